This is an optimization exercise on Yosys and OpenROAD, whose aim is small area, not a production implementation.
In this exercise RTL edits were held to simulation tests only and were not proved equivalent to the original.
Order is by start time. A run may have started before the one above it ended, and the first run may already hold edits.
Not every run is shown, and edits may drop behaviour that the tests do not exercise.
The clock port is modelled as an ideal driver; clocking choices that lean on that would not hold on a real chip.
Power is estimated from default activity; no workload was simulated.

### flow/run.sh
#!/bin/bash
# synth_recipe.tcl (not shown) runs the flow's synth.tcl, then flattens the netlist and writes it again
# the make line also repeats each setting of config.mk as NAME=value (left out here)
make -C /OpenROAD-flow-scripts/flow DESIGN_CONFIG=/design/flow/config.mk WORK_HOME=/design/flow/orfs CLKGATE_MAP_FILE= SYNTH_SCRIPT=/design/flow/synth_recipe.tcl finish
### flow/config.mk
export PLATFORM = sky130hd
export DESIGN_NAME = pwm_in_button
export DESIGN_NICKNAME = pwm_in_button
export VERILOG_FILES = /design/flow/design.v
export SDC_FILE = /design/flow/constraint.sdc
export NUM_CORES = 4
export LEC_CHECK = 0
export CAP_MARGIN = 20
export CORE_MARGIN = 2
export CORE_UTILIZATION = 40
export SLEW_MARGIN = 20
### flow/constraint.sdc
create_clock -name core_clock -period 5.0 [get_ports {clk}]
set_input_delay 1.0000 -clock core_clock [delete_from_list [all_inputs] [get_ports {clk}]]
set_output_delay 1.0000 -clock core_clock [all_outputs]
set_load 0.01 [all_outputs]
### flow/design.v
`timescale 1ns / 1ps
module counter #(size = 8) (clk, rst, ld, ld_val, en, up, val);
    input clk, rst, ld, en, up;
    input [size-1:0] ld_val;
    output reg [size-1:0] val;
    always @(posedge clk, posedge rst) begin
        if (rst) begin
            val <= 0;
        end else if (ld) begin
            val <= ld_val;
        end else if (en) begin
            val <= (up) ? val+1 : val-1;
        end
    end
endmodule
module slow_clk #(reload_ge = 0) (clk, rst, n, clk_out);
    input clk, rst;
    input [31:0] n;
    output reg clk_out;
    wire [31:0] counter_slow_clk_val;
    wire counter_slow_clk_load;
    wire counter_slow_clk_reload = reload_ge ? (counter_slow_clk_val >= n) : (counter_slow_clk_val == n);
    always @(posedge clk, posedge rst) begin
        if (rst) begin
            clk_out <= 0;
        end else if (counter_slow_clk_reload) begin
            clk_out <= ~clk_out;
        end
    end
    counter #(32) counter_slow_clk(clk, rst, counter_slow_clk_load, 0, 1, 1, counter_slow_clk_val);
    assign counter_slow_clk_load = counter_slow_clk_reload;
endmodule
module pos_edge_det (clk, rst, sig, pos_edge);
    input clk, rst, sig;
    output pos_edge;
    reg sig_dly;
    always @(posedge clk, posedge rst) begin
        if (rst) begin
            sig_dly <= 0;
        end else begin
            sig_dly <= sig;
        end
    end
    assign pos_edge = ~sig_dly & sig;
endmodule
module async_to_sync (clk, rst, slow_clk_pe, async, sync);
    input clk, rst, slow_clk_pe, async;
    output reg sync;
    reg intermediate;
    always @(posedge clk, posedge rst) begin
        if (rst) begin
            intermediate <= 0;
            sync <= 0;
        end else if (slow_clk_pe) begin
            intermediate <= async;
            sync <= intermediate;
        end
    end
endmodule
module button_handle (clk, rst, slow_clk_pe, bt_in, bt_out);
    input clk, rst, slow_clk_pe, bt_in;
    output bt_out;
    wire bt_out_intermediate;
    async_to_sync async_to_sync_0 (clk, rst, slow_clk_pe, bt_in, bt_out_intermediate);
    pos_edge_det pos_edge_det_0 (clk, rst, bt_out_intermediate, bt_out);
endmodule
module pwm #(duty_size = 8, cycl_size = 8) (clk, rst, duty_in, cycl_in, pwm_out);
    input clk, rst;
    input [duty_size-1:0] duty_in;
    input [cycl_size-1:0] cycl_in;
    output pwm_out;
    wire [duty_size-1:0] counter_duty_val;
    wire counter_duty_ld, counter_duty_en, slow_clk_cycl;
    counter #(duty_size) counter_duty (clk, rst, counter_duty_ld, 0, counter_duty_en, 1, counter_duty_val);
    assign counter_duty_ld = (counter_duty_val == 254);
    slow_clk #(1) slow_clk_freq (clk, rst, {24'b0, cycl_in}, slow_clk_cycl);
    pos_edge_det pos_edge_det_counter_duty_en (clk, rst, slow_clk_cycl, counter_duty_en);
    assign pwm_out = (counter_duty_val < duty_in);
endmodule
module pwm_in_sync #(duty_size = 8, cycl_size = 8) (clk, rst, increase_duty, decrease_duty, increase_freq, decrease_freq, pwm_out);
    input clk, rst, increase_duty, decrease_duty, increase_freq, decrease_freq;
    output pwm_out;
    reg [duty_size-1:0] duty_in, duty_in_n;
    reg [cycl_size-1:0] cycl_in, cycl_in_n;
    always @(posedge clk, posedge rst) begin
        if (rst) begin
            duty_in <= 0;
            cycl_in <= 0;
        end else begin
            duty_in <= duty_in_n;
            cycl_in <= cycl_in_n;
        end
    end
    always @(duty_in, increase_duty, decrease_duty) begin
        if (increase_duty & duty_in < 255) begin
            duty_in_n <= duty_in + 1;
        end else if (decrease_duty & duty_in > 0) begin
            duty_in_n <= duty_in - 1;
        end else begin
            duty_in_n <= duty_in;
        end
    end
    always @(cycl_in, increase_freq, decrease_freq) begin
        if (decrease_freq & cycl_in < 255) begin
            cycl_in_n <= cycl_in + 1;
        end else if (increase_freq & cycl_in > 0) begin
            cycl_in_n <= cycl_in - 1;
        end else begin
            cycl_in_n <= cycl_in;
        end
    end
    pwm #(duty_size, cycl_size) pwm_0 (clk, rst, duty_in, cycl_in, pwm_out);
endmodule
module pwm_in_button #(n = 49, duty_size = 8, cycl_size = 8) (clk, rst, increase_duty_bt, decrease_duty_bt, increase_freq_bt, decrease_freq_bt, pwm_out);
    input clk, rst, increase_duty_bt, decrease_duty_bt, increase_freq_bt, decrease_freq_bt;
    output pwm_out;
    wire increase_duty, decrease_duty, increase_freq, decrease_freq, clk100Hz, clk100Hz_pe;
    button_handle button_handle_inc_duty (clk, rst, clk100Hz_pe, increase_duty_bt, increase_duty);
    button_handle button_handle_dec_duty (clk, rst, clk100Hz_pe, decrease_duty_bt, decrease_duty);
    button_handle button_handle_inc_freq (clk, rst, clk100Hz_pe, increase_freq_bt, increase_freq);
    button_handle button_handle_dec_freq (clk, rst, clk100Hz_pe, decrease_freq_bt, decrease_freq);
    pwm_in_sync #(duty_size, cycl_size) pwm_in_sync_0 (clk, rst, increase_duty, decrease_duty, increase_freq, decrease_freq, pwm_out);
    slow_clk slow_clk_0(clk, rst, n, clk100Hz);
    pos_edge_det pos_edge_det_clk100Hz(clk, rst, clk100Hz, clk100Hz_pe);
endmodule
==> qor.yml, run 1 <==
die_h_um: 115
cts-htree-levels: 3
hp-start: "button_handle_dec_freq.async_to_sync_0.sync"
critPathBufInv: 2
worstPathRequired_ps: 4000
ys_seq_area_frac: 0.528
drc: 0
r2r-start: "pwm_in_sync_0.cycl_in[0]"
power.leakage_nw: 2.55
cts_tree: "done"
antenna_found_initial: 0
worst_slew_pin_slew_ps: 765
diodes: 0
finalMaxSlewViolations: 0
max_stage_delay_ps: 560
syn_to_final_growth_pct: 12.4
clock_path_buffers: 2
clk_pin_slew_ps: 70
finalInstanceArea_um2: 5540
yosysMostFrequentCell: "dfrtp_1"
regToRegSetupSlack_ps: 2400
layout.nets: 519
finalSetupTns_ps: 0
ys_ff_latch: 104
synth.area.top_cells: "dfrtp_1 53%, ha_1 8.1%, xnor2_1 6.6%"
start_kind: "flop"
synth_warnings: 13
routed-via-count: 3131
grt_max_degree: 80
syn-cell-area_um2: 4930
root_buffer: "clkbuf_16"
wl_per_cell_um: 12.8
cellPowerDensity_nw_per_um2: 276
synthFlopType: "dfrtp_1"
hold_path.class: "reg2reg"
drt-vias-per-instance: 4.98
drt-total-wl_um: 8030
post_cts_buffers: 0
cp_cell_sequence: "inv_1, ha_1, a21o_1, a21o_1, a21oi_1, o21ai_1, o21ai_0, clkdlybuf4s50_1"
synth_edf_count: 0
start_util: 0.411
grt_pass1_vias: 3221
async_flop_share: 1.00
fin_crit_ps: 3420
synth_top_area_frac: 0.528
clk_latency_ps: 340
dp_hpwl_um: 5640
dieArea_um2: 13200
maxCapViolCount: 0
rsz0062_at_grt: "false"
crit_family: "compound AO/OA/AOI/OAI gates"
arrival_ps: 2420
cts.sinks: 104
grt_pass1_wl_um: 14900
drive_above_1_share: 0.0768
ioPinCount: 7
fmaxAchievable_mhz: 292
startpoint: "pwm_in_sync_0.duty_in[1]"
endpoint_kind: "output port"
synth.distinct_cells: 42
chipWidth_um: 115
hold_buffers: 0
gr-total-overflow: 0
fill_cells: 1127
max-slew-margin-rel: 0.489
critPathKind: "reg2out"
critPathMaxFanout: 6
setup_viol: 0
syn_avg_cell_area_um2: 11.2
syn_inst: 442
cts_made_buffers: 9
ant_nets: 0
rows: 40
ir_drop_uv: 183
ctsResizeCount: 0
io_buffers: 6
synthTopCellsByCount: "104 x dfrtp_1, 37 x xnor2_1, 34 x nor2_1, 32 x ha_1, 27 x nand2_1"
cp_slowest_cell: "clkdlybuf4s50_1"
grtUsageTotal: 0.142
drtIter0Drc: 184
final_hold_viol_count: 0
status: "timing/DRC/antenna clean"
period_share: 0.684
cp_common_cell: "a21o_1"
placed_area_um2: 5250
firstDrtPassIters: 4
gp_congestion: 0.774
fin_skew_ps: 8.00
yosysTopAreaCell: "dfrtp_1"
core_area_um2: 12000
==> logic make-up (layout without fill, tap and decap cells) <==
kind of cell    count (synthesis)  count (layout)  share of synthesized area
flops                         104             104                      0.528
compound gates                 58              58                     0.0749
xor+xnor                       56              56                     0.0995
mux                            12              12                     0.0269
fa+ha+maj                      34              34                     0.0893
simple gates                  147             147                      0.157
other cells                     1              23                   0.000760
buf+inv                        30              48                     0.0241
==> stage by stage <==
step                       util  worst slack [ps]  cells  hold WS (ps)  power [mW]
after floorplan               -              1270    464           363       0.883
after detailed placement  0.437              1960    614           378       0.894
after CTS                 0.459              1570    628           395        1.55
after global placement    0.437              2020    614           376       0.893
after global routing      0.461              1380    629           407        1.60
final                     0.461              1580    629           388        1.53
==> metal layers <==
layer	up-vias	track usage	share of wire
met3	10	0.0253	0.020
met2	23	0.222	0.46
met4	0	0.0627	0.019
met1	1510	0.195	0.50
li1	1588	-	-
met5	-	0	0
==> power breakdown <==
part | switching [mW] | internal [mW] | total (mW)
clock network | 0.301 | 0.348 | 0.649
registers | 0.00248 | 0.850 | 0.853
logic | 0.0192 | 0.00716 | 0.0263
total | 0.323 | 1.21 | 1.53
==> worst paths after layout <==
| check | to | cells after the start |
|---|---|---|
| max | pwm_out | 8 |
| min | button_handle_dec_freq.pos_edge_det_0.sig_dly | 0 |
| max reg2reg | pwm_in_sync_0.cycl_in[7] | 10 |
| min reg2reg | button_handle_dec_freq.pos_edge_det_0.sig_dly | 0 |
| max in group asynchronous | pwm_in_sync_0.cycl_in[3] | 4 |
| min in group asynchronous | slow_clk_0.counter_slow_clk.val[23] | 2 |
==> cell type report <==
type / instances / area (um^2) / area share
Sequential cell: 104 / 2600 / 0.470
Multi-Input combinational cell: 330 / 2290 / 0.414
Clock buffer: 10 / 239 / 0.0431
Tap cell: 147 / 184 / 0.0332
Inverter: 26 / 100 / 0.0181
Timing Repair Buffer: 8 / 95.1 / 0.0172
Clock inverter: 4 / 30.0 / 0.00542
==> sequential cells by signal, summed over array words and instances, names as in the netlist, 8 cells and up <==
signal / count
pwm_in_sync_0.pwm_0.counter_duty.val: 8
pwm_in_sync_0.duty_in: 8
slow_clk_0.counter_slow_clk.val: 32
pwm_in_sync_0.pwm_0.slow_clk_freq.counter_slow_clk.val: 32
pwm_in_sync_0.cycl_in: 8
==> layout by cell type (no fill, tap or decap), drive strengths merged, types with 4 or more instances in the layout <==
cell,n
and3,9
mux2,10
nand4,16
nor2b,4
clkdlybuf4s50,6
xor2,19
nand2,27
a21o,9
xnor2,37
nand3,24
nor2,34
clkbuf,10
nor4,14
conb,23
a211oi,4
nand2b,4
dfrtp,104
inv,28
ha,32
nor3,9
o21ai,14
a21oi,19
==> run 2, diff against run 1 <==
==> flow/design.v (replaced) <==
`timescale 1ns / 1ps
module pwm_in_button (clk, rst, increase_duty_bt, decrease_duty_bt, increase_freq_bt, decrease_freq_bt, pwm_out);
    input clk, rst, increase_duty_bt, decrease_duty_bt, increase_freq_bt, decrease_freq_bt;
    output pwm_out;
    integer i;
    reg [5:0] db_cnt;
    reg       db_clk;
    wire      db_wrap = db_cnt[5] & db_cnt[4] & db_cnt[0];    
    wire      tick = db_clk & ~|db_cnt;
    reg [5:0] db_nxt;
    reg       db_c;
    always @* begin
        db_c = 1'b1;
        for (i = 0; i < 6; i = i + 1) begin
            db_nxt[i] = ~db_wrap & (db_cnt[i] ^ db_c);
            db_c = db_c & db_cnt[i];
        end
    end
    always @(posedge clk, posedge rst) begin
        if (rst) begin
            db_cnt <= 0;
            db_clk <= 0;
        end else begin
            db_cnt <= db_nxt;
            db_clk <= db_clk ^ db_wrap;
        end
    end
    wire [3:0] bt = {decrease_freq_bt, increase_freq_bt, decrease_duty_bt, increase_duty_bt};
    reg  [3:0] bt_s1, bt_s2, bt_dly;
    wire [3:0] bt_pulse = bt_s2 & ~bt_dly;
    always @(posedge clk, posedge rst) begin
        if (rst) begin
            bt_s1 <= 0;
            bt_s2 <= 0;
            bt_dly <= 0;
        end else begin
            if (tick) begin
                bt_s1 <= bt;
                bt_s2 <= bt_s1;
            end
            bt_dly <= bt_s2;
        end
    end
    reg [7:0] duty, cycl, duty_nxt, cycl_nxt;
    reg       d_dn, d_go, d_all, c_dn, c_go, c_all, d_t, c_t;
    always @* begin
        d_dn  = bt_pulse[1] & ~(bt_pulse[0] & ~&duty);
        d_all = 1'b1;
        for (i = 0; i < 8; i = i + 1) d_all = d_all & (duty[i] ^ d_dn);
        d_go  = (bt_pulse[0] | bt_pulse[1]) & ~d_all;
        d_t   = d_go;
        for (i = 0; i < 8; i = i + 1) begin
            duty_nxt[i] = duty[i] ^ d_t;
            d_t = d_t & (duty[i] ^ d_dn);
        end
        c_dn  = bt_pulse[2] & ~(bt_pulse[3] & ~&cycl);
        c_all = 1'b1;
        for (i = 0; i < 8; i = i + 1) c_all = c_all & (cycl[i] ^ c_dn);
        c_go  = (bt_pulse[2] | bt_pulse[3]) & ~c_all;
        c_t   = c_go;
        for (i = 0; i < 8; i = i + 1) begin
            cycl_nxt[i] = cycl[i] ^ c_t;
            c_t = c_t & (cycl[i] ^ c_dn);
        end
    end
    always @(posedge clk, posedge rst) begin
        if (rst) begin
            duty <= 0;
            cycl <= 0;
        end else begin
            duty <= duty_nxt;
            cycl <= cycl_nxt;
        end
    end
    reg [7:0] fd_cnt, fd_nxt;
    reg       fd_clk;
    reg       fd_lt, fd_c;
    always @* begin
        fd_lt = 1'b0;    
        for (i = 0; i < 8; i = i + 1)
            fd_lt = (~fd_cnt[i] & cycl[i]) | (~(fd_cnt[i] ^ cycl[i]) & fd_lt);
        fd_c = 1'b1;
        for (i = 0; i < 8; i = i + 1) begin
            fd_nxt[i] = fd_lt & (fd_cnt[i] ^ fd_c);
            fd_c = fd_c & fd_cnt[i];
        end
    end
    wire fd_reload = ~fd_lt;
    wire en = fd_clk & ~|fd_cnt;
    always @(posedge clk, posedge rst) begin
        if (rst) begin
            fd_cnt <= 0;
            fd_clk <= 0;
        end else begin
            fd_cnt <= fd_nxt;
            fd_clk <= fd_clk ^ fd_reload;
        end
    end
    reg [7:0] pc, pc_nxt;
    reg       pc_c, pc_lt;
    wire      pc_wrap = &pc[7:1];
    always @* begin
        pc_c = en;
        for (i = 0; i < 8; i = i + 1) begin
            pc_nxt[i] = ~pc_wrap & (pc[i] ^ pc_c);
            pc_c = pc_c & pc[i];
        end
        pc_lt = 1'b0;
        for (i = 0; i < 8; i = i + 1)
            pc_lt = (~pc[i] & duty[i]) | (~(pc[i] ^ duty[i]) & pc_lt);
    end
    always @(posedge clk, posedge rst) begin
        if (rst)
            pc <= 0;
        else
            pc <= pc_nxt;
    end
    assign pwm_out = pc_lt;
endmodule
==> qor.yml, run 2 <==
cellPowerDensity_nw_per_um2: 224
cts-htree-levels: 2
drc: 0
core_area_um2: 7210
final_hold_viol_count: 0
clk_pin_slew_ps: 90
comb_power_share: 0.019
status: "timing/DRC/antenna clean"
r2r-start: "fd_cnt[0]"
ir_drop_uv: 123
r2r.worst_path.cells: 13
grtUsageTotal: 0.133
drive_above_1_share: 0.100
gr-usage-met2: 0.225
wl_per_cell_um: 12.7
syn_inst: 281
placed_area_um2: 3130
layout_common_cells: "52 x dfrtp_1, 33 x ha_1, 19 x inv_1"
drt-vias-per-instance: 5.17
cts_tree: "done"
hp-start: "bt_s2[0]"
syn_to_final_growth_pct: 8.95
ioPinCount: 7
drtIter0Drc: 72
fmaxAchievable_mhz: 295
crit_family: "compound AO/OA/AOI/OAI gates"
critPathKind: "reg2out"
fin_crit_ps: 3400
cts.sinks: 52
post_cts_buffers: 0
hold_path.class: "reg2reg"
yosysTopAreaCell: "dfrtp_1"
power.leakage_nw: 1.52
async_flop_share: 1.00
period_share: 0.679
rows: 31
drt-total-wl_um: 4930
dp_hpwl_um: 3530
cts_made_buffers: 5
rsz0062_at_grt: "false"
ant_nets: 0
finalMaxSlewViolations: 0
regToRegSetupSlack_ps: 2360
io_buffers: 6
die_h_um: 90.3
ctsResizeCount: 0
clk_latency_ps: 310
fin_skew_ps: 3.17
max-slew-margin-rel: 0.509
synthTopCellsByCount: "52 x dfrtp_1, 33 x ha_1, 20 x inv_1, 17 x nor2_1, 15 x nand2_1"
arrival_ps: 2400
syn_avg_cell_area_um2: 10.6
chipWidth_um: 90.3
grt_util_met1: 0.168
ys_seq_area_frac: 0.437
worstPathRequired_ps: 4000
synth_edf_count: 0
setup_viol: 0
synth.distinct_cells: 48
synth_warnings: 1
p_switching_mw: 0.153
hold-path-endpoint: "bt_dly[0]"
gr-total-overflow: 0
met3_usage: 0.0250
layout.nets: 327
synthFlopType: "dfrtp_1"
worst_slew_pin_slew_ps: 730
finalInstanceArea_um2: 3250
max_stage_delay_ps: 480
grt_pass1_vias: 1992
synth_top_area_frac: 0.437
final_util: 0.450
gr-max-usage-layer: "met2"
grt_pass1_wl_um: 8930
power_frac_seq: 0.580
maxCapViolCount: 0
root_buffer: "clkbuf_8"
clock_path_buffers: 2
critPathBufInv: 1
cp_cell_sequence: "ha_1, nand2_1, nor2_1, o21a_1, o21ai_0, a21oi_1, o41a_1, clkdlybuf4s50_1"
clkPwrFrac: 0.401
critPathMaxFanout: 9
start_kind: "flop"
endpoint_kind: "output port"
finalSetupTns_ps: 0
firstDrtPassIters: 5
p_int_mw: 0.575
grt_max_degree: 53
synth.area.top_cells: "dfrtp_1 44%, ha_1 14%, xnor2_1 3.8%"
start_util: 0.413
sw_frac_of_total: 0.210
whs_path_depth: 0
cp_slowest_cell: "dfrtp_1"
routed-via-count: 2006
antenna_found_initial: 0
hold_buffers: 0
syn-cell-area_um2: 2980
r2r-end: "pc[7]"
final_common_cell: "dfrtp_1"
fill_cells: 700
diodes: 0
ys_ff_latch: 52
yosysMostFrequentCell: "dfrtp_1"
dieArea_um2: 8150
gp_congestion: 0.831
-- run 2: changes by cell type in the layout (fill, tap and decap cells not counted), sizes merged, moves of 8 or more --
cell,previous run,this run
xnor2,37,13
nor2,34,17
dfrtp,104,52
nor4,14,3
a21o,9,0
xor2,19,10
conb,23,0
nand4,16,4
nand2,27,15
inv,28,20
nand3,24,8
a21oi,19,5
-- run 2: cell families after synthesis --
family	Yosys count	synth area share
AO/OA/AOI/OAI	40	0.105
XOR/XNOR	23	0.0676
multiplexers	8	0.0302
adder cells (fa/ha/maj)	33	0.139
AND/OR/NAND/NOR	98	0.182
buffers and inverters	27	0.0395
flip-flops	52	0.437
-- run 2: layout make-up --
class                      instances  area [um^2]  share of cell area
tap                               99          124              0.0382
clock buffer                       5         68.8              0.0212
timing repair buffer               7         67.6              0.0208
multi-input combinational        202         1570               0.483
inverter                          20         75.1              0.0231
sequential                        52         1300               0.401
clock inverter                     3         42.5              0.0131
-- run 2: power by group through the flow --
stage               clock network, mW  registers (mW)  logic [mW]
floorplan                           0           0.431     0.00760
global placement                    0           0.431      0.0148
detailed placement                  0           0.431      0.0151
CTS                             0.306           0.423      0.0151
global route                    0.320           0.423      0.0165
finish                          0.292           0.423      0.0139
-- run 2: worst max path at each step --
stage,startpoint,end,slack (ps),depth (start not counted)
2_1_floorplan,fd_cnt[0],pc[6],2550,12
3_3_place_gp,duty[1],pwm_out,1960,8
3_5_place_dp,duty[1],pwm_out,1950,8
4_1_cts,duty[1],pwm_out,1580,8
5_1_grt,duty[1],pwm_out,1470,8
6_report,duty[1],pwm_out,1600,8
-- run 2: stage by stage --
stage	instances	hold WS, ps	power (mW)	setup slack, ps
after floorplan	281	361	0.438	2550
after global placement	380	378	0.446	1960
after detailed placement	380	389	0.446	1950
after CTS	388	412	0.744	1580
after global routing	388	430	0.759	1470
final	388	408	0.729	1600
-- run 2: metal layers --
layer  vias up  wire length [um]
met5         -                 0
met4         0                59
met3         6               104
met2        17              2350
met1       973              2420
li1       1010                 -
==> run 3, diff against run 2 <==
==> flow/design.v (replaced) <==
`timescale 1ns / 1ps
module pwm_in_button (clk, rst, increase_duty_bt, decrease_duty_bt, increase_freq_bt, decrease_freq_bt, pwm_out);
    input clk, rst, increase_duty_bt, decrease_duty_bt, increase_freq_bt, decrease_freq_bt;
    output pwm_out;
    integer i;
    reg  [6:0] db;
    wire [15:0] db_tt = 16'he619;    
    wire       db_fb = db_tt[{db[6], db[4], db[3], db[1]}];
    wire       tick = ~db[0] & db[1] & ~db[2] & db[3] & ~db[4] & ~db[6];
    always @(posedge clk, posedge rst) begin
        if (rst)
            db <= 0;
        else
            db <= {db[5:0], db_fb};
    end
    wire [3:0] bt = {decrease_freq_bt, increase_freq_bt, decrease_duty_bt, increase_duty_bt};
    reg  [3:0] bt_s1, bt_s2, bt_dly;
    wire [3:0] bt_pulse = bt_s2 & ~bt_dly;
    always @(posedge clk, posedge rst) begin
        if (rst) begin
            bt_s1 <= 0;
            bt_s2 <= 0;
            bt_dly <= 0;
        end else begin
            if (tick) begin
                bt_s1 <= bt;
                bt_s2 <= bt_s1;
            end
            bt_dly <= bt_s2;
        end
    end
    reg [7:0] duty, cycl, duty_nxt, cycl_nxt;
    reg [8:0] d_one, d_zero, c_one, c_zero;
    reg       d_inc, d_dec, c_inc, c_dec;
    always @* begin
        d_one[0] = 1'b1;
        d_zero[0] = 1'b1;
        c_one[0] = 1'b1;
        c_zero[0] = 1'b1;
        for (i = 0; i < 8; i = i + 1) begin
            d_one[i+1]  = d_one[i] & duty[i];
            d_zero[i+1] = d_zero[i] & ~duty[i];
            c_one[i+1]  = c_one[i] & cycl[i];
            c_zero[i+1] = c_zero[i] & ~cycl[i];
        end
        d_inc = bt_pulse[0] & ~d_one[8];
        d_dec = ~d_inc & bt_pulse[1] & ~d_zero[8];
        c_inc = bt_pulse[3] & ~c_one[8];
        c_dec = ~c_inc & bt_pulse[2] & ~c_zero[8];
        for (i = 0; i < 8; i = i + 1) begin
            duty_nxt[i] = duty[i] ^ ((d_inc & d_one[i]) | (d_dec & d_zero[i]));
            cycl_nxt[i] = cycl[i] ^ ((c_inc & c_one[i]) | (c_dec & c_zero[i]));
        end
    end
    always @(posedge clk, posedge rst) begin
        if (rst) begin
            duty <= 0;
            cycl <= 0;
        end else begin
            duty <= duty_nxt;
            cycl <= cycl_nxt;
        end
    end
    reg [7:0] fd_cnt, fd_nxt;
    reg       fd_clk;
    reg       fd_lt, fd_c;
    always @* begin
        fd_lt = 1'b0;    
        for (i = 0; i < 8; i = i + 1)
            fd_lt = (~fd_cnt[i] & cycl[i]) | (~fd_cnt[i] & fd_lt) | (cycl[i] & fd_lt);
        fd_c = 1'b1;
        for (i = 0; i < 8; i = i + 1) begin
            fd_nxt[i] = fd_lt & (fd_cnt[i] ^ fd_c);
            fd_c = fd_c & fd_cnt[i];
        end
    end
    wire en = fd_clk & ~|fd_cnt;
    always @(posedge clk, posedge rst) begin
        if (rst) begin
            fd_cnt <= 0;
            fd_clk <= 0;
        end else begin
            fd_cnt <= fd_nxt;
            fd_clk <= fd_clk ^ ~fd_lt;
        end
    end
    reg [7:0] pc, pc_nxt;
    reg       pc_c, pc_lt;
    wire      pc_wrap = &pc[7:1];
    always @* begin
        pc_c = en;
        for (i = 0; i < 8; i = i + 1) begin
            pc_nxt[i] = ~pc_wrap & (pc[i] ^ pc_c);
            pc_c = pc_c & pc[i];
        end
        pc_lt = 1'b0;    
        for (i = 0; i < 8; i = i + 1)
            pc_lt = (~pc[i] & duty[i]) | (~pc[i] & pc_lt) | (duty[i] & pc_lt);
    end
    always @(posedge clk, posedge rst) begin
        if (rst)
            pc <= 0;
        else
            pc <= pc_nxt;
    end
    assign pwm_out = pc_lt;
endmodule
==> flow/flow/run.sh (new file) <==
#!/bin/bash
# Own layout flow: the standard synthesis, then an area-oriented re-mapping of
# its combinational logic (flip-flops kept as the standard synthesis made them,
# and the result proven equal to it), then the standard layout steps with the
# smallest port buffers and a clock tree without dummy loads.
set -euo pipefail
W=$(pwd)
F=$W/flow
R=$W/orfs/results/$FLOW_PLATFORM/pwm_in_button/base
LIB=$FLOW_HOME/platforms/$FLOW_PLATFORM/lib/sky130_fd_sc_hd__tt_025C_1v80.lib

# 1. standard synthesis
bash standard.sh synth > $W/log_synth.txt 2>&1
cp $R/1_2_yosys.v $W/netlist_standard.v

# 2. re-map the combinational logic for area
if RESYN_LIB=$LIB RESYN_IN=$W/netlist_standard.v RESYN_OUT=$W/netlist_resyn.v \
     RESYN_DONT_USE="$(cat $F/dont_use.txt)" yosys -c $F/resyn.tcl > $W/log_resyn.txt 2>&1 \
   && bash $F/equiv.sh $LIB $W/netlist_standard.v $W/netlist_resyn.v $W/log_equiv.txt; then
  echo "re-mapped netlist proven equal; using it" > $W/log_choice.txt
  cp $W/netlist_resyn.v $R/1_2_yosys.v
  rm -f $R/1_synth.odb $R/1_synth.sdc
  bash standard.sh synth > $W/log_synth_odb.txt 2>&1
else
  echo "re-mapping failed or not proven; keeping the standard netlist" > $W/log_choice.txt
fi

# 3. the standard layout steps
bash standard.sh \
  "BUFFER_PORTS_ARGS=-buffer_cell sky130_fd_sc_hd__buf_1" \
  "CTS_ARGS=-sink_clustering_enable -repair_clock_nets -dont_use_dummy_load -sink_clustering_size 60 -sink_clustering_max_diameter 500 -buf_list sky130_fd_sc_hd__clkbuf_8" \
  finish > $W/log_layout.txt 2>&1
==> flow/flow/cut.py (new file) <==
# cut.py in.v out.v modname : replace flop instances by ports (combinational view)
import re,sys
src=open(sys.argv[1]).read()
inst_re=re.compile(r'^\s*(sky130_fd_sc_hd__(?:df|dl|edf|sdf)\w*)\s+(\\\S+|\w+)\s*\((.*?)\);',re.S|re.M)
ins=[];outs=[];assigns=[]
def repl(m):
    cell,name,body=m.group(1),m.group(2),m.group(3)
    key=re.sub(r'[^A-Za-z0-9_]','_',name)
    for pin,net in re.findall(r'\.(\w+)\(([^()]*)\)',body):
        net=net.strip()
        if pin in ('Q','Q_N'):
            p='ff_%s_%s'%(key,pin); ins.append(p); assigns.append('assign %s = %s ;'%(net,p))
        else:
            p='ff_%s_%s'%(key,pin); outs.append(p); assigns.append('assign %s = %s ;'%(p,net))
    return ''
body=inst_re.sub(repl,src)
hdr=re.search(r'module\s+pwm_in_button\s*\((.*?)\);',body,re.S)
ports=hdr.group(1)
newports=ports+', '+', '.join(ins+outs)
body=body.replace(hdr.group(0),'module %s(%s);\n'%(sys.argv[3],newports)+'\n'.join('  input %s;'%p for p in ins)+'\n'+'\n'.join('  output %s;'%p for p in outs)+'\n',1)
body=body.replace('endmodule','\n'.join(assigns)+'\nendmodule')
open(sys.argv[2],'w').write(body)
==> flow/flow/dont_use.txt (new file) <==
sky130_fd_sc_hd__probe_p_8 sky130_fd_sc_hd__probec_p_8 sky130_fd_sc_hd__lpflow_* sky130_fd_sc_hd__fill_* sky130_fd_sc_hd__tap* sky130_fd_sc_hd__decap_* sky130_fd_sc_hd__diode_* sky130_fd_sc_hd__dly* sky130_fd_sc_hd__clkdly* sky130_fd_sc_hd__clkbuf_* sky130_fd_sc_hd__clkinv* sky130_fd_sc_hd__ebuf* sky130_fd_sc_hd__einv* sky130_fd_sc_hd__buf_[2-9]* sky130_fd_sc_hd__buf_1[0-9]* sky130_fd_sc_hd__bufbuf* sky130_fd_sc_hd__bufinv* sky130_fd_sc_hd__conb_1 sky130_fd_sc_hd__fa_* sky130_fd_sc_hd__ha_* sky130_fd_sc_hd__fah* sky130_fd_sc_hd__macro*
==> flow/flow/equiv.sh (new file) <==
#!/bin/bash
# equiv.sh LIB gold.v gate.v LOG : proves the two netlists' combinational logic
# equal, with every flip-flop cut into a port pair matched by instance name.
LIB=$1; G=$2; T=$3; LOG=$4
D=$(dirname "$0")
python3 $D/cut.py $G eq_gold.v gold
python3 $D/cut.py $T eq_gate.v gate
yosys -p "read_liberty -ignore_miss_func $LIB; read_verilog eq_gold.v eq_gate.v; hierarchy -check; flatten; opt_clean; miter -equiv -flatten -make_outputs gold gate miter; hierarchy -top miter; sat -verify -prove trigger 0 miter" > $LOG 2>&1
==> flow/flow/resyn.tcl (new file) <==
# Re-map the combinational logic of the standard synthesis netlist for area.
# Registers (and every other sequential or tie cell) are kept exactly as the
# standard synthesis made them, with their instance names.
yosys -import
set lib $::env(RESYN_LIB)
set in  $::env(RESYN_IN)
set out $::env(RESYN_OUT)
set dont_use {}
foreach c $::env(RESYN_DONT_USE) { lappend dont_use -dont_use $c }

read_liberty -ignore_miss_func $lib
read_verilog $in
hierarchy -top pwm_in_button
blackbox sky130_fd_sc_hd__df* sky130_fd_sc_hd__dl* sky130_fd_sc_hd__sdf* sky130_fd_sc_hd__edf* sky130_fd_sc_hd__conb*
flatten
hierarchy -top pwm_in_button
opt -purge
abc -script "+strash;&get,-n;&dch,-f;&nf,-R,1000;&put;strash;&get,-n;&dch,-f;&nf,-R,1000;&put" -liberty $lib {*}$dont_use
opt_clean -purge
hilomap -singleton -hicell sky130_fd_sc_hd__conb_1 HI -locell sky130_fd_sc_hd__conb_1 LO
yosys rename -hide w:*.*
opt_clean -purge
read_liberty -lib -ignore_miss_func $lib
check -assert
stat -liberty $lib
write_verilog -noattr -noexpr -nohex -nodec $out
==> flow/standard.sh (new file) <==
#!/bin/bash
# synth_recipe.tcl (not shown) runs the flow's synth.tcl, then flattens the netlist and writes it again
# the make line also repeats each setting of config.mk as NAME=value (left out here)
make -C /OpenROAD-flow-scripts/flow DESIGN_CONFIG=/design/flow/config.mk WORK_HOME=/design/flow/orfs CLKGATE_MAP_FILE= SYNTH_SCRIPT=/design/flow/synth_recipe.tcl "${@:-finish}"
--- a/flow/config.mk
+++ b/flow/config.mk
@@ -5,7 +5,7 @@
 export SDC_FILE = /design/flow/constraint.sdc
 export NUM_CORES = 4
 export LEC_CHECK = 0
-export CAP_MARGIN = 20
+export CAP_MARGIN = 0
 export CORE_MARGIN = 2
 export CORE_UTILIZATION = 40
-export SLEW_MARGIN = 20
+export SLEW_MARGIN = 0
removed: flow/run.sh
==> qor.yml, run 3 <==
syn_inst: 236
start_util: 0.408
gr-total-overflow: 0
drt-total-wl_um: 4220
syn_avg_cell_area_um2: 10.1
maxCapViolCount: 0
met3_usage: 0.0467
grtUsageTotal: 0.144
root_buffer: "clkbuf_8"
ioPinCount: 7
clk_latency_ps: 300
cts_made_buffers: 5
clkPwrFrac: 0.331
drt-vias-per-instance: 5.41
routed-via-count: 1742
fmaxAchievable_mhz: 316
fin_crit_ps: 3160
layout_common_cells: "52 x dfrtp_1, 25 x nor2_1, 20 x inv_1"
die_h_um: 81.3
grt_max_degree: 53
whs_ps: 353
worst_slew_pin_slew_ps: 1060
start_kind: "flop"
fill_cells: 565
drive_above_1_share: 0.0243
p_int_mw: 0.514
power.leakage_nw: 1.14
rows: 28
clk_pin_slew_ps: 90
final_util: 0.440
hold_buffers: 0
antenna_found_initial: 0
cts_tree: "done"
gr-usage-met2: 0.238
finalMaxSlewViolations: 0
gr-max-usage-layer: "met2"
worstPathRequired_ps: 4000
period_share: 0.633
firstDrtPassIters: 4
io_buffers: 6
finalSetupTns_ps: 0
max-slew-margin-rel: 0.294
gp_congestion: 0.762
chipWidth_um: 81.3
core_area_um2: 5850
regArea_um2: 1300
layout.nets: 255
arrival_ps: 2160
p_switching_mw: 0.132
final_hold_viol_count: 0
comb_power_share: 0.016
critPathMaxFanout: 8
status: "timing/DRC/antenna clean"
cts.sinks: 52
hold_path.class: "reg2reg"
clock_path_buffers: 2
r2r-start: "duty[0]"
ctsResizeCount: 0
final_common_cell: "dfrtp_1"
cellPowerDensity_nw_per_um2: 251
setup_viol: 0
fin_skew_ps: 7.37
drtIter0Drc: 88
startpoint: "duty[0]"
critPathKind: "reg2out"
grt_pass1_vias: 1667
ant_nets: 0
diodes: 0
ir_drop_uv: 136
syn_to_final_growth_pct: 7.75
rsz0062_at_grt: "false"
drc: 0
dp_hpwl_um: 2930
grt_pass1_wl_um: 7470
dieArea_um2: 6610
power_frac_seq: 0.653
syn-cell-area_um2: 2390
synth_warnings: 1
sw_frac_of_total: 0.205
wl_per_cell_um: 13.1
cts-htree-levels: 2
multi_input_area_um2: 1010
endpoint_kind: "output port"
hp-start: "db[5]"
grt_util_met1: 0.186
post_cts_buffers: 0
==> run 3: worst paths after layout <==
path	endpoint	slack, ps	cells after the start
max in group asynchronous	pc[0]	3420	2
worst max register to register	duty[5]	2510	5
worst max-delay path	pwm_out	1840	8
worst min-delay path	db[6]	350	0
worst min register to register	db[6]	350	0
min in group asynchronous	bt_s1[0]	930	2
==> run 3: power by group through the flow <==
stage / sequential (mW) / combinational [mW] / clock (mW)
after floorplan: 0.431 / 0.00727 / 0
after global placement: 0.431 / 0.0110 / 0
after detailed placement: 0.431 / 0.0112 / 0
after CTS: 0.422 / 0.0111 / 0.223
after global routing: 0.423 / 0.0129 / 0.242
final: 0.422 / 0.0103 / 0.214
==> run 3: metrics by stage <==
stage | cell area, um^2 | power, mW | std cells | worst slack, ps
after global routing | 2570 | 0.678 | 322 | 1690
after floorplan | 2390 | 0.438 | 236 | 2330
after global placement | 2510 | 0.442 | 317 | 2190
after CTS | 2570 | 0.657 | 322 | 1830
after detailed placement | 2510 | 0.442 | 317 | 2160
final | 2570 | 0.646 | 322 | 1840
==> run 3: worst max-delay path, stage by stage (launching register included) <==
cell and delay [ps]:
dfrtp_1 460, nor2b_1 170, maj3_1 340, a21oi_1 120, o22ai_1 90, o21ai_0 80
a222oi_1 130, maj3_1 360, buf_1 130
==> run 3: layout make-up <==
type                       count  area share
multi-input combinational    163       0.392
clock buffer                   5      0.0267
inverter                      21      0.0306
sequential                    52       0.505
tap                           75      0.0364
timing repair buffer           6     0.00875
==> run 3: layer usage <==
metal	vias to the layer above	wire length (um)	part of all wire
met4	0	28	0.0066
li1	873	-	-
met2	15	1950	0.46
met3	4	112	0.027
met5	-	0	0
met1	850	2130	0.50
==> run 4, diff against run 3 <==
--- a/flow/flow/run.sh
+++ b/flow/flow/run.sh
@@ -13,16 +13,40 @@
 bash standard.sh synth > $W/log_synth.txt 2>&1
 cp $R/1_2_yosys.v $W/netlist_standard.v
 
-# 2. re-map the combinational logic for area
-if RESYN_LIB=$LIB RESYN_IN=$W/netlist_standard.v RESYN_OUT=$W/netlist_resyn.v \
-     RESYN_DONT_USE="$(cat $F/dont_use.txt)" yosys -c $F/resyn.tcl > $W/log_resyn.txt 2>&1 \
-   && bash $F/equiv.sh $LIB $W/netlist_standard.v $W/netlist_resyn.v $W/log_equiv.txt; then
-  echo "re-mapped netlist proven equal; using it" > $W/log_choice.txt
-  cp $W/netlist_resyn.v $R/1_2_yosys.v
+# 2. re-map the combinational logic for area: a few ABC scripts, keep the
+#    smallest netlist that is proven equal to the standard one
+NF='&dch,-f;&nf,-R,1000;&put'
+SCRIPTS=("+strash;&get,-n;$NF;strash;&get,-n;$NF")
+for s in 0 1 2 3 4 5 6 7; do
+  SCRIPTS+=("+strash;&get,-n;&deepsyn,-J,50,-S,$s;$NF")
+done
+best=""; best_area=""
+i=0
+for scr in "${SCRIPTS[@]}"; do
+  out=$W/netlist_resyn_$i.v
+  if RESYN_LIB=$LIB RESYN_IN=$W/netlist_standard.v RESYN_OUT=$out RESYN_SCRIPT="$scr" \
+       RESYN_DONT_USE="$(cat $F/dont_use.txt)" timeout 300 yosys -c $F/resyn.tcl > $W/log_resyn_$i.txt 2>&1; then
+    a=$(awk '/Chip area/ {print $NF}' $out.stat)
+    echo "candidate $i area $a script $scr" >> $W/log_choice.txt
+    if [[ -z "$best_area" ]] || awk -v a="$a" -v b="$best_area" 'BEGIN{exit !(a < b)}'; then
+      if bash $F/equiv.sh $LIB $W/netlist_standard.v $out $W/log_equiv_$i.txt; then
+        best=$out; best_area=$a
+      else
+        echo "candidate $i not proven equal" >> $W/log_choice.txt
+      fi
+    fi
+  else
+    echo "candidate $i failed" >> $W/log_choice.txt
+  fi
+  i=$((i+1))
+done
+if [[ -n "$best" ]]; then
+  echo "using $best ($best_area)" >> $W/log_choice.txt
+  cp $best $R/1_2_yosys.v
   rm -f $R/1_synth.odb $R/1_synth.sdc
   bash standard.sh synth > $W/log_synth_odb.txt 2>&1
 else
-  echo "re-mapping failed or not proven; keeping the standard netlist" > $W/log_choice.txt
+  echo "keeping the standard netlist" >> $W/log_choice.txt
 fi
 
 # 3. the standard layout steps
--- a/flow/flow/resyn.tcl
+++ b/flow/flow/resyn.tcl
@@ -15,12 +15,12 @@
 flatten
 hierarchy -top pwm_in_button
 opt -purge
-abc -script "+strash;&get,-n;&dch,-f;&nf,-R,1000;&put;strash;&get,-n;&dch,-f;&nf,-R,1000;&put" -liberty $lib {*}$dont_use
+abc -script $::env(RESYN_SCRIPT) -liberty $lib {*}$dont_use
 opt_clean -purge
 hilomap -singleton -hicell sky130_fd_sc_hd__conb_1 HI -locell sky130_fd_sc_hd__conb_1 LO
 yosys rename -hide w:*.*
 opt_clean -purge
 read_liberty -lib -ignore_miss_func $lib
 check -assert
-stat -liberty $lib
+tee -o $out.stat stat -liberty $lib
 write_verilog -noattr -noexpr -nohex -nodec $out
==> qor.yml, run 4 <==
syn-cell-area_um2: 2290
regToRegSetupSlack_ps: 1420
syn_to_final_growth_pct: 7.91
start_kind: "flop"
max-slew-margin-rel: 0.311
drt-total-wl_um: 3520
syn_avg_cell_area_um2: 10.7
drtIter0Drc: 45
fmaxAchievable_mhz: 222
grt_max_degree: 53
finalInstanceArea_um2: 2480
r2r-end: "fd_clk"
clk_latency_ps: 310
r2r-start: "fd_cnt[0]"
arrival_ps: 3510
clk_pin_slew_ps: 100
cts.sinks: 52
startpoint: "duty[0]"
routed-via-count: 1478
maxCapViolCount: 0
post_cts_buffers: 0
syn_inst: 214
chipWidth_um: 79.7
ioPinCount: 7
placed_area_um2: 2410
setup_viol: 0
hold_path.class: "reg2reg"
worst_slew_pin_slew_ps: 1030
root_buffer: "clkbuf_8"
gr-total-overflow: 0
hp-start: "db[5]"
gp_congestion: 0.803
start_util: 0.414
final_util: 0.447
stdcell_count: 297
layout.nets: 233
ir_drop_uv: 158
top_layer_used: "met4"
wl_per_cell_um: 11.9
status: "timing/DRC/antenna clean"
worstPathRequired_ps: 4000
grt_pass1_vias: 1408
dp_hpwl_um: 2490
grt_pass1_wl_um: 6310
cellPowerDensity_nw_per_um2: 261
finalMaxSlewViolations: 0
core_area_um2: 5540
clock_path_buffers: 2
critPathMaxFanout: 6
final_common_cell: "dfrtp_1"
rows: 27
ctsResizeCount: 0
hold_buffers: 0
drc: 0
finalSetupTns_ps: 0
die_h_um: 79.7
drive_above_1_share: 0.0267
cts_tree: "done"
drt-vias-per-instance: 4.98
final_hold_viol_count: 0
wl_met1_um: 1790
grtUsageTotal: 0.128
r2r.worst_path.cells: 9
io_buffers: 6
preCtsSetupSlack_ps: 791
synth_warnings: 1
layout_common_cells: "52 x dfrtp_1, 23 x nor2_1, 17 x inv_1"
power.leakage_nw: 1.10
dieArea_um2: 6360
placedCellCount: 292
endpoint_kind: "output port"
setup_ws_ps: 487
cts-htree-levels: 2
fin_crit_ps: 4510
ant_nets: 0
critPathKind: "reg2out"
diodes: 0
fin_skew_ps: 25.4
rsz0062_at_grt: "false"
cts_made_buffers: 5
wl_met3_um: 95
crit_path_end: "pwm_out"
antenna_found_initial: 0
firstDrtPassIters: 4
whs_path_depth: 0
dr_wl_met2_um: 1570
period_share: 0.903
-- run 4: layer usage --
layer	up-vias	track usage
met1	705	0.174
li1	753	-
met5	-	0
met2	14	0.196
met4	0	0.0508
met3	6	0.0339
-- run 4: layout make-up --
type,count,area (um^2)
timing repair buffer,6,22.5
inverter,18,67.6
clock buffer,5,68.8
fill,547,3060
tap,72,90.1
sequential,52,1300
multi-input combinational,144,926
-- run 4: where the power goes --
part / switching [mW] / leakage [nW] / internal [mW]
logic: 0.00832 / 0.377 / 0.00179
clock network: 0.124 / 0.0359 / 0.0906
registers: 0.000666 / 0.690 / 0.422
-- run 4: worst min-delay path by stage --
| stage | end | slack, ps |
|---|---|---|
| CTS | db[6] | 360 |
| global route | db[6] | 370 |
| global placement | db[6] | 330 |
| finish | db[6] | 360 |
| floorplan | db[6] | 330 |
| detailed placement | db[6] | 350 |
-- run 4: per-stage QoR --
| stage | hold WS (ps) | power, mW |
|---|---|---|
| global placement | 335 | 0.442 |
| CTS | 359 | 0.658 |
| finish | 358 | 0.647 |
| global route | 370 | 0.674 |
| detailed placement | 345 | 0.442 |
| floorplan | 331 | 0.438 |
-- run 4: worst max-delay path: stages (launching register included) --
cell     delay, ps
dfrtp_1        440
nor2b_1        160
maj3_1         350
maj3_1         360
maj3_1         360
maj3_1         360
maj3_1         360
maj3_1         360
maj3_1         350
buf_1          130
==> run 5, diff against run 4 <==
--- a/flow/flow/run.sh
+++ b/flow/flow/run.sh
@@ -52,5 +52,5 @@
 # 3. the standard layout steps
 bash standard.sh \
   "BUFFER_PORTS_ARGS=-buffer_cell sky130_fd_sc_hd__buf_1" \
-  "CTS_ARGS=-sink_clustering_enable -repair_clock_nets -dont_use_dummy_load -sink_clustering_size 60 -sink_clustering_max_diameter 500 -buf_list sky130_fd_sc_hd__clkbuf_8" \
+  "CTS_ARGS=-sink_clustering_enable -repair_clock_nets -dont_use_dummy_load -sink_clustering_size 60 -sink_clustering_max_diameter 500 -buf_list sky130_fd_sc_hd__clkbuf_4 -root_buf sky130_fd_sc_hd__clkbuf_8" \
   finish > $W/log_layout.txt 2>&1
--- a/flow/config.mk
+++ b/flow/config.mk
@@ -7,5 +7,5 @@
 export LEC_CHECK = 0
 export CAP_MARGIN = 0
 export CORE_MARGIN = 2
-export CORE_UTILIZATION = 40
+export CORE_UTILIZATION = 80
 export SLEW_MARGIN = 0
==> qor.yml, run 5 <==
rsz0062_at_grt: "false"
ir_drop_uv: 333
drive_above_1_share: 0.0267
grt_pass1_wl_um: 8160
stdcell_count: 256
r2r.worst_path.cells: 9
power.leakage_nw: 1.10
regToRegSetupSlack_ps: 1370
gp_congestion: 0.902
fin_crit_ps: 4630
clock_path_buffers: 2
setup_viol: 0
dp_hpwl_um: 2990
hp-start: "db[5]"
chipWidth_um: 57.6
antenna_found_initial: 0
arrival_ps: 3630
placedCellCount: 251
start_kind: "flop"
drt-total-wl_um: 4750
maxCapViolCount: 0
clk_pin_slew_ps: 90
cp_slowest_cell: "dfrtp_1"
syn_avg_cell_area_um2: 10.7
max-slew-margin-rel: 0.310
die_h_um: 57.6
diodes: 0
start_util: 0.839
worst_slew_pin_slew_ps: 1030
ant_nets: 0
drtIter0Drc: 165
finalMaxSlewViolations: 0
ctsResizeCount: 0
cellPowerDensity_nw_per_um2: 266
core_area_um2: 2730
cts_tree: "done"
hold-path-endpoint: "db[6]"
cts_made_buffers: 5
finalSetupTns_ps: 0
wl_per_cell_um: 18.5
crit_family: "adder cells"
final_common_cell: "dfrtp_1"
ioPinCount: 7
r2r-end: "fd_cnt[1]"
grt_pass1_vias: 1723
critPathMaxFanout: 6
dieArea_um2: 3310
firstDrtPassIters: 4
critPathKind: "reg2out"
cp_cell_sequence: "nor2b_1, maj3_1, maj3_1, maj3_1, maj3_1, maj3_1, maj3_1, maj3_1, buf_1"
clk_latency_ps: 310
preCtsSetupSlack_ps: 708
layout.nets: 233
whs_path_depth: 0
grt_max_degree: 53
final_hold_viol_count: 0
endpoint_kind: "output port"
syn_to_final_growth_pct: 5.67
synth_warnings: 1
hold_buffers: 0
whs_ps: 371
syn-cell-area_um2: 2290
cts-htree-levels: 2
grtUsageTotal: 0.331
status: "timing/DRC/antenna clean"
fmaxAchievable_mhz: 216
fin_skew_ps: 21.2
max_stage_delay_ps: 460
syn_inst: 214
drc: 0
drt-vias-per-instance: 6.47
hold_path.class: "reg2reg"
critPathBufInv: 1
cp_common_cell: "maj3_1"
io_buffers: 6
layout_common_cells: "52 x dfrtp_1, 23 x nor2_1, 17 x inv_1"
setup_ws_ps: 371
rows: 19
root_buffer: "clkbuf_8"
gr-total-overflow: 0
cts.sinks: 52
worstPathRequired_ps: 4000
period_share: 0.926
post_cts_buffers: 0
r2r-start: "fd_cnt[0]"
routed-via-count: 1656
## run 5: final cells by class
cell class | instances | area (um^2)
repair buffers | 6 | 22.5
flip-flops and latches | 52 | 1300
fillers | 122 | 309
inverters | 18 | 67.6
well taps | 31 | 38.8
multi-input cells | 144 | 926
clock buffers | 5 | 68.8
## run 5: how the worst max path moves through the flow
stage,slack [ps],start,cells past startpoint,to
finish,370,duty[0],9,pwm_out
global placement,840,duty[0],9,pwm_out
CTS,380,duty[0],9,pwm_out
detailed placement,710,duty[0],9,pwm_out
global route,230,duty[0],9,pwm_out
floorplan,950,duty[0],8,pwm_out
## run 5: per-stage QoR
stage,cell area (um^2),util,total power [mW]
2_1_floorplan,2290,-,0.438
5_1_grt,2420,0.887,0.658
3_3_place_gp,2360,0.862,0.441
3_5_place_dp,2360,0.862,0.442
4_1_cts,2420,0.887,0.641
6_report,2420,0.887,0.644
## run 5: power breakdown
group,switching [mW],internal [mW],leakage (nW)
Sequential,0.000980,0.422,0.690
Combinational,0.00859,0.00180,0.377
Clock,0.121,0.0905,0.0359
## run 5: routing by layer
layer | vias up | global-route usage | routed length, um
met5 | - | 0 | 0
met4 | 0 | 0.116 | 116
met3 | 20 | 0.0748 | 316
met2 | 88 | 0.552 | 2440
met1 | 795 | 0.429 | 1880
li1 | 753 | - | -
==> run 6, diff against run 5 <==
==> flow/flow/run.sh (replaced) <==
#!/bin/bash
# Own layout flow: the standard synthesis, then an area-oriented re-mapping of
# its combinational logic (flip-flops kept as the standard synthesis made them,
# and the result proven equal to it), then the standard layout steps with the
# smallest port buffers and a clock tree without dummy loads.
set -euo pipefail
W=$(pwd)
F=$W/flow
R=$W/orfs/results/$FLOW_PLATFORM/pwm_in_button/base
LIB=$FLOW_HOME/platforms/$FLOW_PLATFORM/lib/sky130_fd_sc_hd__tt_025C_1v80.lib

# 1. standard synthesis
bash standard.sh synth > $W/log_synth.txt 2>&1
cp $R/1_2_yosys.v $W/netlist_standard.v

# 2. re-map the combinational logic for area. Round 0 tries a plain ABC
#    mapping and &deepsyn with several seeds on the standard netlist; each later
#    round starts &deepsyn again from the best netlist so far. A candidate is
#    kept only if it is smaller and proven equal to the standard netlist.
NF='&dch,-f;&nf,-R,1000;&put'
best=$W/netlist_standard.v
best_area=$(awk '/Chip area/ {print $NF}' $W/orfs/reports/$FLOW_PLATFORM/pwm_in_button/base/synth_stat.txt 2>/dev/null || true)
best_area=${best_area:-1e18}
echo "standard netlist area $best_area" > $W/log_choice.txt
candidate() {  # candidate ID INPUT SCRIPT
  RESYN_LIB=$LIB RESYN_IN=$2 RESYN_OUT=$W/cand_$1.v RESYN_SCRIPT="$3" \
    RESYN_DONT_USE="$(cat $F/dont_use.txt)" timeout 600 yosys -c $F/resyn.tcl > $W/log_resyn_$1.txt 2>&1 || true
}
for round in 0 1 2; do
  src=$best
  ids=()
  if [[ $round == 0 ]]; then
    candidate r0_plain $src "+strash;&get,-n;$NF;strash;&get,-n;$NF" &
    ids+=(r0_plain)
  fi
  for k in 0 1 2 3 4 5 6 7; do
    s=$((round * 8 + k))
    candidate r${round}_s$s $src "+strash;&get,-n;&deepsyn,-J,50,-S,$s;$NF" &
    ids+=(r${round}_s$s)
    if (( ${#ids[@]} % 4 == 0 )); then wait; fi
  done
  wait
  for id in "${ids[@]}"; do
    out=$W/cand_$id.v
    [[ -f $out.stat ]] || { echo "candidate $id failed" >> $W/log_choice.txt; continue; }
    a=$(awk '/Chip area/ {print $NF}' $out.stat)
    echo "candidate $id area $a" >> $W/log_choice.txt
    if awk -v a="$a" -v b="$best_area" 'BEGIN{exit !(a < b)}'; then
      if bash $F/equiv.sh $LIB $W/netlist_standard.v $out $W/log_equiv_$id.txt; then
        best=$out; best_area=$a
      else
        echo "candidate $id not proven equal" >> $W/log_choice.txt
      fi
    fi
  done
done
if [[ $best != $W/netlist_standard.v ]]; then
  echo "using $best ($best_area)" >> $W/log_choice.txt
  cp $best $R/1_2_yosys.v
  rm -f $R/1_synth.odb $R/1_synth.sdc
  bash standard.sh synth > $W/log_synth_odb.txt 2>&1
else
  echo "keeping the standard netlist" >> $W/log_choice.txt
fi

# 3. the standard layout steps
bash standard.sh \
  "BUFFER_PORTS_ARGS=-buffer_cell sky130_fd_sc_hd__buf_1" \
  "PRE_CTS_TCL=$F/cts_pre.tcl" CLK_GROUPS=3 CLK_BUF_CELL=sky130_fd_sc_hd__clkbuf_8 \
  "CTS_ARGS=-dont_use_dummy_load -buf_list sky130_fd_sc_hd__clkbuf_8" \
  finish > $W/log_layout.txt 2>&1
==> flow/flow/cts_pre.tcl (new file) <==
# Clock tree made here instead of by TritonCTS: the flip-flops are split by
# position (recursive bisection) into CLK_GROUPS groups of equal size, and each group is driven by
# one clock buffer placed at its centre and fed straight from the clock port.
# Every flip-flop sees the same depth of one buffer. TritonCTS is then told to
# leave these nets alone.
set ngroups $::env(CLK_GROUPS)
set cell $::env(CLK_BUF_CELL)
set block [ord::get_db_block]
set clknet [$block findNet clk]
set master [[ord::get_db] findMaster $cell]
set sinks {}
foreach it [$clknet getITerms] {
  set bb [[$it getInst] getBBox]
  lappend sinks [list [expr {([$bb xMin] + [$bb xMax]) / 2}] [expr {([$bb yMin] + [$bb yMax]) / 2}] $it]
}
# recursive bisection along the longer side of each part's bounding box
proc split_sinks {sinks parts} {
  if {$parts <= 1} { return [list $sinks] }
  set xs {}; set ys {}
  foreach s $sinks { lappend xs [lindex $s 0]; lappend ys [lindex $s 1] }
  set xs [lsort -integer $xs]; set ys [lsort -integer $ys]
  if {[lindex $xs end] - [lindex $xs 0] >= [lindex $ys end] - [lindex $ys 0]} { set key 0 } else { set key 1 }
  set sinks [lsort -integer -index $key $sinks]
  set p1 [expr {$parts / 2}]
  set p2 [expr {$parts - $p1}]
  set cut [expr {[llength $sinks] * $p1 / $parts}]
  return [concat [split_sinks [lrange $sinks 0 [expr {$cut - 1}]] $p1] [split_sinks [lrange $sinks $cut end] $p2]]
}
set groups [split_sinks $sinks $ngroups]
set skip {clk}
for {set g 0} {$g < $ngroups} {incr g} {
  set group [lindex $groups $g]
  set leaf [odb::dbNet_create $block clknet_leaf_$g]
  set inst [odb::dbInst_create $block $master clkbuf_leaf_$g]
  set sx 0; set sy 0
  foreach s $group {
    set it [lindex $s 2]
    $it disconnect
    $it connect $leaf
    set sx [expr {$sx + [lindex $s 0]}]; set sy [expr {$sy + [lindex $s 1]}]
  }
  set k [llength $group]
  [$inst findITerm A] connect $clknet
  [$inst findITerm X] connect $leaf
  $inst setLocation [expr {$sx / $k}] [expr {$sy / $k}]
  $inst setPlacementStatus PLACED
  lappend skip clknet_leaf_$g
  puts "clock buffer clkbuf_leaf_$g ($cell) drives $k flip-flops"
}
set_cts_config -skip_nets $skip
--- a/flow/config.mk
+++ b/flow/config.mk
@@ -6,6 +6,6 @@
 export NUM_CORES = 4
 export LEC_CHECK = 0
 export CAP_MARGIN = 0
-export CORE_MARGIN = 2
-export CORE_UTILIZATION = 80
+export CORE_AREA = 2.76 2.72 61.64 62.56
+export DIE_AREA = 0 0 64.4 65.28
 export SLEW_MARGIN = 0
==> qor.yml, run 6 <==
drt-vias-per-instance: 5.84
grt_max_degree: 53
chipWidth_um: 64.4
status: "timing/DRC/antenna clean"
antenna_found_initial: 0
fill_cells: 307
drive_above_1_share: 0.0182
grt_pass1_wl_um: 6510
wl_per_cell_um: 14.1
r2r-end: "cycl[5]"
whs_path_depth: 0
r2r-start: "cycl[1]"
gp_congestion: 0.860
ctsResizeCount: 0
fin_crit_ps: 3270
syn_inst: 211
io_buffers: 6
setup_viol: 0
regToRegSetupSlack_ps: 1970
grtUsageTotal: 0.189
fin_skew_ps: 12.8
final_common_cell: "dfrtp_1"
worst_slew_pin_slew_ps: 997
cp_cell_sequence: "nand2b_1, maj3_1, maj3_1, o21ai_0, a31oi_1, a221oi_1, a2bb2oi_1, buf_1"
hold_path.class: "reg2reg"
crit_family: "adder cells"
endpoint_kind: "output port"
grt_pass1_vias: 1506
critPathMaxFanout: 3
syn_to_final_growth_pct: 5.43
layout.nets: 228
cp_common_cell: "maj3_1"
critPathKind: "reg2out"
drtIter0Drc: 69
max-slew-margin-rel: 0.334
gr-total-overflow: 0
drc: 0
synth_warnings: 1
hp-start: "db[5]"
die_h_um: 65.3
start_util: 0.647
routed-via-count: 1566
cellPowerDensity_nw_per_um2: 245
critPathBufInv: 1
finalSetupTns_ps: 0
drt-total-wl_um: 3790
final_hold_viol_count: 0
syn_avg_cell_area_um2: 10.8
rows: 22
cp_slowest_cell: "dfrtp_1"
ant_nets: 0
r2r.worst_path.cells: 10
ir_drop_uv: 205
arrival_ps: 2270
period_share: 0.654
dp_hpwl_um: 2740
whs_ps: 365
max_stage_delay_ps: 420
layout_common_cells: "52 x dfrtp_1, 20 x nor2_1, 15 x inv_1, 15 x nand2_1, 14 x xnor2_1"
firstDrtPassIters: 4
maxCapViolCount: 0
syn-cell-area_um2: 2280
dieArea_um2: 4200
clk_pin_slew_ps: 100
diodes: 0
ioPinCount: 7
hold_buffers: 0
worstPathRequired_ps: 4000
hold-path-endpoint: "db[6]"
start_kind: "flop"
clk_latency_ps: 160
core_area_um2: 3520
post_cts_buffers: 0
finalMaxSlewViolations: 0
rsz0062_at_grt: "false"
fmaxAchievable_mhz: 306
power.leakage_nw: 1.06
==> run 6: report_power, final <==
group	leakage [nW]	internal [mW]	total [mW]	switching, mW
clock	0.0216	0.0558	0.157	0.101
sequential	0.690	0.422	0.423	0.000785
combinational	0.353	0.00179	0.00997	0.00818
total	1.06	0.479	0.589	0.110
==> run 6: how the worst max path moves through the flow <==
| stage | start | to | slack, ps | cells past startpoint |
|---|---|---|---|---|
| after floorplan | pc[0] | pwm_out | 2170 | 7 |
| final | pc[0] | pwm_out | 1730 | 8 |
| after CTS | pc[0] | pwm_out | 1970 | 8 |
| after global routing | duty[0] | pwm_out | 1650 | 8 |
| after global placement | pc[0] | pwm_out | 2060 | 8 |
| after detailed placement | pc[0] | pwm_out | 1970 | 8 |
==> run 6: layout make-up <==
class                      count  area [um^2]  area share
inverter                      16         60.1      0.0250
sequential                    52         1300       0.541
tap                           48         60.1      0.0250
timing repair buffer           6         22.5     0.00937
buffer                         3         41.3      0.0172
multi-input combinational    143          918       0.382
==> run 6: through the flow <==
stage / total power, mW / util / worst slack, ps / cells / instance area (um^2)
after global routing: 0.611 / 0.682 / 1650 / 268 / 2400
after detailed placement: 0.442 / 0.670 / 1970 / 265 / 2360
after CTS: 0.560 / 0.682 / 1970 / 268 / 2400
after floorplan: 0.438 / - / 2170 / 211 / 2280
after global placement: 0.441 / 0.670 / 2060 / 265 / 2360
final: 0.589 / 0.682 / 1730 / 268 / 2400
==> run 6: worst register-to-register path, stage by stage (launching register included) <==
cell	delay [ps]
dfrtp_1	440
and4b_1	250
nand2_1	110
nor4_1	360
nor3b_1	150
or3_1	410
a41o_1	250
or3_1	350
o21ai_0	260
o21ai_0	180
xnor2_1	160
==> run 6: routing by layer <==
| metal | up-vias | GRT usage | wire [um] |
|---|---|---|---|
| met5 | - | 0 | 0 |
| met4 | 0 | 0.0160 | 36 |
| met3 | 3 | 0.0154 | 123 |
| met2 | 22 | 0.335 | 1840 |
| met1 | 788 | 0.267 | 1780 |
| li1 | 753 | - | - |
==> run 7, diff against run 6 <==
--- a/flow/flow/run.sh
+++ b/flow/flow/run.sh
@@ -26,7 +26,7 @@
   RESYN_LIB=$LIB RESYN_IN=$2 RESYN_OUT=$W/cand_$1.v RESYN_SCRIPT="$3" \
     RESYN_DONT_USE="$(cat $F/dont_use.txt)" timeout 600 yosys -c $F/resyn.tcl > $W/log_resyn_$1.txt 2>&1 || true
 }
-for round in 0 1 2; do
+for round in 0 1 2 3 4; do
   src=$best
   ids=()
   if [[ $round == 0 ]]; then
@@ -35,7 +35,8 @@
   fi
   for k in 0 1 2 3 4 5 6 7; do
     s=$((round * 8 + k))
-    candidate r${round}_s$s $src "+strash;&get,-n;&deepsyn,-J,50,-S,$s;$NF" &
+    J=$(( round == 0 ? 50 : 100 ))
+    candidate r${round}_s$s $src "+strash;&get,-n;&deepsyn,-J,$J,-S,$s;$NF" &
     ids+=(r${round}_s$s)
     if (( ${#ids[@]} % 4 == 0 )); then wait; fi
   done
==> qor.yml, run 7 <==
worst_slew_pin_slew_ps: 1030
clk_latency_ps: 160
syn_inst: 208
diodes: 0
io_buffers: 6
stdcell_count: 265
routed-via-count: 1485
finalMaxSlewViolations: 0
met3_usage: 0.0120
cellPowerDensity_nw_per_um2: 246
grt_max_degree: 53
fin_crit_ps: 3130
dieArea_um2: 4200
drt-total-wl_um: 3470
maxCapViolCount: 0
grt_pass1_wl_um: 6400
drtIter0Drc: 115
grtUsageTotal: 0.185
layout_common_cells: "52 x dfrtp_1, 17 x nor2_1, 15 x inv_1, 15 x xnor2_1, 14 x a21oi_1"
endpoint_kind: "output port"
final_hold_viol_count: 0
hold_buffers: 0
ir_drop_uv: 197
chipWidth_um: 64.4
rsz0062_at_grt: "false"
power.leakage_nw: 1.03
finalSetupTns_ps: 0
clk_pin_slew_ps: 100
finalInstanceArea_um2: 2380
preCtsSetupSlack_ps: 2070
gr-usage-met2: 0.309
drc: 0
final_util: 0.675
final_common_cell: "dfrtp_1"
ctsResizeCount: 0
syn-cell-area_um2: 2250
fmaxAchievable_mhz: 320
critPathKind: "reg2out"
placed_area_um2: 2340
dp_hpwl_um: 2580
syn_avg_cell_area_um2: 10.8
critPathBufInv: 2
wl_per_cell_um: 13.1
placedCellCount: 262
grt_pass1_vias: 1449
synth_warnings: 1
antenna_found_initial: 0
ant_nets: 0
setup_ws_ps: 1870
worstPathRequired_ps: 4000
hold_path.class: "reg2reg"
syn_to_final_growth_pct: 5.49
period_share: 0.626
core_area_um2: 3520
critPathMaxFanout: 5
status: "timing/DRC/antenna clean"
setup_viol: 0
ioPinCount: 7
max_stage_delay_ps: 420
start_kind: "flop"
firstDrtPassIters: 4
arrival_ps: 2130
drive_above_1_share: 0.0184
rows: 22
fill_cells: 310
die_h_um: 65.3
post_cts_buffers: 0
fin_skew_ps: 8.85
cp_slowest_cell: "dfrtp_1"
gr-max-usage-layer: "met2"
drt-vias-per-instance: 5.60
crit_family: "adder cells"
gr-total-overflow: 0
gp_congestion: 0.980
layout.nets: 225
grt_util_met1: 0.275
max-slew-margin-rel: 0.314
cp_cell_sequence: "inv_1, a211oi_1, o21ai_0, o21ai_0, a21oi_1, a21oi_1, maj3_1, maj3_1, buf_1"
start_util: 0.640
## run 7: cell count changes in the layout (fill, tap and decap cells not counted), moves of 3 or more
| cell | change |
|---|---|
| a21oi_1 | +3 |
| o31ai_1 | -3 |
| nor2_1 | -3 |
| nand2b_1 | -4 |
| nand3_1 | +3 |
| and3_1 | -3 |
## run 7: where the power goes
group	switching [mW]	internal, mW	total, mW
Sequential	0.000760	0.422	0.423
Clock	0.0961	0.0557	0.152
Combinational	0.00827	0.00178	0.0101
## run 7: final timing paths
check                          start         to  slack, ps  cells past startpoint
hold reg to reg                db[5]      db[6]        370                      0
setup reg to reg           fd_cnt[0]  fd_cnt[6]       2110                      9
setup / recovery             duty[1]    pwm_out       1870                      9
max in group asynchronous        rst    duty[0]       3300                      2
hold / removal                 db[5]      db[6]        370                      0
min in group asynchronous        rst   bt_s2[3]       1050                      2
## run 7: cell type report
class | count | area [um^2] | share of cell area
sequential | 52 | 1300 | 0.547
multi-input combinational | 140 | 893 | 0.376
inverter | 16 | 60.1 | 0.0252
tap | 48 | 60.1 | 0.0252
buffer | 3 | 41.3 | 0.0174
timing repair buffer | 6 | 22.5 | 0.00947
## run 7: worst register-to-register path: stages, from the launching register on
cell and delay (ps):
dfrtp_1 420, nand2b_1 160, maj3_1 350, maj3_1 350, o21a_1 100, a221oi_1 210
o2bb2ai_1 110, maj3_1 360, maj3_1 500, nor3b_1 240
## run 7: per-stage QoR
stage	hold slack, ps	total power, mW
2_1_floorplan	331	0.438
3_3_place_gp	336	0.441
3_5_place_dp	339	0.442
4_1_cts	346	0.559
5_1_grt	377	0.611
6_report	368	0.584
## run 7: routing by layer
| metal | up-vias | routed length [um] |
|---|---|---|
| met1 | 726 | 1730 |
| li1 | 740 | - |
| met5 | - | 0 |
| met4 | 0 | 56 |
| met2 | 14 | 1630 |
| met3 | 5 | 62 |
==> run 8, diff against run 7 <==
--- a/flow/flow/run.sh
+++ b/flow/flow/run.sh
@@ -2,7 +2,9 @@
 # Own layout flow: the standard synthesis, then an area-oriented re-mapping of
 # its combinational logic (flip-flops kept as the standard synthesis made them,
 # and the result proven equal to it), then the standard layout steps with the
-# smallest port buffers and a clock tree without dummy loads.
+# smallest port buffers and a one-level clock tree (cts_pre.tcl: three clock
+# buffers fed from the clock port, each driving a third of the flip-flops;
+# TritonCTS is told to skip those nets).
 set -euo pipefail
 W=$(pwd)
 F=$W/flow
==> qor.yml, run 8 <==
critPathMaxFanout: 5
synth_warnings: 1
diodes: 0
arrival_ps: 2130
clkPwrFrac: 0.260
p_total_mw: 0.584
clk_pin_slew_ps: 100
syn-cell-area_um2: 2250
drive_above_1_share: 0.0184
gr-total-overflow: 0
fin_crit_ps: 3130
start_kind: "flop"
worst_slew_pin_slew_ps: 1030
whs_path_depth: 0
ant_nets: 0
grt_pass1_vias: 1449
hold-path-endpoint: "db[6]"
firstDrtPassIters: 4
antenna_found_initial: 0
p_int_mw: 0.479
wl_per_cell_um: 13.1
gp_congestion: 0.980
drtIter0Drc: 115
drt-total-wl_um: 3470
hold_path.class: "reg2reg"
drc: 0
rows: 22
r2r.worst_path.cells: 9
sw_frac_of_total: 0.180
syn_avg_cell_area_um2: 10.8
period_share: 0.626
syn_inst: 208
fin_skew_ps: 8.85
dp_hpwl_um: 2580
dr_wl_met2_um: 1630
drt-vias-per-instance: 5.60
chipWidth_um: 64.4
wl_met1_um: 1730
routed-via-count: 1485
p_switching_mw: 0.105
r2r-start: "fd_cnt[0]"
maxCapViolCount: 0
start_util: 0.640
syn_to_final_growth_pct: 5.49
post_cts_buffers: 0
regToRegSetupSlack_ps: 2110
layout.nets: 225
wl_met3_um: 62
ir_drop_uv: 197
critPathKind: "reg2out"
finalSetupTns_ps: 0
endpoint_kind: "output port"
dieArea_um2: 4200
hold_buffers: 0
grt_max_degree: 53
power.leakage_nw: 1.03
r2r-end: "fd_cnt[6]"
io_buffers: 6
rsz0062_at_grt: "false"
final_common_cell: "dfrtp_1"
clk_latency_ps: 160
setup_viol: 0
max-slew-margin-rel: 0.314
layout_common_cells: "52 x dfrtp_1, 17 x nor2_1, 15 x inv_1, 15 x xnor2_1, 14 x a21oi_1"
hp-start: "db[5]"
core_area_um2: 3520
final_hold_viol_count: 0
top_layer_used: "met4"
status: "timing/DRC/antenna clean"
finalMaxSlewViolations: 0
fmaxAchievable_mhz: 320
die_h_um: 65.3
power_frac_seq: 0.723
cellPowerDensity_nw_per_um2: 246
worstPathRequired_ps: 4000
ioPinCount: 7
comb_power_share: 0.017
grt_pass1_wl_um: 6400
ctsResizeCount: 0
grtUsageTotal: 0.185
## run 8: worst max path at each step
stage / startpoint / to / slack, ps / depth (start not counted)
after detailed placement: duty[1] / pwm_out / 2070 / 9
after CTS: duty[1] / pwm_out / 2070 / 9
after global placement: duty[1] / pwm_out / 2110 / 9
after global routing: duty[1] / pwm_out / 1650 / 9
final: duty[1] / pwm_out / 1870 / 9
after floorplan: fd_cnt[0] / fd_clk / 2270 / 9
## run 8: through the flow
stage | cells | utilization | hold slack (ps) | instance area (um^2) | setup WS, ps
6_report | 265 | 0.675 | 368 | 2380 | 1870
5_1_grt | 265 | 0.675 | 377 | 2380 | 1650
4_1_cts | 265 | 0.675 | 346 | 2380 | 2070
3_5_place_dp | 262 | 0.663 | 339 | 2340 | 2070
3_3_place_gp | 262 | 0.663 | 336 | 2340 | 2110
2_1_floorplan | 208 | - | 331 | 2250 | 2270
## run 8: layer usage
| metal | vias up | GRT usage |
|---|---|---|
| met3 | 5 | 0.0120 |
| met1 | 726 | 0.275 |
| met5 | - | 0 |
| met2 | 14 | 0.309 |
| li1 | 740 | - |
| met4 | 0 | 0.0293 |
## run 8: final cells by class
class,count,area (um^2)
plain buffers,3,41.3
fillers,310,1140
inverters,16,60.1
multi-input cells,140,893
flip-flops and latches,52,1300
well taps,48,60.1
repair buffers,6,22.5
## run 8: worst max-delay path, cell delays in order, from the launching register on
cell and delay (ps):
dfrtp_1 420, inv_1 150, a211oi_1 90, o21ai_0 150, o21ai_0 90, a21oi_1 150, a21oi_1 60, maj3_1 360
maj3_1 360, buf_1 140
## run 8: power groups by stage
stage                     sequential, mW  combinational, mW  clock (mW)
final                              0.423             0.0101       0.152
after detailed placement           0.431             0.0108           0
after floorplan                    0.431            0.00727           0
after global routing               0.423             0.0121       0.176
after CTS                          0.431             0.0107       0.118
after global placement             0.431             0.0102           0

[static timing again, ports no longer ideal]
No port has a modelled driver above. Below, the same layouts with a new extraction and two added sets of constraints.
Step 1, drivers: a clkbuf_16 drives clk and a buf_2 each remaining input, both assumed.
Step 2 moves the port delays by t, midway between the first and last clock arrival at a register: inputs arrive t later, outputs are due t later. That takes back most of the time a late clock gives input paths.
Three values: no drivers, after step 1, after step 2; two values: the first two.
| run | t (ns) | setup slack, ns | worst setup path at the end | latest minus earliest clock arrival (ns) |
|---|---|---|---|---|
| run 1 | 0.378 | 1.579 / 1.543 / 1.920 | register to output | 0.008 / 0.009 |
| run 2 | 0.336 | 1.605 / 1.577 / 1.912 | register to output | 0.004 / 0.003 |
| run 3 | 0.319 | 1.836 / 1.810 / 2.129 | register to output | 0.009 / 0.008 |
| run 4 | 0.325 | 0.487 / 0.461 / 0.786 | register to output | 0.027 / 0.026 |
| run 5 | 0.322 | 0.371 / 0.344 / 0.666 | register to output | 0.022 / 0.022 |
| run 6 | 0.203 | 1.729 / 1.683 / 1.886 | register to output | 0.013 / 0.013 |
| run 7 | 0.195 | 1.872 / 1.830 / 2.025 | register to output | 0.010 / 0.010 |
| run 8 | 0.195 | 1.872 / 1.830 / 2.025 | register to output | 0.010 / 0.010 |
After both steps every run listed still meets setup and hold.
